Background: an optimization exercise with open tools, aiming at small area. Do not read the settings as production practice. RTL that was checked went through simulation tests only; none was proved equivalent to the original. The runs stand in the order in which they began. Some may have run side by side, so a run need not build on the results above it, and the first need not be the original design. Some runs may be left out. An edit can pass the tests and still lose a function that they never use. For run 3, only the layout was checked, not whether the RTL still works.

`run.sh`:
```
#!/bin/bash
# synth_recipe.tcl (not shown) runs the flow's synth.tcl, then flattens the netlist and writes it again
# the make line also repeats each setting of config.mk as NAME=value (left out here)
make -C /OpenROAD-flow-scripts/flow DESIGN_CONFIG=/design/flow/config.mk WORK_HOME=/design/flow/orfs CLKGATE_MAP_FILE= SYNTH_SCRIPT=/design/flow/synth_recipe.tcl finish
```
`constraint.sdc`:
```
create_clock -name core_clock -period 90.0 [get_ports {clk}]
set_input_delay 18.0000 -clock core_clock [delete_from_list [all_inputs] [get_ports {clk}]]
set_output_delay 18.0000 -clock core_clock [all_outputs]
set_load 0.01 [all_outputs]
```
`config.mk`:
```
export PLATFORM = sky130hd
export DESIGN_NAME = converter
export DESIGN_NICKNAME = converter
export VERILOG_FILES = /design/flow/design.v
export SDC_FILE = /design/flow/constraint.sdc
export NUM_CORES = 4
export LEC_CHECK = 0
export CAP_MARGIN = 20
export CORE_MARGIN = 2
export CORE_UTILIZATION = 40
export SLEW_MARGIN = 20
```
`design.v`:
```
module converter(
    input clk,
    input rst,
    input [31:0] im,
    input iop,
    output reg [31:0]result,
    output [7:0] pc1,
    output [7:0] pc2,
    output [7:0] pc3,
    output [7:0] pc4,
    output [7:0] pn5,
    output [7:0] pn6,
    output [7:0] pn7,
    output [7:0] pn8
);
    reg [3:0] curr_state;
    reg [3:0] next_state;
    reg [31:0] m;
    reg [31:0] nm;
    reg [31:0] nresult;
    wire [47:0] mprod = m * 48'd62137 + 48'd50000000;
    wire [47:0] mmiles = mprod / 48'd100000000;
     drawBits resultado(
        .ingresadoEx(nresult[13:0]), 
        .valor1(pc1), 
        .valor2(pc2), 
        .valor3(pc3), 
        .valor4(pc4));
     drawBits numero(   
        .ingresadoEx(im[13:0]), 
        .valor1(pn5), 
        .valor2(pn6), 
        .valor3(pn7), 
        .valor4(pn8));
    always @ (posedge clk)
    begin
        if(rst)
            curr_state <= 4'b0000;
        else
            curr_state <= next_state; 
    end
    always @ (posedge clk)
    begin
        m <= nm;
        result <= nresult;
    end
    always @ (*)
    begin
        nm = m;
        nresult = result;
        case (curr_state)
            4'b0001: nresult = 32'd0;
            4'b0010: begin
                nm = im;
            end
            4'b0100: begin
                nm = m / 1000;
            end
            4'b0101: begin
                nm = mmiles[31:0];
            end
            4'b0111: nresult =  nm;
        endcase
    end
    always @ (*)
    begin
        case (curr_state)
        4'b0000:
            if (im == 32'd0)
               next_state = 4'b0001;
            else
                next_state = 4'b0010;
        4'b0001:
            next_state = 4'b1000;
        4'b0010:
             next_state = 4'b0011;
        4'b0011:
            if (iop == 32'd1)
                next_state = 4'b0100;
            else
                next_state = 4'b0101;
        4'b0100:
            next_state = 4'b0111;
        4'b0101:
            next_state = 4'b0111;
        4'b1000:
            next_state = 4'b1000;
        default:
            next_state = curr_state;
        endcase
    end
endmodule
module drawBits(
    input [13:0] ingresadoEx,
    output [7:0] valor1,
    output [7:0] valor2,
    output [7:0] valor3,
    output [7:0] valor4
);
    reg [13:0] contador, contador2, contador3;
    reg [13:0] comparador;
    reg [13:0] pantalla1;
    reg [13:0] pantalla2;
    reg [13:0] pantalla3;
    reg [13:0] pantalla4;
    integer i;
    dTB np1(
        .ingresado(pantalla1), 
        .valorBits(valor1));
    dTB np2(
        .ingresado(pantalla2), 
        .valorBits(valor2));
    dTB np3(
        .ingresado(pantalla3), 
        .valorBits(valor3));
    dTB np4(
        .ingresado(pantalla4), 
        .valorBits(valor4));
     always @(*) 
        begin
            comparador = ingresadoEx;
            contador = 14'b0;
            contador2 = 14'b0;
            contador3 = 14'b0;
            pantalla1 = 14'b0;
            pantalla2 = 14'b0;
            pantalla3 = 14'b0;
            pantalla4 = 14'b0;
            if (comparador < 10) begin
                pantalla1 = 14'b0;
                pantalla2 = 14'b0;
                pantalla3 = 14'b0;
                pantalla4 = comparador;
            end
            else if(comparador < 100) begin
                contador = 14'b0;
                pantalla1 = 14'b0;
                pantalla2 = 14'b0;
                for (i = 0; i < 10; i = i + 1) if (comparador >= 10) 
                begin
                    contador = contador + 4'd1;
                    comparador = comparador - 10;
                end
                pantalla3 = contador;
                pantalla4 = comparador;
            end
            else if (comparador < 1000) begin
                contador = 14'b0;
                contador2 = 14'b0;
                pantalla1 = 14'b0;
                for (i = 0; i < 10; i = i + 1) if (comparador >= 100) begin
                    comparador = comparador - 100;
                    contador2 = contador2 + 4'd1;
                end
                for (i = 0; i < 10; i = i + 1) if (comparador >= 10) 
                begin
                    contador = contador + 4'd1;
                    comparador = comparador - 10;
                end
                pantalla2 = contador2;
                pantalla3 = contador;
                pantalla4 = comparador;
            end 
            else
            begin
                contador = 14'b0;
                contador2 = 14'b0;
                contador3 = 14'b0;
                for (i = 0; i < 17; i = i + 1) if (comparador >= 1000) begin 
                    comparador = comparador - 1000;
                    contador3 = contador3 + 4'd1;
                end
                for (i = 0; i < 10; i = i + 1) if (comparador >= 100) begin
                    comparador = comparador - 100;
                    contador2 = contador2 + 4'd1;
                end
                for (i = 0; i < 10; i = i + 1) if (comparador >= 10) 
                begin
                    contador = contador + 4'd1;
                    comparador = comparador - 10;
                end
                pantalla1 = contador3;
                pantalla2 = contador2;
                pantalla3 = contador;
                pantalla4 = comparador;
            end      
        end
endmodule
module dTB(
        input [13:0] ingresado,
        output [7:0] valorBits
        );
        reg [7:0] screen;
        assign valorBits = screen;
        always @ (*)
        begin
            if(ingresado == 0)begin
                screen <= 8'b11111100;
            end
            else if(ingresado == 1)begin
                screen <= 8'b01100000;
            end
            else if (ingresado == 2) begin
                screen <= 8'b11011010;
            end
            else if (ingresado == 3) begin
                screen <= 8'b11110010;
            end
            else if (ingresado == 4) begin
                screen <= 8'b01100110;
            end
            else if (ingresado == 5) begin
                screen <= 8'b10110110;
            end
            else if (ingresado == 6) begin
                screen <= 8'b00111110;
            end
            else if (ingresado == 7) begin
                screen <= 8'b11100000;
            end
            else if (ingresado == 8) begin
                screen <= 8'b11111110;
            end
            else if (ingresado == 9) begin
                screen <= 8'b11100110;
            end
            else
            begin
                screen <= 8'b00000000;
            end
        end
    endmodule   
```
==> run_results.csv, run 1 <==
group,metric,value,unit
floorplanning,core,291000,sq um
sta,worst_hold_slack,0.746,ns
setup_path,cpPeakStageDelay,0.74,ns
setup_path,cp-start-kind,"input port",
clocking,cts_made_buffers,9,
setup_path,reg2reg_depth,134,
setup_path,worstPathArrival,68.51,ns
synth,synth_xor_area_share,13.9,%
cells_and_area,fin_util,42.4,%
clocking,cts_tree,"done",
hold_path,holdPathStages,2,
floorplanning,die_area,297000,sq um
hold_path,hp-class,"reg2reg",
synth,syn_area,117000,sq um
route,routedWlPerCell,17.9,microns
synth,ys_types,219,
floorplanning,core.rowCount,198,
setup_path,cp_data_required_time,72.00,ns
placed_design,post_dp_cell_area,122000,sq um
sta,max_clock_freq,0.0116,GHz
setup_path,cp.buffers_inverters,29,
placed_design,portBuffers,122,
clocking,cts_sinks,68,
synth,synth_seq_area_share,1.59,%
cells_and_area,drive_gt1_share,10.3,%
setup_path,path_delay_family,"simple AND/OR/NAND/NOR gates",
floorplanning,pin_count,131,
synth,synth-seq-cells,68,
outcome,status,"complete, no violations",
route,ant_nets,0,
sta,slew_viol_final,0,
setup_path,rrSetupSlack,39.98,ns
synth,synth-compound-area-share,31.9,%
global_routing,grt_max_degree,53,
synth,avgSynthCellArea,7.06,sq um
synth,synthSimpleGateAreaFrac,30.5,%
route,vias,126000,
placed_design,dp_hpwl,298,mm
synth,synth_top_area_cell,"xnor2_1",
route,drc_errors,0,
synth,yosys_warnings,3,
global_routing,antenna_found_initial,17,
global_routing,grt_util_all_layers,23.1,%
synth,synth_top_area_share,9.52,%
synth,syn_inst,16600,
synth,async_flop_share,0,%
route,drtIter0Drc,9673,
global_routing,grt_pass1_vias,116000,
setup_path,cpMaxStageDelayCell,"o31ai_1",
route,routed_wl,366,mm
clocking,clk_latency,0.39,ns
synth,ys.flop_type,"edfxtp_1",
floorplanning,die_w,545,microns
sta,fin_setup_tns,0,ns
synth,synth_area_leaders,"xnor2_1 9.5%, ha_1 6.9%, nand2_1 4.9%, nor2_1 4.6%, fa_1 3.9%",
clocking,path_clk_slew,0.07,ns
cells_and_area,final_area,123000,sq um
global_routing,overflow,0,
synth,yosys.area_share.adder,11.1,%
setup_path,critPathKind,"in2out",
synth,yosysMostFrequentCell,"nand2_1",
sta,relSlewSlack,28.1,%
synth,synth_top_family_by_area,"compound AO/OA/AOI/OAI gates",
synth,synthMuxAreaShare,4.45,%
clocking,clk_path_buf_depth,2,
placed_design,place_congestion,0.931,
sta,setup_viol,0,
sta,clock_skew,0.0156,ns
sta,fin_crit,86.51,ns
floorplanning,die_y,545,microns
cells_and_area,area_growth_syn_to_layout,5.28,%
clocking,clockRootBuffer,"clkbuf_16",
run,drv_cap,0,
sta,fin_crit_sh,96.1,%
synth,synth_edf_count,50,
synth,yosys-top-cells-count,"1524 x nand2_1, 1428 x nor2_1, 1275 x xnor2_1",
floorplanning,start_util,40.2,%
setup_path,cp_num_cells,231,
route,vias_per_cell,6.15,
sta,hold_viol_final,0,
clocking,cts_max_level,3,
setup_path,cp-end-kind,"output port",
sta,worst_pin_slew,1.05,ns
route,drt_pass1_iterations,7,
cells_and_area,nNetsFinal,17400,
setup_path,cp_max_fo,20,
global_routing,grt_pass1_wl,600,mm
[final timing paths]
check	endpoint	from
min reg2reg	curr_state[3]	curr_state[3]
max	pn8[2]	im[4]
min	curr_state[3]	curr_state[3]
max reg2reg	m[0]	m[3]
[flip-flops by register name, summed over array words and instances (netlist names)]
| signal | flops |
|---|---|
| result | 32 |
| m | 32 |
| curr_state | 4 |
[area by class of cell]
type,instances,area [sq um]
fillers,30600,168000
multi-input cells,15000,109000
well taps,3900,4880
repair buffers,479,3930
inverters,991,3780
flip-flops and latches,68,1860
clock buffers,9,225
clock inverters,7,97.6
diodes,4,10.0
[cell families (layout without fill, tap and decap cells)]
family,count (synthesis),in the layout
other,1,12
buffers and inverters,1567,1486
adder cells (fa/ha/maj),912,912
AND/OR/NAND/NOR,6739,6739
flip-flops,68,68
AO/OA/AOI/OAI,5012,5014
multiplexers,484,484
XOR/XNOR,1821,1821
[placed cells by master, fill, tap and decap left out, types with 506 or more instances in the layout]
master,count
o21ai_0,690
nor3_1,515
xnor2_1,1257
nor2_1,1419
xor2_1,506
a21oi_1,864
nand3_1,654
inv_1,951
nand2_1,1522
ha_1,637
[routing by layer]
layer | GRT usage (%) | share of wire, % | vias to the layer above
li1 | - | - | 62300
met1 | 32.1 | 47 | 59500
met2 | 39.5 | 47 | 3374
met3 | 1.31 | 4.6 | 399
met4 | 4.30 | 1.7 | 16
met5 | 0 | 0.029 | -
[worst reg2reg max path, delay by kind of cell (launching register included)]
| kind | cells | cell delay [ns] |
|---|---|---|
| AOI/OAI and AO/OA | 75 | 26.35 |
| adders and majority gates | 7 | 2.91 |
| and+or+nand+nor | 30 | 12.88 |
| muxes | 4 | 1.38 |
| DFF | 1 | 0.69 |
| buffers and inverters | 10 | 1.71 |
| xor gates and xnor gates | 8 | 3.82 |
[what timing repair did]
item,4_1_cts,5_1_grt
setup endpoints to repair,14,14
buffers inserted,5,45
gates resized for setup,6,117
cloned,0,2
hold buffers,0,0
pin swaps,2,21
[through the flow]
step           worst slack [ns]  instances
3_5_place_dp             -0.627      20400
4_1_cts                  0.0755      20400
5_1_grt                  -0.316      20400
2_1_floorplan              3.04      16600
3_3_place_gp              0.192      20400
6_report                   3.49      20400
Power of run 1 is not shown: default switching activity piles up to over one toggle a cycle in this logic, so the estimate is an artifact.
==> inputs of run 2 (changes only) <==
==> design.v (replaced) <==
module converter(
    input clk,
    input rst,
    input [31:0] im,
    input iop,
    output [31:0] result,
    output [7:0] pc1,
    output [7:0] pc2,
    output [7:0] pc3,
    output [7:0] pc4,
    output [7:0] pn5,
    output [7:0] pn6,
    output [7:0] pn7,
    output [7:0] pn8
);
    reg [2:0] ph;        
    reg [27:0] rem;      
    reg [22:0] q;        
    assign result = {9'd0, q};
    reg [6:0] bits;
    always @(*) begin
        if (rst) bits = {3'b000, im[31:28]};
        else case (ph)
            3'd1: bits = im[27:21];
            3'd2: bits = im[20:14];
            3'd3: bits = im[13:7];
            default: bits = im[6:0];
        endcase
    end
    function [27:0] add28(input [27:0] a, input [27:0] b);
        reg c;
        integer k;
        begin
            c = 1'b0;
            for (k = 0; k < 28; k = k + 1) begin
                add28[k] = a[k] ^ b[k] ^ c;
                c = (a[k] & b[k]) | (c & (a[k] ^ b[k]));
            end
        end
    endfunction
    reg [27:0] r, addend;
    reg [6:0] d0, d1;
    integer i;
    always @(*) begin
        r = rst ? 28'd0 : rem;
        for (i = 6; i >= 0; i = i - 1) begin
            if (iop) begin
                d1[i] = r[10];
                d0[i] = !r[10] && r[9];
            end else begin
                d1[i] = r[27] || (r[26] && r[25]);
                d0[i] = !d1[i] && r[26];
            end
            case ({iop, bits[i], d1[i], d0[i]})
                4'b0000: addend = 28'd0;
                4'b0001: addend = -28'd100000000;
                4'b0010: addend = -28'd200000000;
                4'b0100: addend = 28'd62137;
                4'b0101: addend = 28'd62137 - 28'd100000000;
                4'b0110: addend = 28'd62137 - 28'd200000000;
                4'b1000: addend = 28'd0;
                4'b1001: addend = -28'd1000;
                4'b1010: addend = -28'd2000;
                4'b1100: addend = 28'd1;
                4'b1101: addend = 28'd1 - 28'd1000;
                4'b1110: addend = 28'd1 - 28'd2000;
                default: addend = 28'd0;
            endcase
            r = add28({r[26:0], 1'b0}, addend);
        end
    end
    wire last = !rst && ph == 3'd4;
    wire corr = last && (iop ? (r >= 28'd1000) : (r >= 28'd50000000));
    reg [7:0] s;
    reg [15:0] qhi;
    reg c;
    integer k;
    always @(*) begin
        c = corr;
        for (k = 0; k < 7; k = k + 1) begin
            s[k] = d0[k] ^ (k > 0 ? d1[k-1] : 1'b0) ^ c;
            c = (d0[k] & (k > 0 ? d1[k-1] : 1'b0)) | (c & (d0[k] ^ (k > 0 ? d1[k-1] : 1'b0)));
        end
        s[7] = d1[6] | c;
        c = s[7];
        for (k = 0; k < 16; k = k + 1) begin
            qhi[k] = (q[k] & !rst) ^ c;
            c = c & q[k] & !rst;
        end
    end
    always @(posedge clk) begin
        if (rst) ph <= 3'd1;
        else if (ph != 3'd5) ph <= ph + 3'd1;
        if (rst || ph != 3'd5) begin
            rem <= r;
            q <= {qhi, s[6:0]};
        end
    end
    drawBits resultado(.v(q[13:0]), .s1(pc1), .s2(pc2), .s3(pc3), .s4(pc4));
    drawBits numero(.v(im[13:0]), .s1(pn5), .s2(pn6), .s3(pn7), .s4(pn8));
endmodule
module drawBits(
    input [13:0] v,
    output [7:0] s1,
    output [7:0] s2,
    output [7:0] s3,
    output [7:0] s4
);
    function [3:0] add3(input [3:0] x);
        case (x)
            4'd5: add3 = 4'd8;
            4'd6: add3 = 4'd9;
            4'd7: add3 = 4'd10;
            4'd8: add3 = 4'd11;
            4'd9: add3 = 4'd12;
            default: add3 = x;
        endcase
    endfunction
    reg [19:0] b;
    integer i;
    always @(*) begin
        b = 20'd0;
        for (i = 13; i >= 0; i = i - 1) begin
            b[3:0] = add3(b[3:0]);
            b[7:4] = add3(b[7:4]);
            b[11:8] = add3(b[11:8]);
            b[15:12] = add3(b[15:12]);
            b = {b[18:0], v[i]};
        end
    end
    wire [7:0] t1;
    dTB a(.d(b[15:12]), .s(t1));
    dTB c(.d(b[11:8]), .s(s2));
    dTB e(.d(b[7:4]), .s(s3));
    dTB f(.d(b[3:0]), .s(s4));
    assign s1 = (b[19:16] != 4'd0) ? 8'd0 : t1;
endmodule
module dTB(
    input [3:0] d,
    output reg [7:0] s
);
    always @(*) begin
        case (d)
            4'd0: s = 8'b11111100;
            4'd1: s = 8'b01100000;
            4'd2: s = 8'b11011010;
            4'd3: s = 8'b11110010;
            4'd4: s = 8'b01100110;
            4'd5: s = 8'b10110110;
            4'd6: s = 8'b00111110;
            4'd7: s = 8'b11100000;
            4'd8: s = 8'b11111110;
            4'd9: s = 8'b11100110;
            default: s = 8'b00000000;
        endcase
    end
endmodule
--- a/config.mk
+++ b/config.mk
@@ -6,4 +6,5 @@
 export NUM_CORES = 4
 export LEC_CHECK = 0
+export ABC_AREA = 1
 export CAP_MARGIN = 20
 export CORE_MARGIN = 2
==> run_results.csv, run 2 <==
group,metric,value,unit
cells_and_area,area_growth_syn_to_layout,17.4,%
global_routing,overflow,0,
global_routing,grt_util_all_layers,20.4,%
setup_path,critPathKind,"in2reg",
cells_and_area,drive_gt1_share,13.8,%
setup_path,worstReg2RegStart,"ph[0]",
cells_and_area,largestRegisters,"rem x28, q x23, ph x3",
setup_path,cpPeakStageDelay,0.59,ns
route,routedWlPerCell,13.9,microns
route,ant_nets,0,
global_routing,antenna_found_initial,0,
global_routing,grt_pass1_wl,56.4,mm
synth,synth_top_area_cell,"fa_1",
setup_path,rrSetupSlack,20.20,ns
route,drc_errors,0,
synth,avgSynthCellArea,6.96,sq um
cells_and_area,layout_common_cells,"421 x nand2_1, 402 x inv_1, 138 x fa_1",
cells_and_area,largest_register_ff_count,28,
cells_and_area,layout_commonest_cell,"nand2_1",
placed_design,dp.cells,2429,
placed_design,place_congestion,0.885,
setup_path,cp_max_fo,6,
clocking,hold_buffers,0,
sta,max_clock_freq,0.0115,GHz
synth,yosysMostFrequentCell,"nand2_1",
setup_path,crit_start,"rst",
route,vias,12000,
synth,synth_seq_area_share,12.1,%
synth,async_flop_share,0,%
sta,fin_crit_sh,96.3,%
clocking,cts_made_buffers,5,
clocking,clk_path_buf_depth,2,
sta,slew_viol_final,0,
synth,ys_types,51,
sta,relSlewSlack,28.6,%
floorplanning,core,32500,sq um
global_routing,grt_max_degree,59,
route,drtIter0Drc,756,
sta,fin_crit,86.63,ns
hold_path,hp-class,"reg2reg",
placed_design,dp_hpwl,29.2,mm
cells_and_area,largest_register,"rem",
synth,yosys_warnings,3,
synth,synth_edf_count,51,
cells_and_area,nNetsFinal,2294,
cells_and_area,n_antenna_cell,0,
sta,fin_ws,3.37,ns
floorplanning,start_util,40.4,%
synth,synth_top_area_share,24.4,%
floorplanning,core.rowCount,66,
setup_path,cp_common_cell,"fa_1",
synth,ys.flop_type,"edfxtp_1",
sta,worst_pin_slew,1.06,ns
setup_path,cp.buffers_inverters,86,
cells_and_area,fin_util,47.4,%
route,vias_per_cell,4.88,
synth,yosys-top-cells-count,"435 x nand2_1, 410 x inv_1, 160 x fa_1",
placed_design,portBuffers,113,
setup_path,worstPathArrival,86.69,ns
setup_path,cp-end-kind,"register",
setup_path,cpMaxStageDelayCell,"fa_2",
global_routing,grt_pass1_vias,11600,
clocking,clk_latency,0.31,ns
sta,hold_viol_final,0,
floorplanning,die_y,185,microns
cells_and_area,final_cells,2456,
sta,setup_viol,0,
clocking,cts_sinks,54,
route,routed_wl,34.2,mm
placed_design,post-place-ws,-0.786,ns
run,drv_cap,0,
clocking,cts_tree,"done",
floorplanning,die_area,34300,sq um
cells_and_area,fillCellCount,3293,
clocking,path_clk_slew,0.08,ns
route,drt_pass1_iterations,6,
outcome,status,"complete, no violations",
hold_path,min_from,"ph[1]",
synth,synth-seq-cells,54,
floorplanning,pin_count,131,
setup_path,path_delay_family,"adder cells",
setup_path,cp-start-kind,"input port",
sta,clock_skew,0.00754,ns
setup_path,cp_data_required_time,90.06,ns
clocking,cts_max_level,2,
floorplanning,die_w,185,microns
synth,syn_area,13100,sq um
synth,syn_inst,1884,
synth,synth_area_leaders,"fa_1 24%, nand2_1 12%, inv_1 12%, edfxtp_1 12%, ha_1 8.2%",
clocking,clockRootBuffer,"clkbuf_16",
==> run 2: metrics by stage <==
step,instance area (sq um),setup TNS [ns],hold WS [ns]
2_1_floorplan,13200,0,0.491
6_report,15400,0,0.537
3_5_place_dp,14700,-2.77,0.529
4_1_cts,14900,0,0.540
3_3_place_gp,14700,0,0.517
5_1_grt,15400,-0.0932,0.588
==> run 2: area by class of cell <==
class                      instances  area [sq um]  share of cell area, %
tap                              442           553                   3.59
multi-input combinational       1360         10100                   65.3
clock buffer                       5           125                  0.813
inverter                         452          1700                   11.0
sequential                        54          1590                   10.3
clock inverter                     3          28.8                  0.187
timing repair buffer             140          1350                   8.74
==> run 2: cell families after synthesis <==
family / Yosys count / synth area share (%)
other cells: 1 / 0.0286
simple gates: 848 / 28.8
buf+inv: 486 / 14.4
fa+ha+maj: 246 / 32.6
compound gates: 230 / 10.8
flops: 54 / 12.1
xor+xnor: 19 / 1.27
==> run 2: worst paths after layout <==
check          end  cells after the start
max          q[22]                    334
min          ph[1]                      2
max reg2reg  q[22]                    333
min reg2reg  ph[1]                      2
==> run 2: timing repair <==
action | 4_1_cts | 5_1_grt
setup buffers | 0 | 19
cloned | 0 | 0
pin swaps | 0 | 22
setup endpoints to repair | 3 | 22
gates resized for setup | 3 | 113
==> run 2: per-layer routing <==
| layer | routed length [microns] | global-route usage [%] | up-vias |
|---|---|---|---|
| li1 | - | - | 6058 |
| met5 | 0 | 0 | - |
| met2 | 16400 | 35.0 | 258 |
| met3 | 1400 | 1.49 | 29 |
| met1 | 15900 | 28.5 | 5631 |
| met4 | 442 | 4.00 | 0 |
==> run 2: worst register-to-register path, delay by kind of cell, from the launching register on <==
| family | cells | cell delay (ns) |
|---|---|---|
| adder cells (fa/ha/maj) | 181 | 53.92 |
| flip-flops | 1 | 0.36 |
| AO/OA/AOI/OAI | 16 | 2.61 |
| XOR/XNOR | 7 | 1.15 |
| buffers and inverters | 85 | 6.06 |
| AND/OR/NAND/NOR | 44 | 5.46 |
Power of run 2 is left out for the same reason.
==> inputs of run 3 (changes only) <==
--- a/design.v
+++ b/design.v
@@ -39,48 +39,45 @@
         end
     endfunction
-    reg [27:0] r, addend;
-    reg [6:0] d0, d1;
-    integer i;
+    function [30:0] step4(input [27:0] r, input [1:0] m, input op);
+        reg [2:0] d;
+        reg [4:0] u;
+        reg [27:0] a;
+        begin
+            if (op) d = r[10:8];
+            else begin
+                u = r[27:23];
+                d = (u >= 5'd4) + (u >= 5'd6) + (u >= 5'd9) + (u >= 5'd12) + (u >= 5'd15);
+            end
+            a = (op ? {26'd0, m} : 28'd62137 * m) - (op ? 28'd1000 : 28'd100000000) * d;
+            step4 = {d, add28({r[25:0], 2'b00}, a)};
+        end
+    endfunction
+    function [29:0] step2(input [27:0] r, input b, input op);
+        reg [1:0] d;
+        reg [27:0] a;
+        begin
+            if (op) d = r[10] ? 2'd2 : r[9] ? 2'd1 : 2'd0;
+            else d = (r[27] || (r[26] && r[25])) ? 2'd2 : r[26] ? 2'd1 : 2'd0;
+            a = (op ? {27'd0, b} : (b ? 28'd62137 : 28'd0)) - (op ? 28'd1000 : 28'd100000000) * d;
+            step2 = {d, add28({r[26:0], 1'b0}, a)};
+        end
+    endfunction
+    reg [27:0] r;
+    reg [2:0] da, db, dc;
+    reg [1:0] de;
     always @(*) begin
         r = rst ? 28'd0 : rem;
-        for (i = 6; i >= 0; i = i - 1) begin
-            if (iop) begin
-                d1[i] = r[10];
-                d0[i] = !r[10] && r[9];
-            end else begin
-                d1[i] = r[27] || (r[26] && r[25]);
-                d0[i] = !d1[i] && r[26];
-            end
-            case ({iop, bits[i], d1[i], d0[i]})
-                4'b0000: addend = 28'd0;
-                4'b0001: addend = -28'd100000000;
-                4'b0010: addend = -28'd200000000;
-                4'b0100: addend = 28'd62137;
-                4'b0101: addend = 28'd62137 - 28'd100000000;
-                4'b0110: addend = 28'd62137 - 28'd200000000;
-                4'b1000: addend = 28'd0;
-                4'b1001: addend = -28'd1000;
-                4'b1010: addend = -28'd2000;
-                4'b1100: addend = 28'd1;
-                4'b1101: addend = 28'd1 - 28'd1000;
-                4'b1110: addend = 28'd1 - 28'd2000;
-                default: addend = 28'd0;
-            endcase
-            r = add28({r[26:0], 1'b0}, addend);
-        end
+        {da, r} = step4(r, bits[6:5], iop);
+        {db, r} = step4(r, bits[4:3], iop);
+        {dc, r} = step4(r, bits[2:1], iop);
+        {de, r} = step2(r, bits[0], iop);
     end
     wire last = !rst && ph == 3'd4;
     wire corr = last && (iop ? (r >= 28'd1000) : (r >= 28'd50000000));
-    reg [7:0] s;
+    wire [7:0] s = {da, 5'd0} + {db, 3'd0} + {dc, 1'b0} + de + corr;
     reg [15:0] qhi;
     reg c;
     integer k;
     always @(*) begin
-        c = corr;
-        for (k = 0; k < 7; k = k + 1) begin
-            s[k] = d0[k] ^ (k > 0 ? d1[k-1] : 1'b0) ^ c;
-            c = (d0[k] & (k > 0 ? d1[k-1] : 1'b0)) | (c & (d0[k] ^ (k > 0 ? d1[k-1] : 1'b0)));
-        end
-        s[7] = d1[6] | c;
         c = s[7];
         for (k = 0; k < 16; k = k + 1) begin
@@ -92,8 +89,6 @@
         if (rst) ph <= 3'd1;
         else if (ph != 3'd5) ph <= ph + 3'd1;
-        if (rst || ph != 3'd5) begin
-            rem <= r;
-            q <= {qhi, s[6:0]};
-        end
+        rem <= r;
+        if (rst || ph != 3'd5) q <= {qhi, s[6:0]};
     end
     drawBits resultado(.v(q[13:0]), .s1(pc1), .s2(pc2), .s3(pc3), .s4(pc4));
==> flow/run.sh (new file) <==
#!/bin/bash
# Own layout flow: the standard ORFS flow, with an area-oriented ABC script
# for synthesis (no buffering/upsizing, no full-adder extraction) and small
# buffers on the ports. Each tool's full log stays under orfs/logs/; make's own
# output goes to flow_make.log in the work folder.
set -euo pipefail
W=$(pwd)
rm -rf "$W/myscripts"
cp -r "$FLOW_HOME/scripts" "$W/myscripts"
cp "$W/flow/abc_area.script" "$W/myscripts/abc_area.script"
bash "$W/standard.sh" \
    SCRIPTS_DIR="$W/myscripts" \
    ADDER_MAP_FILE= \
    ABC_AREA=1 \
    "BUFFER_PORTS_ARGS=-buffer_cell sky130_fd_sc_hd__buf_1" \
    finish > "$W/flow_make.log" 2>&1
==> flow/abc_area.script (new file) <==
strash
&get -n
&deepsyn -T 20
&put
dch -f
amap
topo
==> standard.sh (new file) <==
#!/bin/bash
# synth_recipe.tcl (not shown) runs the flow's synth.tcl, then flattens the netlist and writes it again
# the make line also repeats each setting of config.mk as NAME=value (left out here)
make -C /OpenROAD-flow-scripts/flow DESIGN_CONFIG=/design/flow/config.mk WORK_HOME=/design/flow/orfs CLKGATE_MAP_FILE= SYNTH_SCRIPT=/design/flow/synth_recipe.tcl "${@:-finish}"
--- a/config.mk
+++ b/config.mk
@@ -10,3 +10,4 @@
 export CORE_MARGIN = 2
 export CORE_UTILIZATION = 40
+export CTS_BUF_LIST = sky130_fd_sc_hd__clkbuf_8
 export SLEW_MARGIN = 20
removed: run.sh
==> run_results.csv, run 3 <==
group,metric,value,unit
synth,synth_edf_count,23,
synth,async_flop_share,0,%
clocking,post_cts_buffers,0,
synth,synth_area_leaders,"nor2_1 19%, o21ai_0 14%, a21oi_1 11%, nand2_1 9.3%, edfxtp_1 7.8%",
run,drv_cap,0,
setup_path,cp-start-kind,"input port",
cells_and_area,nNetsFinal,1818,
floorplanning,die_w,153,microns
cells_and_area,area_growth_syn_to_layout,9.63,%
setup_path,cpPeakStageDelay,0.64,ns
route,ant_nets,0,
setup_path,cp_common_cell,"nand2_1",
synth,synth-seq-cells,54,
route,drt_pass1_iterations,5,
synth,synth_top_area_cell,"nor2_1",
global_routing,grt_pass1_vias,9721,
floorplanning,core,21800,sq um
cells_and_area,layout_common_cells,"450 x nor2_1, 240 x o21ai_0, 220 x nand2_1",
synth,ys.flop_type,"dfxtp_1",
clocking,cts_made_buffers,5,
floorplanning,pin_count,131,
setup_path,cp_data_required_time,90.09,ns
setup_path,worstReg2RegStart,"ph[1]",
global_routing,grt_max_degree,35,
sta,rsz0062_at_grt,"false",
cells_and_area,largest_register,"rem",
sta,worst_pin_slew,0.809,ns
route,routedWlPerCell,13.5,microns
clocking,clockRootBuffer,"clkbuf_8",
clocking,cts_tree,"done",
floorplanning,die_y,153,microns
outcome,status,"complete, no violations",
global_routing,antenna_found_initial,0,
placed_design,portBuffers,113,
synth,yosys_warnings,3,
sta,hold_viol_final,0,
route,vias_per_cell,5.49,
hold_path,hp-class,"reg2reg",
synth,yosysMostFrequentCell,"nor2_1",
synth,syn_area,8870,sq um
route,vias,11300,
synth,avgSynthCellArea,5.35,sq um
synth,yosys-top-cells-count,"450 x nor2_1, 240 x o21ai_0, 220 x nand2_1",
cells_and_area,n_antenna_cell,0,
sta,relSlewSlack,45.5,%
sta,fin_crit_sh,58.1,%
sta,clock_skew,0.0173,ns
floorplanning,start_util,40.6,%
clocking,clk_path_buf_depth,2,
global_routing,grt_util_all_layers,23.3,%
cells_and_area,layout_commonest_cell,"nor2_1",
sta,setup_viol,0,
clocking,cts_max_level,2,
cells_and_area,largest_register_ff_count,28,
placed_design,dp.cells,2056,
synth,syn_inst,1658,
floorplanning,core.rowCount,54,
route,routed_wl,27.8,mm
placed_design,dp_hpwl,23.2,mm
floorplanning,die_area,23400,sq um
clocking,cts_sinks,54,
placed_design,place_congestion,0.890,
setup_path,cpMaxStageDelayCell,"o21ai_0",
synth,synth_seq_area_share,14.8,%
route,drtIter0Drc,760,
synth,synth_top_area_share,19.0,%
clocking,hold_buffers,0,
setup_path,crit_start,"rst",
sta,fin_setup_tns,0,ns
setup_path,cp_max_fo,34,
clocking,post_cts_resized,0,
setup_path,cp-end-kind,"register",
hold_path,min_from,"ph[2]",
clocking,clk_latency,0.35,ns
cells_and_area,drive_gt1_share,0.841,%
sta,fin_crit,52.30,ns
global_routing,overflow,0,
global_routing,grt_pass1_wl,46.0,mm
cells_and_area,final_cells,2064,
setup_path,worstPathArrival,52.39,ns
sta,slew_viol_final,0,
sta,worst_hold_slack,0.527,ns
setup_path,critPathKind,"in2reg",
sta,max_clock_freq,0.0191,GHz
cells_and_area,largestRegisters,"rem x28, q x23, ph x3",
clocking,path_clk_slew,0.12,ns
route,drc_errors,0,
synth,ys_types,43,
run 3: cell count changes after synthesis, moves of 145 or more:
cell	change
nor2_1	+310
a21oi_1	+145
o21ai_0	+157
fa_1	-160
nand2_1	-215
inv_1	-410
clkinv_1	+172
run 3: logic make-up (layout without fill, tap and decap cells):
group	count (synthesis)	count (layout)	share of synthesized area, %
AOI/OAI and AO/OA	627	627	40.4
xor gates and xnor gates	3	3	0.296
buffers and inverters	192	302	8.84
DFF	54	54	14.8
other	1	17	0.0423
and+or+nand+nor	781	781	35.7
run 3: path summary, 6_finish.rpt:
| kind | endpoint | slack, ns | cells past startpoint |
|---|---|---|---|
| worst max-delay path | q[22] | 37.70 | 242 |
| worst min-delay path | ph[2] | 0.53 | 2 |
| worst max register to register | q[22] | 54.94 | 240 |
| worst min register to register | ph[2] | 0.53 | 2 |
run 3: cell type report:
type / count / area (sq um)
tap: 280 / 350
clock buffer: 5 / 68.8
sequential: 54 / 1310
fill: 2447 / 12100
inverter: 175 / 657
multi-input combinational: 1428 / 6840
timing repair buffer: 119 / 469
clock inverter: 3 / 28.8
run 3: layer usage:
metal	GRT usage, %	vias to the layer above	share of wire [%]	wire length (microns)
met5	0	-	0	0
met4	5.82	0	1.9	526
met3	1.59	43	5.6	1550
met2	39.1	349	45	12400
met1	32.5	4916	48	13300
li1	-	6023	-	-
run 3: worst max-delay path: cells and delay by family:
family	cells	cell delay, ns
buffers and inverters	15	2.62
AOI/OAI and AO/OA	85	15.36
and+or+nand+nor	142	16.35
run 3: stage by stage:
| step | setup WS, ns | instance area, sq um | utilization [%] |
|---|---|---|---|
| after floorplan | 43.79 | 8930 | - |
| after CTS | 38.25 | 9720 | 44.5 |
| after global placement | 39.05 | 9620 | 44.1 |
| final | 37.70 | 9730 | 44.6 |
| after global routing | 32.34 | 9730 | 44.6 |
| after detailed placement | 38.08 | 9620 | 44.1 |
Power of run 3 is left out for the same reason.
==> inputs of run 4 (changes only) <==
--- a/design.v
+++ b/design.v
@@ -15,5 +15,5 @@
 );
     reg [2:0] ph;        
-    reg [27:0] rem;      
+    reg [26:0] rem;      
     reg [22:0] q;        
     assign result = {9'd0, q};
@@ -28,52 +28,48 @@
         endcase
     end
-    function [27:0] add28(input [27:0] a, input [27:0] b);
+    function [26:0] add(input [26:0] a, input [26:0] b);
         reg c;
         integer k;
         begin
             c = 1'b0;
-            for (k = 0; k < 28; k = k + 1) begin
-                add28[k] = a[k] ^ b[k] ^ c;
+            for (k = 0; k < 27; k = k + 1) begin
+                add[k] = a[k] ^ b[k] ^ c;
                 c = (a[k] & b[k]) | (c & (a[k] ^ b[k]));
             end
         end
     endfunction
-    function [30:0] step4(input [27:0] r, input [1:0] m, input op);
+    function [29:0] step4(input [26:0] r, input [1:0] m, input op);
         reg [2:0] d;
-        reg [4:0] u;
-        reg [27:0] a;
+        reg [26:0] a;
         begin
-            if (op) d = r[10:8];
-            else begin
-                u = r[27:23];
-                d = (u >= 5'd4) + (u >= 5'd6) + (u >= 5'd9) + (u >= 5'd12) + (u >= 5'd15);
-            end
-            a = (op ? {26'd0, m} : 28'd62137 * m) - (op ? 28'd1000 : 28'd100000000) * d;
-            step4 = {d, add28({r[25:0], 2'b00}, a)};
+            if (op) d = (r[10:8] >= 3'd1) + (r[10:8] >= 3'd2) + (r[10:8] >= 3'd3) + (r[10:8] >= 3'd4) + (r[10:8] >= 3'd5);
+            else d = (r[26:23] >= 4'd3) + (r[26:23] >= 4'd6) + (r[26:23] >= 4'd9) + (r[26:23] >= 4'd12) + (r[26:23] >= 4'd15);
+            a = (op ? {25'd0, m} : 27'd62137 * m) - (op ? 27'd1000 : 27'd100000000) * d;
+            step4 = {d, add({r[24:0], 2'd0}, a)};
         end
     endfunction
-    function [29:0] step2(input [27:0] r, input b, input op);
-        reg [1:0] d;
-        reg [27:0] a;
+    function [30:0] step8(input [26:0] r, input [2:0] m, input op);
+        reg [3:0] d;
+        reg [26:0] a;
         begin
-            if (op) d = r[10] ? 2'd2 : r[9] ? 2'd1 : 2'd0;
-            else d = (r[27] || (r[26] && r[25])) ? 2'd2 : r[26] ? 2'd1 : 2'd0;
-            a = (op ? {27'd0, b} : (b ? 28'd62137 : 28'd0)) - (op ? 28'd1000 : 28'd100000000) * d;
-            step2 = {d, add28({r[26:0], 1'b0}, a)};
+            if (op) d = (r[10:7] >= 4'd1) + (r[10:7] >= 4'd2) + (r[10:7] >= 4'd3) + (r[10:7] >= 4'd4) + (r[10:7] >= 4'd5) + (r[10:7] >= 4'd6) + (r[10:7] >= 4'd7) + (r[10:7] >= 4'd8) + (r[10:7] >= 4'd9) + (r[10:7] >= 4'd10) + (r[10:7] >= 4'd11);
+            else d = (r[26:22] >= 5'd3) + (r[26:22] >= 5'd6) + (r[26:22] >= 5'd9) + (r[26:22] >= 5'd12) + (r[26:22] >= 5'd15) + (r[26:22] >= 5'd18) + (r[26:22] >= 5'd21) + (r[26:22] >= 5'd24) + (r[26:22] >= 5'd27) + (r[26:22] >= 5'd30);
+            a = (op ? {24'd0, m} : 27'd62137 * m) - (op ? 27'd1000 : 27'd100000000) * d;
+            step8 = {d, add({r[23:0], 3'd0}, a)};
         end
     endfunction
-    reg [27:0] r;
-    reg [2:0] da, db, dc;
-    reg [1:0] de;
+    reg [26:0] r;
+    reg [3:0] d0;
+    reg [2:0] d1;
+    reg [2:0] d2;
     always @(*) begin
-        r = rst ? 28'd0 : rem;
-        {da, r} = step4(r, bits[6:5], iop);
-        {db, r} = step4(r, bits[4:3], iop);
-        {dc, r} = step4(r, bits[2:1], iop);
-        {de, r} = step2(r, bits[0], iop);
+        r = rst ? 27'd0 : rem;
+        {d0, r} = step8(r, bits[6:4], iop);
+        {d1, r} = step4(r, bits[3:2], iop);
+        {d2, r} = step4(r, bits[1:0], iop);
     end
     wire last = !rst && ph == 3'd4;
-    wire corr = last && (iop ? (r >= 28'd1000) : (r >= 28'd50000000));
-    wire [7:0] s = {da, 5'd0} + {db, 3'd0} + {dc, 1'b0} + de + corr;
+    wire corr = last && (iop ? (r >= 27'd1000) : (r >= 27'd50000000));
+    wire [7:0] s = ({5'd0, d0} << 4) + ({5'd0, d1} << 2) + ({5'd0, d2} << 0) + corr;
     reg [15:0] qhi;
     reg c;
--- a/config.mk
+++ b/config.mk
@@ -11,3 +11,4 @@
 export CORE_UTILIZATION = 40
 export CTS_BUF_LIST = sky130_fd_sc_hd__clkbuf_8
+export CTS_CLUSTER_SIZE = 10
 export SLEW_MARGIN = 20
==> run_results.csv, run 4 <==
group,metric,value,unit
global_routing,grt_pass1_vias,8989,
clocking,cts_made_buffers,5,
global_routing,grt_max_degree,35,
setup_path,cp_common_cell,"nor2_1",
sta,fin_crit,45.16,ns
synth,synth_top_area_cell,"nor2_1",
cells_and_area,nNetsFinal,1749,
sta,hold_viol_final,0,
setup_path,worstPathArrival,27.16,ns
route,wl_met1,12.2,mm
cells_and_area,largestRegisters,"rem x27, q x23, ph x3",
synth,ys.flop_type,"dfxtp_1",
placed_design,place_congestion,0.891,
sta,setup_viol,0,
setup_path,critPathKind,"in2out",
synth,synth_edf_count,23,
sta,slew_viol_final,0,
sta,fin_setup_tns,0,ns
floorplanning,start_util,40.5,%
floorplanning,pin_count,131,
setup_path,cpMaxStageDelayCell,"o21ai_0",
sta,fin_crit_sh,50.2,%
clocking,cts_max_level,2,
synth,ys_types,40,
synth,synth_area_leaders,"nor2_1 19%, o21ai_0 13%, a21oi_1 11%, nand2_1 9.1%, edfxtp_1 8.1%",
global_routing,grt_util_all_layers,22.4,%
placed_design,portBuffers,113,
setup_path,cp-end-kind,"output port",
setup_path,cp_max_fo,6,
global_routing,antenna_found_initial,0,
route,vias_per_cell,5.33,
synth,yosys_warnings,3,
route,met3_length,1.24,mm
cells_and_area,largest_register,"rem",
route,routedWlPerCell,12.9,microns
route,drtIter0Drc,708,
synth,synth_top_area_share,19.1,%
route,top_layer,"met4",
floorplanning,die_y,150,microns
cells_and_area,multi_input_area,6480,sq um
clocking,post_cts_resized,0,
global_routing,grt_pass1_wl,41.5,mm
sta,relSlewSlack,38.9,%
sta,max_clock_freq,0.0221,GHz
synth,async_flop_share,0,%
synth,syn_inst,1585,
clocking,clockRootBuffer,"clkbuf_8",
setup_path,cp-start-kind,"input port",
cells_and_area,seq_area,1290,sq um
floorplanning,core,21000,sq um
clocking,clk_path_buf_depth,2,
route,drc_errors,0,
cells_and_area,n_antenna_cell,0,
clocking,cts_tree,"done",
clocking,cts_sinks,53,
cells_and_area,area_growth_syn_to_layout,10.4,%
floorplanning,die_w,150,microns
hold_path,hp-class,"reg2reg",
synth,syn_area,8490,sq um
synth,synth-seq-cells,53,
run,drv_cap,0,
route,vias,10600,
sta,rsz0062_at_grt,"false",
setup_path,cpPeakStageDelay,0.35,ns
clocking,hold_buffers,0,
route,ant_nets,0,
floorplanning,core.rowCount,53,
cells_and_area,fillCellCount,2314,
route,drt_pass1_iterations,6,
global_routing,overflow,0,
clocking,post_cts_buffers,0,
clocking,path_clk_slew,0.11,ns
synth,yosys-top-cells-count,"432 x nor2_1, 226 x o21ai_0, 205 x nand2_1",
cells_and_area,largest_register_ff_count,27,
clocking,clk_latency,0.34,ns
route,routed_wl,25.6,mm
cells_and_area,layout_common_cells,"432 x nor2_1, 226 x o21ai_0, 205 x nand2_1",
cells_and_area,drive_gt1_share,0.991,%
sta,clock_skew,0.00907,ns
outcome,status,"complete, no violations",
synth,avgSynthCellArea,5.36,sq um
setup_path,cp_data_required_time,72.00,ns
synth,synth_seq_area_share,15.2,%
cells_and_area,layout_commonest_cell,"nor2_1",
floorplanning,die_area,22400,sq um
synth,yosysMostFrequentCell,"nor2_1",
sta,worst_pin_slew,0.908,ns
placed_design,dp_hpwl,21.2,mm
route,met2_length,11.7,mm
run 4: metal layers:
metal	global-route usage, %	vias up
li1	-	5776
met1	30.0	4549
met2	38.1	248
met3	2.87	36
met4	5.61	0
met5	0	-
run 4: kinds of logic after synthesis:
family | after synthesis | share of synthesized area (%)
buffers and inverters | 190 | 9.15
other | 1 | 0.0442
DFF | 53 | 15.2
AOI/OAI and AO/OA | 600 | 40.4
and+or+nand+nor | 741 | 35.2
run 4: path summary, 6_finish.rpt:
| check | start | to | slack (ns) | cells after the start |
|---|---|---|---|---|
| worst max-delay path | im[13] | pn7[1] | 44.84 | 57 |
| worst min-delay path | ph[0] | ph[0] | 0.43 | 1 |
| worst min register to register | ph[0] | ph[0] | 0.43 | 1 |
| worst max register to register | ph[1] | q[22] | 65.25 | 150 |
run 4: per-stage QoR:
step | setup slack [ns] | hold slack, ns | instance area [sq um] | utilization, % | instances
floorplan | 46.46 | 0.385 | 8550 | - | 1601
global placement | 45.52 | 0.400 | 9270 | 44.2 | 1982
detailed placement | 44.95 | 0.400 | 9270 | 44.2 | 1982
CTS | 44.91 | 0.426 | 9370 | 44.7 | 1990
global route | 43.49 | 0.460 | 9370 | 44.7 | 1990
finish | 44.84 | 0.425 | 9370 | 44.7 | 1990
run 4: worst max-delay path: cells and delay by family:
family                 cells  cell delay (ns)
AND/OR/NAND/NOR           24             3.75
AO/OA/AOI/OAI             19             3.40
buffers and inverters     14             1.98
run 4: final cells by class:
cell class | count | area share, %
flip-flops and latches | 53 | 13.8
clock inverters | 3 | 0.401
clock buffers | 5 | 0.734
inverters | 173 | 6.93
repair buffers | 123 | 5.34
well taps | 275 | 3.67
multi-input cells | 1358 | 69.1
Power of run 4 is left out for the same reason.
==> inputs of run 5 (changes only) <==
==> design.v (replaced) <==
module converter(
    input clk,
    input rst,
    input [31:0] im,
    input iop,
    output [31:0] result,
    output [7:0] pc1,
    output [7:0] pc2,
    output [7:0] pc3,
    output [7:0] pc4,
    output [7:0] pn5,
    output [7:0] pn6,
    output [7:0] pn7,
    output [7:0] pn8
);
    reg [2:0] ph;        
    reg [26:0] rem;      
    reg [22:0] q;        
    assign result = {9'd0, q};
    function [6:0] pick(input first, input [2:0] p, input [31:0] x);
        begin
            if (first) pick = {3'b000, x[31:28]};
            else case (p)
                3'd1: pick = x[27:21];
                3'd2: pick = x[20:14];
                3'd3: pick = x[13:7];
                default: pick = x[6:0];
            endcase
        end
    endfunction
    wire [6:0] bits = pick(rst, ph, im);
    function [26:0] add(input [26:0] a, input [26:0] b);
        reg c;
        integer k;
        begin
            c = 1'b0;
            for (k = 0; k < 27; k = k + 1) begin
                add[k] = a[k] ^ b[k] ^ c;
                c = (a[k] & b[k]) | (c & (a[k] ^ b[k]));
            end
        end
    endfunction
    function [29:0] step4(input [26:0] r, input [1:0] m, input op);
        reg [2:0] d;
        reg [26:0] a;
        begin
            if (op) d = (r[10:8] >= 3'd1) + (r[10:8] >= 3'd2) + (r[10:8] >= 3'd3) + (r[10:8] >= 3'd4) + (r[10:8] >= 3'd5);
            else d = (r[26:23] >= 4'd3) + (r[26:23] >= 4'd6) + (r[26:23] >= 4'd9) + (r[26:23] >= 4'd12);
            a = (op ? {25'd0, m} : 27'd62137 * m) - (op ? 27'd1000 : 27'd100000000) * d;
            step4 = {d, add({r[24:0], 2'd0}, a)};
        end
    endfunction
    function [30:0] step8(input [26:0] r, input [2:0] m, input op);
        reg [3:0] d;
        reg [26:0] a;
        begin
            if (op) d = (r[10:7] >= 4'd1) + (r[10:7] >= 4'd2) + (r[10:7] >= 4'd3) + (r[10:7] >= 4'd4) + (r[10:7] >= 4'd5) + (r[10:7] >= 4'd6) + (r[10:7] >= 4'd7) + (r[10:7] >= 4'd8) + (r[10:7] >= 4'd9) + (r[10:7] >= 4'd10) + (r[10:7] >= 4'd11);
            else d = (r[26:22] >= 5'd3) + (r[26:22] >= 5'd6) + (r[26:22] >= 5'd9) + (r[26:22] >= 5'd12) + (r[26:22] >= 5'd15) + (r[26:22] >= 5'd18) + (r[26:22] >= 5'd21) + (r[26:22] >= 5'd24) + (r[26:22] >= 5'd27);
            a = (op ? {24'd0, m} : 27'd62137 * m) - (op ? 27'd1000 : 27'd100000000) * d;
            step8 = {d, add({r[23:0], 3'd0}, a)};
        end
    endfunction
    function [36:0] steps(input [26:0] r0, input [6:0] x, input op);
        reg [26:0] r;
        reg [3:0] d0;
        reg [2:0] d1;
        reg [2:0] d2;
        begin
            r = r0;
            {d0, r} = step8(r, x[6:4], op);
            {d1, r} = step4(r, x[3:2], op);
            {d2, r} = step4(r, x[1:0], op);
            steps = {d0, d1, d2, r};
        end
    endfunction
    wire [26:0] r;
    wire [3:0] d0;
    wire [2:0] d1;
    wire [2:0] d2;
    assign {d0, d1, d2, r} = steps(rst ? 27'd0 : rem, bits, iop);
    wire last = !rst && ph == 3'd4;
    wire corr = last && (iop ? (r >= 27'd1000) : (r >= 27'd50000000));
    wire [7:0] s = ({5'd0, d0} << 4) + ({5'd0, d1} << 2) + ({5'd0, d2} << 0) + corr;
    function [15:0] inc(input [15:0] x, input c0);
        reg c;
        integer k;
        begin
            c = c0;
            for (k = 0; k < 16; k = k + 1) begin
                inc[k] = x[k] ^ c;
                c = c & x[k];
            end
        end
    endfunction
    wire [15:0] qhi = inc(rst ? 16'd0 : q[15:0], s[7]);
    always @(posedge clk) begin
        if (rst) ph <= 3'd1;
        else if (ph != 3'd5) ph <= ph + 3'd1;
        rem <= r;
        if (rst || ph != 3'd5) q <= {qhi, s[6:0]};
    end
    drawBits resultado(.v(q[13:0]), .s1(pc1), .s2(pc2), .s3(pc3), .s4(pc4));
    drawBits numero(.v(im[13:0]), .s1(pn5), .s2(pn6), .s3(pn7), .s4(pn8));
endmodule
module drawBits(
    input [13:0] v,
    output [7:0] s1,
    output [7:0] s2,
    output [7:0] s3,
    output [7:0] s4
);
    function [3:0] add3(input [3:0] x);
        case (x)
            4'd5: add3 = 4'd8;
            4'd6: add3 = 4'd9;
            4'd7: add3 = 4'd10;
            4'd8: add3 = 4'd11;
            4'd9: add3 = 4'd12;
            default: add3 = x;
        endcase
    endfunction
    function [19:0] dd(input [13:0] x);
        integer i;
        begin
            dd = 20'd0;
            for (i = 13; i >= 0; i = i - 1) begin
                dd[3:0] = add3(dd[3:0]);
                dd[7:4] = add3(dd[7:4]);
                dd[11:8] = add3(dd[11:8]);
                dd[15:12] = add3(dd[15:12]);
                dd = {dd[18:0], x[i]};
            end
        end
    endfunction
    wire [19:0] b = dd(v);
    wire [7:0] t1;
    dTB a(.d(b[15:12]), .s(t1));
    dTB c(.d(b[11:8]), .s(s2));
    dTB e(.d(b[7:4]), .s(s3));
    dTB f(.d(b[3:0]), .s(s4));
    assign s1 = (b[19:16] != 4'd0) ? 8'd0 : t1;
endmodule
module dTB(
    input [3:0] d,
    output [7:0] s
);
    function [7:0] seg(input [3:0] x);
        case (x)
            4'd0: seg = 8'b11111100;
            4'd1: seg = 8'b01100000;
            4'd2: seg = 8'b11011010;
            4'd3: seg = 8'b11110010;
            4'd4: seg = 8'b01100110;
            4'd5: seg = 8'b10110110;
            4'd6: seg = 8'b00111110;
            4'd7: seg = 8'b11100000;
            4'd8: seg = 8'b11111110;
            4'd9: seg = 8'b11100110;
            default: seg = 8'b00000000;
        endcase
    endfunction
    assign s = seg(d);
endmodule
==> run_results.csv, run 5 <==
group,metric,value,unit
global_routing,use_met1,32.0,%
floorplanning,die_y,150,microns
outcome,status,"complete, no violations",
cells_and_area,fillCellCount,2303,
global_routing,grt.busiest_layer,"met2",
placed_design,dp_hpwl,22.1,mm
placed_design,place_congestion,0.964,
setup_path,cp_data_required_time,90.20,ns
synth,yosys-top-cells-count,"450 x nor2_1, 237 x o21ai_0, 197 x nand2_1",
global_routing,overflow,0,
clocking,hold_buffers,0,
cells_and_area,drive_gt1_share,0.810,%
setup_path,cp_max_fo,35,
route,drc_errors,0,
synth,syn_area,8550,sq um
clocking,path_clk_slew,0.12,ns
setup_path,cp-start-kind,"input port",
global_routing,grt_max_degree,36,
global_routing,antenna_found_initial,0,
cells_and_area,largest_register_ff_count,27,
setup_path,cp-end-kind,"register",
clocking,clockRootBuffer,"clkbuf_8",
route,vias_per_cell,5.34,
sta,max_clock_freq,0.0216,GHz
floorplanning,core,21000,sq um
placed_design,portBuffers,113,
synth,synth_top_area_cell,"nor2_1",
synth,ys.flop_type,"dfxtp_1",
route,ant_nets,0,
synth,yosys_warnings,3,
synth,synth_seq_area_share,15.1,%
setup_path,worstPathArrival,46.42,ns
clocking,cts_made_buffers,5,
sta,setup_viol,0,
clocking,clk_latency,0.34,ns
setup_path,cpMaxStageDelayCell,"a211oi_1",
global_routing,grt_pass1_vias,9360,
cells_and_area,n_antenna_cell,0,
floorplanning,die_w,150,microns
sta,hold_viol_final,0,
floorplanning,die_area,22600,sq um
sta,slew_viol_final,0,
setup_path,r2r_end,"q[22]",
synth,avgSynthCellArea,5.33,sq um
cells_and_area,area_growth_syn_to_layout,9.86,%
route,routed_wl,26.5,mm
setup_path,worstReg2RegStart,"ph[1]",
cells_and_area,seq_area,1290,sq um
cells_and_area,largest_register,"rem",
synth,syn_inst,1603,
setup_path,rrSetupSlack,61.17,ns
sta,fin_setup_tns,0,ns
synth,yosysMostFrequentCell,"nor2_1",
global_routing,grt_pass1_wl,42.9,mm
setup_path,cpPeakStageDelay,0.49,ns
sta,clock_skew,0.0210,ns
hold_path,min_from,"ph[2]",
clocking,cts_sinks,53,
synth,synth-seq-cells,53,
cells_and_area,nNetsFinal,1763,
clocking,cts_max_level,2,
route,vias,10700,
hold_path,hp-class,"reg2reg",
synth,synth_top_area_share,19.8,%
cells_and_area,multi_input_area,6470,sq um
cells_and_area,layout_common_cells,"450 x nor2_1, 237 x o21ai_0, 197 x nand2_1",
cells_and_area,largestRegisters,"rem x27, q x23, ph x3",
run,drv_cap,0,
setup_path,critPathKind,"in2reg",
global_routing,grt_util_all_layers,23.2,%
synth,synth_area_leaders,"nor2_1 20%, o21ai_0 14%, a21oi_1 9.3%, nand2_1 8.6%, clkinv_1 8.5%",
clocking,clk_path_buf_depth,2,
route,drt_pass1_iterations,6,
sta,relSlewSlack,37.3,%
synth,ys_types,40,
synth,async_flop_share,0,%
hold_path,min_to,"ph[2]",
route,routedWlPerCell,13.2,microns
route,drtIter0Drc,784,
clocking,post_cts_buffers,0,
setup_path,cp_common_cell,"nor2_1",
setup_path,reg2reg_depth,187,
global_routing,use_met2,38.8,%
floorplanning,start_util,40.7,%
floorplanning,pin_count,131,
global_routing,met3_usage,2.21,%
synth,synth_edf_count,23,
sta,fin_crit,46.22,ns
hold_path,holdPathStages,1,
clocking,post_cts_resized,0,
cells_and_area,layout_commonest_cell,"nor2_1",
sta,rsz0062_at_grt,"false",
sta,fin_crit_sh,51.4,%
floorplanning,core.rowCount,53,
clocking,cts_tree,"done",
sta,worst_pin_slew,0.931,ns
run 5: cell types whose count changed in the layout (fill, tap and decap cells not counted), moves of 6 or more:
cell and delta:
a21o_1 -6, a21oi_1 -26, and2_0 +6, and3_1 -6, clkinv_1 +19, nand2_1 -8
nand3_1 -12, nor2_1 +18, nor2b_1 +13, o21a_1 -13, o21ai_0 +11, o21bai_1 +6
o22ai_1 +13, or3_1 +7
run 5: logic make-up (layout without fill, tap and decap cells):
group,Yosys count,in the layout,synth area share (%)
buffers and inverters,210,320,9.96
AOI/OAI and AO/OA,589,589,39.4
xor gates and xnor gates,1,1,0.102
DFF,53,53,15.1
and+or+nand+nor,749,749,35.4
other,1,17,0.0439
run 5: layout make-up:
class / instances / share of cell area [%]
multi-input cells: 1356 / 68.8
flip-flops and latches: 53 / 13.7
inverters: 193 / 7.71
repair buffers: 119 / 5.03
well taps: 275 / 3.66
clock buffers: 5 / 0.733
clock inverters: 3 / 0.266
run 5: per-layer routing:
layer  wire (microns)  up-vias
met4              477        0
met2            11700      287
met3             1260       39
met1            13000     4630
li1                 -     5747
met5                0        -
run 5: critical path, delay by kind of cell:
kind,cells,cell delay (ns)
AOI/OAI and AO/OA,73,13.73
and+or+nand+nor,97,11.80
buffers and inverters,19,2.59
xor gates and xnor gates,1,0.16
run 5: through the flow:
stage	cell area [sq um]	setup WS [ns]	util [%]	hold slack, ns	cells
floorplan	8610	46.16	-	0.439	1619
global route	9390	39.10	44.7	0.516	2004
global placement	9290	45.01	44.2	0.456	1995
CTS	9380	44.31	44.6	0.484	2003
detailed placement	9290	44.12	44.2	0.462	1995
finish	9390	43.78	44.7	0.485	2004
run 5: how the worst max path moves through the flow:
stage,endpoint,slack (ns),from,cells after the start
floorplan,pn8[5],46.16,im[13],50
global placement,pn8[5],45.01,im[13],52
detailed placement,q[22],44.12,rst,190
CTS,q[22],44.31,rst,190
global route,q[22],39.10,rst,192
finish,q[22],43.78,rst,190
Power of run 5 is left out for the same reason.
==> inputs of run 6 (changes only) <==
--- a/design.v
+++ b/design.v
@@ -45,7 +45,6 @@
         reg [26:0] a;
         begin
-            if (op) d = (r[10:8] >= 3'd1) + (r[10:8] >= 3'd2) + (r[10:8] >= 3'd3) + (r[10:8] >= 3'd4) + (r[10:8] >= 3'd5);
-            else d = (r[26:23] >= 4'd3) + (r[26:23] >= 4'd6) + (r[26:23] >= 4'd9) + (r[26:23] >= 4'd12);
-            a = (op ? {25'd0, m} : 27'd62137 * m) - (op ? 27'd1000 : 27'd100000000) * d;
+            d = (r[26:23] >= 4'd3) + (r[26:23] >= 4'd6) + (r[26:23] >= 4'd9) + (r[26:23] >= 4'd12);
+            a = (op ? 27'd100000 : 27'd62137) * m - 27'd100000000 * d;
             step4 = {d, add({r[24:0], 2'd0}, a)};
         end
@@ -55,7 +54,6 @@
         reg [26:0] a;
         begin
-            if (op) d = (r[10:7] >= 4'd1) + (r[10:7] >= 4'd2) + (r[10:7] >= 4'd3) + (r[10:7] >= 4'd4) + (r[10:7] >= 4'd5) + (r[10:7] >= 4'd6) + (r[10:7] >= 4'd7) + (r[10:7] >= 4'd8) + (r[10:7] >= 4'd9) + (r[10:7] >= 4'd10) + (r[10:7] >= 4'd11);
-            else d = (r[26:22] >= 5'd3) + (r[26:22] >= 5'd6) + (r[26:22] >= 5'd9) + (r[26:22] >= 5'd12) + (r[26:22] >= 5'd15) + (r[26:22] >= 5'd18) + (r[26:22] >= 5'd21) + (r[26:22] >= 5'd24) + (r[26:22] >= 5'd27);
-            a = (op ? {24'd0, m} : 27'd62137 * m) - (op ? 27'd1000 : 27'd100000000) * d;
+            d = (r[26:22] >= 5'd3) + (r[26:22] >= 5'd6) + (r[26:22] >= 5'd9) + (r[26:22] >= 5'd12) + (r[26:22] >= 5'd15) + (r[26:22] >= 5'd18) + (r[26:22] >= 5'd21) + (r[26:22] >= 5'd24) + (r[26:22] >= 5'd27);
+            a = (op ? 27'd100000 : 27'd62137) * m - 27'd100000000 * d;
             step8 = {d, add({r[23:0], 3'd0}, a)};
         end
@@ -80,5 +78,5 @@
     assign {d0, d1, d2, r} = steps(rst ? 27'd0 : rem, bits, iop);
     wire last = !rst && ph == 3'd4;
-    wire corr = last && (iop ? (r >= 27'd1000) : (r >= 27'd50000000));
+    wire corr = last && (iop ? (r >= 27'd100000000) : (r >= 27'd50000000));
     wire [7:0] s = ({5'd0, d0} << 4) + ({5'd0, d1} << 2) + ({5'd0, d2} << 0) + corr;
     function [15:0] inc(input [15:0] x, input c0);
@@ -139,5 +137,5 @@
     dTB e(.d(b[7:4]), .s(s3));
     dTB f(.d(b[3:0]), .s(s4));
-    assign s1 = (b[19:16] != 4'd0) ? 8'd0 : t1;
+    assign s1 = b[16] ? 8'd0 : t1;   
 endmodule
 module dTB(
==> flow/abc_area.script (replaced) <==
strash
&get -n
&deepsyn -T 20
&put
dch -f
amap
strash
&get -n
&deepsyn -T 20
&put
dch -f
amap
topo
==> run_results.csv, run 6 <==
group,metric,value,unit
sta,slew_viol_final,0,
clocking,cts_sinks,53,
global_routing,grt.busiest_layer,"met2",
placed_design,place_congestion,0.923,
global_routing,use_met2,37.6,%
setup_path,rrSetupSlack,61.74,ns
floorplanning,core,20300,sq um
setup_path,cp_max_fo,6,
clocking,clk_latency,0.33,ns
floorplanning,die_area,21900,sq um
cells_and_area,area_growth_syn_to_layout,10.6,%
clocking,hold_buffers,0,
sta,relSlewSlack,43.0,%
cells_and_area,layout_commonest_cell,"nor2_1",
global_routing,antenna_found_initial,0,
sta,clock_skew,0.0163,ns
sta,rsz0062_at_grt,"false",
setup_path,path_delay_family,"compound AO/OA/AOI/OAI gates",
sta,setup_viol,0,
clocking,cts_max_level,2,
sta,hold_viol_final,0,
floorplanning,core.rowCount,52,
synth,ys_types,37,
floorplanning,start_util,40.8,%
floorplanning,pin_count,131,
floorplanning,die_w,148,microns
synth,ys.flop_type,"dfxtp_1",
global_routing,met3_usage,2.04,%
sta,worst_pin_slew,0.846,ns
setup_path,cp-end-kind,"output port",
run,drv_cap,0,
route,ant_nets,0,
setup_path,cpPeakStageDelay,0.59,ns
synth,yosys_warnings,3,
synth,yosys-top-cells-count,"427 x nor2_1, 239 x o21ai_0, 191 x nand2_1",
setup_path,cp_num_cells,54,
synth,avgSynthCellArea,5.36,sq um
cells_and_area,largest_register_ff_count,27,
clocking,path_clk_slew,0.10,ns
setup_path,crit_start,"im[13]",
global_routing,grt_pass1_wl,40.5,mm
route,drtIter0Drc,724,
setup_path,cp_common_cell,"nor2_1",
synth,yosysMostFrequentCell,"nor2_1",
placed_design,portBuffers,113,
outcome,status,"complete, no violations",
setup_path,cp.buffers_inverters,12,
setup_path,cp_data_required_time,72.00,ns
synth,synth_seq_area_share,15.6,%
cells_and_area,n_antenna_cell,0,
setup_path,cp-start-kind,"input port",
setup_path,worstReg2RegStart,"ph[0]",
synth,synth-seq-cells,53,
clocking,post_cts_buffers,0,
sta,fin_crit,45.93,ns
synth,syn_area,8290,sq um
clocking,clk_path_buf_depth,2,
cells_and_area,largest_register,"rem",
cells_and_area,nNetsFinal,1712,
cells_and_area,layout_common_cells,"427 x nor2_1, 239 x o21ai_0, 191 x nand2_1",
route,drc_errors,0,
synth,synth_edf_count,23,
setup_path,worstPathArrival,27.93,ns
route,drt_pass1_iterations,7,
clocking,cts_made_buffers,5,
synth,synth_top_area_cell,"nor2_1",
global_routing,grt_max_degree,35,
hold_path,hp-class,"reg2reg",
global_routing,use_met1,31.2,%
setup_path,critical_path.endpoint,"pn6[1]",
cells_and_area,largestRegisters,"rem x27, q x23, ph x3",
sta,max_clock_freq,0.0218,GHz
clocking,cts_tree,"done",
setup_path,critPathKind,"in2out",
clocking,clockRootBuffer,"clkbuf_8",
setup_path,r2r_end,"q[21]",
route,routedWlPerCell,12.9,microns
floorplanning,die_y,148,microns
sta,fin_crit_sh,51.0,%
synth,async_flop_share,0,%
global_routing,overflow,0,
synth,syn_inst,1547,
sta,fin_setup_tns,0,ns
setup_path,reg2reg_depth,175,
synth,synth_area_leaders,"nor2_1 19%, o21ai_0 14%, a21oi_1 10%, nand2_1 8.7%, edfxtp_1 8.3%",
synth,synth_top_area_share,19.3,%
global_routing,grt_pass1_vias,8723,
route,vias_per_cell,5.30,
setup_path,cpMaxStageDelayCell,"o21ai_0",
route,routed_wl,25.2,mm
global_routing,grt_util_all_layers,22.1,%
cells_and_area,drive_gt1_share,1.25,%
route,vias,10300,
clocking,post_cts_resized,0,
placed_design,dp_hpwl,21.0,mm
-- run 6: cell types whose count changed in the layout (fill, tap and decap cells not counted), moves of 4 or more --
cell	delta
nor2b_1	-16
o31ai_1	-4
o21bai_1	-7
buf_4	+6
nand2_1	-6
nor2_1	-23
nor3_1	-11
or3_1	-6
a21o_1	+5
and3_1	+4
or2_0	+13
o211ai_1	+4
a21oi_1	+6
clkinv_1	-12
-- run 6: worst min-delay path by stage --
stage	cells after the start	to	slack (ns)	start
CTS	2	ph[2]	0.60	ph[2]
global route	2	ph[2]	0.62	ph[2]
finish	2	ph[2]	0.60	ph[2]
global placement	2	ph[2]	0.57	ph[2]
floorplan	2	ph[2]	0.47	ph[2]
detailed placement	2	ph[2]	0.59	ph[2]
-- run 6: layer usage --
metal | part of all wire, % | up-vias
met3 | 5.5 | 20
met5 | 0 | -
li1 | - | 5628
met4 | 1.0 | 0
met1 | 48 | 4394
met2 | 45 | 285
-- run 6: cell type report --
class,instances,area (sq um)
inverters,181,679
flip-flops and latches,53,1290
multi-input cells,1312,6250
repair buffers,124,508
well taps,270,338
clock inverters,3,28.8
fillers,2224,11100
clock buffers,5,68.8
-- run 6: stage by stage --
stage,area (sq um),utilization [%],cells,setup slack [ns],hold slack [ns]
CTS,9160,45.1,1948,44.32,0.601
global placement,9070,44.7,1940,44.53,0.575
detailed placement,9070,44.7,1940,44.37,0.586
finish,9170,45.2,1948,44.07,0.597
global route,9170,45.2,1948,39.91,0.624
floorplan,8350,-,1563,46.27,0.470
-- run 6: worst min-delay path, cell delays in order, from the launching register on --
cell and delay, ns:
dfxtp_1 0.40, clkinv_1 0.09, a221oi_1 0.07
-- run 6: kinds of logic (layout without fill, tap and decap cells) --
kind of cell	after synthesis	after routing	synth area share, %
buffers and inverters	198	313	9.74
flip-flops	53	53	15.6
AO/OA/AOI/OAI	594	594	40.6
other	1	17	0.0452
AND/OR/NAND/NOR	701	701	34.0
Power of run 6 is left out for the same reason.
==> inputs of run 7 (changes only) <==
--- a/design.v
+++ b/design.v
@@ -91,10 +91,10 @@
         end
     endfunction
-    wire [15:0] qhi = inc(rst ? 16'd0 : q[15:0], s[7]);
+    wire [15:0] qhi = inc(q[15:0], s[7]);
     always @(posedge clk) begin
         if (rst) ph <= 3'd1;
         else if (ph != 3'd5) ph <= ph + 3'd1;
         rem <= r;
-        if (rst || ph != 3'd5) q <= {qhi, s[6:0]};
+        if (ph != 3'd5) q <= {qhi, s[6:0]};
     end
     drawBits resultado(.v(q[13:0]), .s1(pc1), .s2(pc2), .s3(pc3), .s4(pc4));
==> flow/abc_area.script (replaced) <==
strash
&get -n
&deepsyn -T 20
&put
dch -f
amap
strash
&get -n
&deepsyn -T 20
&put
dch -f
amap -m
topo
--- a/config.mk
+++ b/config.mk
@@ -10,5 +10,4 @@
 export CORE_MARGIN = 2
 export CORE_UTILIZATION = 40
-export CTS_BUF_LIST = sky130_fd_sc_hd__clkbuf_8
-export CTS_CLUSTER_SIZE = 10
+export CTS_BUF_LIST = sky130_fd_sc_hd__clkbuf_16
 export SLEW_MARGIN = 20
==> run_results.csv, run 7 <==
group,metric,value,unit
cells_and_area,area_growth_syn_to_layout,10.6,%
route,drt_pass1_iterations,5,
clocking,cts_tree,"done",
synth,ys_types,39,
cells_and_area,final_cells,1908,
cells_and_area,n_antenna_cell,0,
route,routed_wl,23.5,mm
setup_path,cp.buffers_inverters,15,
setup_path,cp_common_cell,"nor2_1",
route,drtIter0Drc,450,
placed_design,post_dp_cell_area,8950,sq um
route,routedWlPerCell,12.3,microns
setup_path,critPathKind,"in2out",
placed_design,portBuffers,113,
synth,synth-seq-cells,53,
clocking,post_cts_buffers,0,
run,drv_cap,0,
synth,synth_top_area_cell,"nor2_1",
sta,clock_skew,0.0109,ns
synth,yosys-top-cells-count,"391 x nor2_1, 227 x o21ai_0, 197 x nand2_1",
sta,fin_crit,46.18,ns
global_routing,grt_util_all_layers,21.2,%
floorplanning,core,20200,sq um
global_routing,antenna_found_initial,0,
synth,synth_seq_area_share,15.7,%
placed_design,dp_hpwl,19.9,mm
hold_path,hp-class,"reg2reg",
setup_path,cp-start-kind,"input port",
setup_path,cp_data_required_time,72.00,ns
cells_and_area,layout_common_cells,"391 x nor2_1, 227 x o21ai_0, 197 x nand2_1",
setup_path,worstPathArrival,28.18,ns
synth,avgSynthCellArea,5.44,sq um
global_routing,grt_pass1_vias,8505,
floorplanning,pin_count,131,
sta,worst_pin_slew,0.842,ns
route,ant_nets,0,
setup_path,cp-end-kind,"output port",
clocking,hold_buffers,0,
cells_and_area,drive_gt1_share,0.733,%
cells_and_area,nNetsFinal,1672,
cells_and_area,largest_register,"rem",
sta,setup_viol,0,
cells_and_area,largestRegisters,"rem x27, q x23, ph x3",
clocking,cts_sinks,53,
global_routing,grt_pass1_wl,38.4,mm
synth,syn_area,8230,sq um
clocking,cts_max_level,2,
route,vias,9977,
sta,rsz0062_at_grt,"false",
clocking,clockRootBuffer,"clkbuf_16",
sta,fin_setup_tns,0,ns
outcome,status,"complete, no violations",
synth,async_flop_share,0,%
floorplanning,die_y,147,microns
synth,synth_area_leaders,"nor2_1 18%, o21ai_0 14%, a21oi_1 10%, nand2_1 9.0%, edfxtp_1 8.4%",
setup_path,cpPeakStageDelay,0.63,ns
clocking,cts_made_buffers,5,
setup_path,cpMaxStageDelayCell,"o21ai_0",
synth,syn_inst,1514,
cells_and_area,fillCellCount,2250,
floorplanning,die_w,147,microns
cells_and_area,final_area,9110,sq um
global_routing,overflow,0,
clocking,post_cts_resized,0,
placed_design,place_congestion,0.883,
synth,ys.flop_type,"dfxtp_1",
synth,yosysMostFrequentCell,"nor2_1",
setup_path,cp_max_fo,8,
cells_and_area,layout_commonest_cell,"nor2_1",
clocking,path_clk_slew,0.07,ns
synth,synth_edf_count,23,
sta,relSlewSlack,43.5,%
sta,slew_viol_final,0,
sta,hold_viol_final,0,
clocking,clk_path_buf_depth,2,
sta,fin_crit_sh,51.3,%
floorplanning,die_area,21700,sq um
floorplanning,start_util,40.7,%
floorplanning,core.rowCount,52,
placed_design,dp.cells,1900,
clocking,clk_latency,0.31,ns
cells_and_area,largest_register_ff_count,27,
synth,synth_top_area_share,17.8,%
setup_path,path_delay_family,"compound AO/OA/AOI/OAI gates",
route,vias_per_cell,5.23,
global_routing,grt_max_degree,24,
synth,yosys_warnings,3,
route,drc_errors,0,
sta,max_clock_freq,0.0217,GHz
-- run 7: cell count changes in the layout (fill, tap and decap cells not counted), sizes merged, moves of 10 or more --
cell,delta
o21a,+12
o22ai,-10
a21o,+13
nor2,-36
clkinv,-11
o21ai,-12
-- run 7: layer usage --
metal / global-route usage, % / vias to the layer above / wire length [microns]
met4: 5.67 / 0 / 452
met2: 37.3 / 203 / 11000
met1: 27.8 / 4251 / 11100
li1: - / 5496 / -
met5: 0 / - / 0
met3: 2.19 / 27 / 891
-- run 7: cell families after synthesis --
family	count (synthesis)	synth area share, %
buffers and inverters	187	9.30
DFF	53	15.7
AOI/OAI and AO/OA	602	42.0
xor gates and xnor gates	1	0.106
and+or+nand+nor	670	32.9
other	1	0.0456
-- run 7: worst paths after layout --
check | depth (start not counted) | endpoint | start | slack [ns]
setup / recovery | 59 | pn8[5] | im[13] | 43.82
hold / removal | 1 | ph[0] | ph[0] | 0.44
setup reg to reg | 157 | q[22] | ph[0] | 62.82
hold reg to reg | 1 | ph[0] | ph[0] | 0.44
-- run 7: metrics by stage --
stage / hold slack (ns) / setup WS (ns) / util, %
floorplan: 0.393 / 45.69 / -
global placement: 0.417 / 44.46 / 44.3
detailed placement: 0.419 / 44.02 / 44.3
CTS: 0.437 / 43.95 / 45.0
global route: 0.461 / 41.73 / 45.0
finish: 0.438 / 43.82 / 45.0
-- run 7: worst reg2reg max path, delay by kind of cell (launching register included) --
family                 cells  cell delay, ns
and+or+nand+nor           87           12.38
AOI/OAI and AO/OA         55           11.02
DFF                        1            0.38
buffers and inverters     15            3.17
-- run 7: final cells by class --
| cell class | count | area [sq um] | area share [%] |
|---|---|---|---|
| clock buffers | 5 | 125 | 1.37 |
| flip-flops and latches | 53 | 1290 | 14.2 |
| clock inverters | 3 | 26.3 | 0.289 |
| multi-input cells | 1290 | 6230 | 68.5 |
| inverters | 170 | 638 | 7.01 |
| well taps | 270 | 338 | 3.71 |
| repair buffers | 117 | 454 | 4.99 |
Power of run 7 is left out for the same reason.
==> inputs of run 8 (changes only) <==
--- a/config.mk
+++ b/config.mk
@@ -10,4 +10,5 @@
 export CORE_MARGIN = 2
 export CORE_UTILIZATION = 40
-export CTS_BUF_LIST = sky130_fd_sc_hd__clkbuf_16
+export CTS_BUF_LIST = sky130_fd_sc_hd__clkbuf_8
+export CTS_CLUSTER_SIZE = 6
 export SLEW_MARGIN = 20
==> run_results.csv, run 8 <==
group,metric,value,unit
outcome,status,"complete, no violations",
clocking,hold_buffers,0,
sta,setup_viol,0,
synth,synth_seq_area_share,15.7,%
sta,clock_skew,0.0118,ns
synth,async_flop_share,0,%
route,drtIter0Drc,458,
placed_design,portBuffers,113,
sta,fin_ws,43.83,ns
synth,yosys-top-cells-count,"391 x nor2_1, 227 x o21ai_0, 197 x nand2_1",
cells_and_area,largestRegisters,"rem x27, q x23, ph x3",
run,drv_cap,0,
synth,synth_top_area_cell,"nor2_1",
sta,fin_crit,46.17,ns
synth,yosys_warnings,3,
synth,synth_top_area_share,17.8,%
global_routing,grt_max_degree,24,
synth,avgSynthCellArea,5.44,sq um
cells_and_area,nNetsFinal,1672,
cells_and_area,n_antenna_cell,0,
clocking,cts_made_buffers,5,
clocking,cts_max_level,2,
clocking,post_cts_resized,0,
global_routing,overflow,0,
cells_and_area,layout_commonest_cell,"nor2_1",
route,vias_per_cell,5.22,
synth,synth_edf_count,23,
setup_path,cpMaxStageDelayCell,"o21ai_0",
placed_design,place_congestion,0.883,
clocking,post_cts_buffers,0,
floorplanning,pin_count,131,
synth,synth_area_leaders,"nor2_1 18%, o21ai_0 14%, a21oi_1 10%, nand2_1 9.0%, edfxtp_1 8.4%",
cells_and_area,layout_common_cells,"391 x nor2_1, 227 x o21ai_0, 197 x nand2_1",
synth,ys_types,39,
setup_path,worstPathArrival,28.17,ns
cells_and_area,seq_area,1290,sq um
floorplanning,die_y,147,microns
cells_and_area,multi_input_area,6230,sq um
global_routing,antenna_found_initial,0,
setup_path,cp-end-kind,"output port",
clocking,clockRootBuffer,"clkbuf_8",
floorplanning,die_w,147,microns
setup_path,cpPeakStageDelay,0.63,ns
setup_path,cp_data_required_time,72.00,ns
cells_and_area,area_growth_syn_to_layout,9.96,%
clocking,cts_sinks,53,
synth,synth-seq-cells,53,
cells_and_area,drive_gt1_share,0.733,%
synth,ys.flop_type,"dfxtp_1",
placed_design,dp.cells,1900,
sta,fin_crit_sh,51.3,%
route,routed_wl,23.5,mm
synth,syn_area,8230,sq um
cells_and_area,largest_register,"rem",
sta,relSlewSlack,43.9,%
cells_and_area,final_cells,1908,
sta,max_clock_freq,0.0217,GHz
clocking,clk_path_buf_depth,2,
global_routing,grt_pass1_vias,8479,
route,vias,9966,
setup_path,cp-start-kind,"input port",
synth,syn_inst,1514,
sta,fin_setup_tns,0,ns
setup_path,cp_max_fo,8,
setup_path,cp_common_cell,"nor2_1",
floorplanning,core.rowCount,52,
global_routing,grt_util_all_layers,21.1,%
hold_path,hp-class,"reg2reg",
cells_and_area,fillCellCount,2261,
setup_path,critPathKind,"in2out",
route,drc_errors,0,
route,drt_pass1_iterations,5,
sta,worst_pin_slew,0.836,ns
cells_and_area,final_area,9050,sq um
floorplanning,start_util,40.7,%
placed_design,post_dp_cell_area,8950,sq um
floorplanning,core,20200,sq um
placed_design,dp_hpwl,19.9,mm
sta,rsz0062_at_grt,"false",
clocking,clk_latency,0.34,ns
route,ant_nets,0,
sta,slew_viol_final,0,
cells_and_area,largest_register_ff_count,27,
floorplanning,die_area,21700,sq um
global_routing,grt_pass1_wl,38.2,mm
clocking,path_clk_slew,0.10,ns
clocking,cts_tree,"done",
sta,hold_viol_final,0,
placed_design,post-place-ws,44.02,ns
route,routedWlPerCell,12.3,microns
synth,yosysMostFrequentCell,"nor2_1",
run 8: cell counts after synthesis:
No cell type changed its count.
run 8: worst paths after layout:
| path | start | to | slack [ns] | cells after the start |
|---|---|---|---|---|
| setup / recovery | im[13] | pn8[5] | 43.83 | 59 |
| hold / removal | ph[0] | ph[0] | 0.45 | 1 |
| setup reg to reg | ph[0] | q[22] | 62.78 | 157 |
| hold reg to reg | ph[0] | ph[0] | 0.45 | 1 |
run 8: metal layers:
layer	global-route usage (%)	up-vias	wire, microns
li1	-	5509	-
met5	0	-	0
met1	27.7	4212	11100
met2	36.9	209	10800
met4	5.96	0	558
met3	2.25	36	978
run 8: final cells by class:
type,instances,share of cell area (%)
multi-input cells,1290,68.9
flip-flops and latches,53,14.3
inverters,170,7.05
repair buffers,117,5.02
well taps,270,3.73
clock buffers,5,0.760
clock inverters,3,0.290
run 8: stage by stage:
stage	hold slack (ns)	utilization, %
floorplan	0.393	-
global placement	0.417	44.3
detailed placement	0.419	44.3
CTS	0.445	44.7
global route	0.471	44.7
finish	0.445	44.7
run 8: cells by family after synthesis:
logic type	count (synthesis)	synth area share [%]
simple gates	670	32.9
compound gates	602	42.0
buf+inv	187	9.30
flops	53	15.7
xor+xnor	1	0.106
other cells	1	0.0456
run 8: worst max-delay path: cells and delay by family:
kind / cells / cell delay [ns]
compound gates: 21 / 4.74
simple gates: 23 / 3.35
buf+inv: 15 / 2.10
Power of run 8 is left out for the same reason.
==> inputs of run 9 (changes only) <==
--- a/design.v
+++ b/design.v
@@ -59,5 +59,5 @@
         end
     endfunction
-    function [36:0] steps(input [26:0] r0, input [6:0] x, input op);
+    function [36:0] steps(input [26:0] r0, input [6:0] x, input op, input first);
         reg [26:0] r;
         reg [3:0] d0;
@@ -67,4 +67,5 @@
             r = r0;
             {d0, r} = step8(r, x[6:4], op);
+            if (first) begin d0 = 4'd0; r = 27'd0; end
             {d1, r} = step4(r, x[3:2], op);
             {d2, r} = step4(r, x[1:0], op);
@@ -76,5 +77,5 @@
     wire [2:0] d1;
     wire [2:0] d2;
-    assign {d0, d1, d2, r} = steps(rst ? 27'd0 : rem, bits, iop);
+    assign {d0, d1, d2, r} = steps(rem, bits, iop, rst);
     wire last = !rst && ph == 3'd4;
     wire corr = last && (iop ? (r >= 27'd100000000) : (r >= 27'd50000000));
--- a/config.mk
+++ b/config.mk
@@ -10,5 +10,4 @@
 export CORE_MARGIN = 2
 export CORE_UTILIZATION = 40
-export CTS_BUF_LIST = sky130_fd_sc_hd__clkbuf_8
-export CTS_CLUSTER_SIZE = 6
+export CTS_BUF_LIST = sky130_fd_sc_hd__clkbuf_16
 export SLEW_MARGIN = 20
==> run_results.csv, run 9 <==
group,metric,value,unit
outcome,status,"complete, no violations",
setup_path,cp-start-kind,"input port",
cells_and_area,layout_commonest_cell,"nor2_1",
placed_design,dp.cells,1858,
sta,clock_skew,0.0169,ns
floorplanning,start_util,41.1,%
clocking,clockRootBuffer,"clkbuf_16",
synth,ys_types,42,
floorplanning,core.rowCount,51,
floorplanning,die_area,21300,sq um
cells_and_area,area_growth_syn_to_layout,10.9,%
placed_design,dp_hpwl,19.8,mm
route,drt_pass1_iterations,5,
hold_path,hp-class,"reg2reg",
floorplanning,core,19700,sq um
setup_path,cp-end-kind,"output port",
setup_path,cpMaxStageDelayCell,"o21ai_0",
route,met2_length,10.5,mm
sta,fin_ws,43.77,ns
synth,yosysMostFrequentCell,"nor2_1",
route,drc_errors,0,
synth,synth_top_area_share,18.1,%
clocking,clk_path_buf_depth,2,
cells_and_area,nNetsFinal,1635,
setup_path,cpPeakStageDelay,0.64,ns
sta,max_clock_freq,0.0216,GHz
route,vias_per_cell,5.29,
placed_design,post-place-ws,44.00,ns
synth,synth-seq-cells,53,
sta,setup_viol,0,
clocking,post_cts_buffers,0,
sta,rsz0062_at_grt,"false",
synth,yosys-top-cells-count,"390 x nor2_1, 200 x o21ai_0, 189 x nand2_1",
sta,fin_crit_sh,51.4,%
placed_design,portBuffers,113,
floorplanning,die_w,146,microns
run,drv_cap,0,
global_routing,grt_max_degree,34,
cells_and_area,fillCellCount,2176,
synth,synth_seq_area_share,16.0,%
synth,syn_inst,1476,
route,routed_wl,23.7,mm
route,wl_met1,11.6,mm
floorplanning,die_y,146,microns
sta,fin_setup_tns,0,ns
synth,ys.flop_type,"dfxtp_1",
route,top_layer,"met4",
clocking,cts_sinks,53,
global_routing,grt_pass1_wl,39.1,mm
placed_design,place_congestion,0.892,
route,vias,9880,
sta,fin_crit,46.23,ns
clocking,cts_max_level,2,
synth,yosys_warnings,3,
cells_and_area,final_cells,1866,
cells_and_area,largestRegisters,"rem x27, q x23, ph x3",
route,ant_nets,0,
sta,worst_hold_slack,0.420,ns
synth,syn_area,8080,sq um
synth,synth_area_leaders,"nor2_1 18%, o21ai_0 12%, a21oi_1 11%, nand2_1 8.8%, edfxtp_1 8.6%",
synth,async_flop_share,0,%
setup_path,cp_common_cell,"nor2_1",
setup_path,worstPathArrival,28.23,ns
global_routing,grt_util_all_layers,21.8,%
clocking,path_clk_slew,0.07,ns
sta,hold_viol_final,0,
route,drtIter0Drc,526,
cells_and_area,largest_register_ff_count,27,
cells_and_area,layout_common_cells,"390 x nor2_1, 200 x o21ai_0, 189 x nand2_1",
route,met3_length,1.19,mm
synth,synth_top_area_cell,"nor2_1",
global_routing,grt_pass1_vias,8455,
clocking,cts_made_buffers,5,
sta,relSlewSlack,46.4,%
synth,avgSynthCellArea,5.47,sq um
sta,worst_pin_slew,0.795,ns
clocking,post_cts_resized,0,
global_routing,antenna_found_initial,0,
cells_and_area,n_antenna_cell,0,
global_routing,overflow,0,
clocking,hold_buffers,0,
cells_and_area,largest_register,"rem",
clocking,clk_latency,0.32,ns
cells_and_area,drive_gt1_share,0.812,%
floorplanning,pin_count,131,
setup_path,cp_data_required_time,72.00,ns
synth,synth_edf_count,23,
setup_path,critPathKind,"in2out",
sta,slew_viol_final,0,
setup_path,cp_max_fo,9,
route,routedWlPerCell,12.7,microns
clocking,cts_tree,"done",
## run 9: cell count changes in the layout (fill, tap and decap cells not counted), sizes merged, moves of 6 or more
cell,change
or2,-11
a211oi,+7
nor2b,-9
nand2,-8
a21oi,+10
a211o,+8
o21ai,-27
clkinv,-8
a21o,-6
## run 9: cells by family after synthesis
| logic type | after synthesis | share of synthesized area, % |
|---|---|---|
| AOI/OAI and AO/OA | 595 | 42.9 |
| xor gates and xnor gates | 1 | 0.108 |
| buffers and inverters | 179 | 9.11 |
| DFF | 53 | 16.0 |
| other | 1 | 0.0464 |
| and+or+nand+nor | 647 | 31.9 |
## run 9: path summary, 6_finish.rpt
kind	from	endpoint	slack [ns]	depth (start not counted)
worst max register to register	rem[25]	q[22]	63.69	157
worst max-delay path	im[13]	pn8[5]	43.77	56
worst min-delay path	ph[0]	ph[0]	0.42	1
worst min register to register	ph[0]	ph[0]	0.42	1
## run 9: layout make-up
class | instances | area (sq um) | share of cell area [%]
clock buffers | 5 | 125 | 1.40
inverters | 162 | 608 | 6.79
clock inverters | 3 | 28.8 | 0.321
repair buffers | 118 | 462 | 5.16
flip-flops and latches | 53 | 1290 | 14.4
well taps | 265 | 332 | 3.70
multi-input cells | 1260 | 6110 | 68.2
## run 9: metal layers
| metal | global-route usage (%) | vias up |
|---|---|---|
| li1 | - | 5409 |
| met1 | 30.1 | 4234 |
| met5 | 0 | - |
| met3 | 2.50 | 23 |
| met4 | 5.10 | 0 |
| met2 | 36.6 | 214 |
## run 9: through the flow
step | instance area [sq um] | utilization, %
finish | 8960 | 45.6
global route | 8960 | 45.6
CTS | 8960 | 45.6
detailed placement | 8800 | 44.8
global placement | 8800 | 44.8
floorplan | 8140 | -
## run 9: worst max-delay path: cells and delay by family
| kind | cells | cell delay, ns |
|---|---|---|
| AO/OA/AOI/OAI | 24 | 5.00 |
| buffers and inverters | 10 | 1.67 |
| AND/OR/NAND/NOR | 22 | 3.58 |
Power of run 9 is left out for the same reason.
==> inputs of run 10 (changes only) <==
--- a/config.mk
+++ b/config.mk
@@ -11,3 +11,5 @@
 export CORE_UTILIZATION = 40
 export CTS_BUF_LIST = sky130_fd_sc_hd__clkbuf_16
+export CTS_CLUSTER_DIAMETER = 200
+export CTS_CLUSTER_SIZE = 30
 export SLEW_MARGIN = 20
==> run_results.csv, run 10 <==
group,metric,value,unit
cells_and_area,final_cells,1866,
clocking,cts_tree,"done",
synth,synthMuxAreaShare,0,%
global_routing,antenna_found_initial,0,
sta,relSlewSlack,46.4,%
floorplanning,pin_count,131,
synth,yosysMostFrequentCell,"nor2_1",
synth,ys_types,42,
cells_and_area,n_antenna_cell,0,
hold_path,hp-class,"reg2reg",
synth,yosys.area_share.adder,0,%
placed_design,dp.cells,1858,
setup_path,cpMaxStageDelayCell,"o21ai_0",
placed_design,post_dp_cell_area,8800,sq um
setup_path,cp-end-kind,"output port",
synth,yosys_warnings,3,
clocking,clk_latency,0.32,ns
placed_design,post-place-ws,44.00,ns
clocking,post_cts_resized,0,
cells_and_area,layout_commonest_cell,"nor2_1",
floorplanning,core.rowCount,51,
route,ant_nets,0,
sta,setup_viol,0,
sta,slew_viol_final,0,
cells_and_area,area_growth_syn_to_layout,10.9,%
route,vias_per_cell,5.29,
synth,ys.flop_type,"dfxtp_1",
route,routed_wl,23.7,mm
synth,synth_area_leaders,"nor2_1 18%, o21ai_0 12%, a21oi_1 11%, nand2_1 8.8%, edfxtp_1 8.6%",
clocking,cts_sinks,53,
sta,hold_viol_final,0,
floorplanning,die_area,21300,sq um
setup_path,worstPathArrival,28.23,ns
synth,synth-seq-cells,53,
route,vias,9880,
global_routing,grt_pass1_wl,39.1,mm
synth,synth-compound-area-share,42.9,%
clocking,clockRootBuffer,"clkbuf_16",
route,drc_errors,0,
route,drt_pass1_iterations,5,
floorplanning,die_y,146,microns
outcome,status,"complete, no violations",
global_routing,use_met1,30.1,%
cells_and_area,drive_gt1_share,0.812,%
sta,max_clock_freq,0.0216,GHz
clocking,cts_made_buffers,5,
cells_and_area,fillCellCount,2176,
global_routing,grt.busiest_layer,"met2",
sta,fin_crit_sh,51.4,%
cells_and_area,largest_register,"rem",
setup_path,cp.buffers_inverters,10,
global_routing,grt_pass1_vias,8455,
synth,synth_top_area_cell,"nor2_1",
synth,synthSimpleGateAreaFrac,31.9,%
clocking,cts_max_level,2,
setup_path,cp_max_fo,9,
sta,fin_crit,46.23,ns
synth,synth_top_family_by_area,"compound AO/OA/AOI/OAI gates",
setup_path,cpPeakStageDelay,0.64,ns
clocking,hold_buffers,0,
sta,fin_setup_tns,0,ns
cells_and_area,largestRegisters,"rem x27, q x23, ph x3",
global_routing,use_met2,36.6,%
synth,synth_seq_area_share,16.0,%
route,routedWlPerCell,12.7,microns
floorplanning,core,19700,sq um
setup_path,cp_data_required_time,72.00,ns
run,drv_cap,0,
global_routing,overflow,0,
cells_and_area,nNetsFinal,1635,
sta,worst_pin_slew,0.795,ns
sta,fin_ws,43.77,ns
placed_design,portBuffers,113,
synth,async_flop_share,0,%
clocking,path_clk_slew,0.07,ns
setup_path,path_delay_family,"compound AO/OA/AOI/OAI gates",
placed_design,place_congestion,0.892,
clocking,clk_path_buf_depth,2,
clocking,post_cts_buffers,0,
route,drtIter0Drc,526,
sta,rsz0062_at_grt,"false",
synth,synth_xor_area_share,0.108,%
global_routing,grt_max_degree,34,
setup_path,cp_common_cell,"nor2_1",
cells_and_area,final_area,8960,sq um
global_routing,grt_util_all_layers,21.8,%
synth,yosys-top-cells-count,"390 x nor2_1, 200 x o21ai_0, 189 x nand2_1",
global_routing,met3_usage,2.50,%
synth,syn_area,8080,sq um
cells_and_area,largest_register_ff_count,27,
sta,clock_skew,0.0169,ns
floorplanning,start_util,41.1,%
placed_design,dp_hpwl,19.8,mm
setup_path,cp-start-kind,"input port",
synth,synth_edf_count,23,
floorplanning,die_w,146,microns
synth,synth_top_area_share,18.1,%
cells_and_area,layout_common_cells,"390 x nor2_1, 200 x o21ai_0, 189 x nand2_1",
synth,avgSynthCellArea,5.47,sq um
synth,syn_inst,1476,
setup_path,critPathKind,"in2out",
[run 10: kinds of logic (layout without fill, tap and decap cells)]
logic type	Yosys count	after routing
compound gates	595	595
other cells	1	17
simple gates	647	647
buf+inv	179	288
flops	53	53
xor+xnor	1	1
[run 10: final cells by class]
class                      instances  area, sq um  share of cell area, %
multi-input combinational       1260         6110                   68.2
sequential                        53         1290                   14.4
timing repair buffer             118          462                   5.16
clock buffer                       5          125                   1.40
inverter                         162          608                   6.79
clock inverter                     3         28.8                  0.321
tap                              265          332                   3.70
[run 10: metrics by stage]
step	hold slack [ns]	util (%)
CTS	0.419	45.6
global placement	0.402	44.8
floorplan	0.385	-
detailed placement	0.402	44.8
finish	0.420	45.6
global route	0.442	45.6
[run 10: final timing paths]
check	from	endpoint	slack [ns]	cells after the start
worst max-delay path	im[13]	pn8[5]	43.77	56
worst min-delay path	ph[0]	ph[0]	0.42	1
worst max register to register	rem[25]	q[22]	63.69	157
worst min register to register	ph[0]	ph[0]	0.42	1
[run 10: metal layers]
layer,wire length (microns),vias up
met4,376,0
li1,-,5409
met1,11600,4234
met3,1190,23
met5,0,-
met2,10500,214
[run 10: worst register-to-register path: cells and delay by family (launching register included)]
family	cells	cell delay, ns
and+or+nand+nor	83	10.98
buffers and inverters	13	2.46
AOI/OAI and AO/OA	61	12.21
DFF	1	0.39
Power of run 10 is left out for the same reason.

-- separate check: timing with driven ports --
No port has a modelled driver above. Below, the same layouts with a new extraction and two added sets of constraints. Step 1 sets driving cells, clkbuf_16 on the clock port and buf_2 on the other inputs (assumed; they add their load-dependent delay and slew). Step 2 moves the port delays by t, midway between the first and last clock arrival at a register: inputs arrive t later, outputs are due t later. That takes back most of the time a late clock gives input paths. a / b / c = ideal ports / drivers / drivers and shift; a / b = the first two.
run	shift t [ns]	slack for setup (ns)	worst setup path at the end
run 1	0.435	3.487 / 3.424 / 3.424	input to output
run 2	0.343	3.371 / 3.360 / 3.017	input to register
run 3	0.379	37.700 / 37.717 / 37.339	input to register
run 4	0.372	44.844 / 44.824 / 44.824	input to output
run 5	0.369	43.783 / 43.804 / 43.435	input to register
run 6	0.362	44.075 / 44.053 / 44.053	input to output
run 7	0.349	43.825 / 43.803 / 43.803	input to output
run 8	0.371	43.827 / 43.806 / 43.806	input to output
run 9	0.356	43.771 / 43.745 / 43.745	input to output
run 10	0.356	43.771 / 43.745 / 43.745	input to output
After both steps every run listed still meets setup and hold. For run 3, which loses most, drivers alone change the setup slack by +0.017 ns; drivers and shift together by -0.361 ns.
